Background: an optimization exercise with open tools, aiming at small area. Do not read the settings as production practice. Where RTL was checked, it was by simulation tests only, not by an equivalence proof against the original. The runs stand in the order in which they began. Some may have run side by side, so a run need not build on the results above it, and the first need not be the original design. Some runs may be left out. An edit can pass the tests and still lose a function that they never use. For runs 1 to 5, only the layout was checked, not whether the RTL still works. The clock port is modelled as an ideal driver, which makes a skipped or thinned clock tree look cheaper than it is; a real chip needs a root buffer or a tree. No activity file was given, so power comes from the tool's default toggle rates.

==> flow/run.sh <==
#!/bin/bash
# Standard ORFS layout with three changes:
#  - one shared tie cell for the constant outputs (no per-port tie duplication)
#  - port buffers use the smallest buffer cell
#  - clock tree without dummy loads
set -euo pipefail
CTS="-sink_clustering_enable -repair_clock_nets -dont_use_dummy_load"
bash standard.sh SKIP_REPAIR_TIE_FANOUT=1 \
  "BUFFER_PORTS_ARGS=-buffer_cell sky130_fd_sc_hd__buf_1" \
  "CTS_ARGS=$CTS" finish > standard.log 2>&1
==> constraint.sdc <==
create_clock -name core_clock -period 20.0 [get_ports {CLK}]
set_input_delay 4.0000 -clock core_clock [delete_from_list [all_inputs] [get_ports {CLK}]]
set_output_delay 4.0000 -clock core_clock [all_outputs]
set_load 0.01 [all_outputs]
==> design.v <==
module Filter(input CLK,
              input RST,
              input IN,
              output [7:0] OUT);
  reg x, y1, y2;
  reg       ph;
  reg [5:0] cnt;
  reg [4:0] acc;
  reg       flag;
  wire [6:0] cnt_inc = {1'b0, cnt} + {6'd0, ~ph};
  wire       last = cnt_inc[6];           
  wire ea = IN & ~y1 & ~last;
  wire eb = y2 & ~y1 & ~last;
  wire [4:0] base = ph ? 5'd0 : acc;
  wire [5:0] sum  = {1'b0, base} + {5'd0, ea} + {5'd0, eb};
  always @(posedge CLK or negedge RST) begin
    if (!RST) begin
      x <= 1'b0;
      y1 <= 1'b0;
      y2 <= 1'b0;
      ph <= 1'b1;
      cnt <= 6'd0;
      flag <= 1'b0;
    end else begin
      x <= IN;
      y1 <= x;
      y2 <= y1;
      ph <= last;
      cnt <= cnt_inc[5:0];
      flag <= (flag & ~ph) | sum[5];
    end
  end
  always @(posedge CLK) begin
    acc <= sum[4:0];
  end
  assign OUT = {7'd0, ph & flag};
endmodule
==> config.mk <==
export PLATFORM = sky130hd
export DESIGN_NAME = Filter
export DESIGN_NICKNAME = Filter
export VERILOG_FILES = /design/flow/design.v
export SDC_FILE = /design/flow/constraint.sdc
export NUM_CORES = 4
export LEC_CHECK = 0
export CAP_MARGIN = 20
export CORE_MARGIN = 2
export CORE_UTILIZATION = 40
export SLEW_MARGIN = 20
==> standard.sh <==
#!/bin/bash
# synth_recipe.tcl (not shown) runs the flow's synth.tcl, then flattens the netlist and writes it again
# the make line also repeats each setting of config.mk as NAME=value (left out here)
make -C /OpenROAD-flow-scripts/flow DESIGN_CONFIG=/design/flow/config.mk WORK_HOME=/design/flow/orfs CLKGATE_MAP_FILE= SYNTH_SCRIPT=/design/flow/synth_recipe.tcl "${@:-finish}"
==> results of run 1 <==
-- logic make-up (layout without fill, tap and decap cells) --
group | Yosys count | in the layout
AND/OR/NAND/NOR | 18 | 18
buffers and inverters | 10 | 9
flip-flops | 16 | 16
XOR/XNOR | 7 | 7
AO/OA/AOI/OAI | 2 | 2
adder cells (fa/ha/maj) | 4 | 4
other | 1 | 1
-- state kept, by name, indices dropped and copies added, names as in the netlist --
register,count
x,1
y1,1
acc,5
ph,1
cnt,6
y2,1
flag,1
-- power breakdown --
group	switching (W)	internal (W)	total [W]
clock network	0.00000902	0.00000697	0.0000160
logic	0.00000623	0.00000628	0.0000125
registers	0.00000372	0.0000391	0.0000429
-- cell usage after synthesis, types with 3 or more instances --
cell / number / area [sq um]
sky130_fd_sc_hd__buf_4: 7 / 52.55
sky130_fd_sc_hd__dfrtp_1: 10 / 250.2
sky130_fd_sc_hd__dfxtp_1: 5 / 100.1
sky130_fd_sc_hd__ha_1: 3 / 37.54
sky130_fd_sc_hd__inv_1: 3 / 11.26
sky130_fd_sc_hd__nand2_1: 6 / 22.52
sky130_fd_sc_hd__nand3_1: 3 / 15.01
sky130_fd_sc_hd__nor2_1: 4 / 15.01
sky130_fd_sc_hd__xnor2_1: 3 / 26.28
sky130_fd_sc_hd__xor2_1: 4 / 35.03
-- worst register-to-register path, delay by kind of cell (launching register included) --
family                     cells  cell delay, ns
AOI/OAI and AO/OA              1            0.15
xor gates and xnor gates       1            0.13
adders and majority gates      4            1.06
buffers and inverters          2            0.17
DFF                            1            0.58
and+or+nand+nor                4            0.34
-- per-stage QoR --
| step | hold slack (ns) | total power (W) |
|---|---|---|
| after global routing | 0.3736 | 0.00007684 |
| after detailed placement | 0.3411 | 0.00005624 |
| after floorplan | 0.3312 | 0.00005429 |
| after global placement | 0.3321 | 0.00005573 |
| after CTS | 0.3600 | 0.00007190 |
| final | 0.3576 | 0.00007135 |
-- layer usage --
| layer | up-vias | global-route usage (%) | routed length (um) |
|---|---|---|---|
| met5 | - | 0 | 0 |
| li1 | 173 | - | - |
| met3 | 0 | 4.800 | 44 |
| met2 | 6 | 13.33 | 308 |
| met1 | 150 | 13.87 | 413 |
| met4 | 0 | 7.059 | 0 |
-- worst max-delay path by stage --
stage / startpoint / endpoint / slack (ns)
after floorplan: IN / acc[4]$_DFF_P_ / 15.01
after global placement: IN / acc[4]$_DFF_P_ / 14.84
after detailed placement: IN / acc[4]$_DFF_P_ / 14.84
after CTS: ph$_DFF_PN1_ / OUT[0] / 14.86
after global routing: ph$_DFF_PN1_ / OUT[0] / 14.83
final: ph$_DFF_PN1_ / OUT[0] / 14.88
-- final cells by class --
class	instances	area, sq um
Fill cell	155	870.8
Tap cell	16	20.02
Timing Repair Buffer	3	11.26
Clock buffer	3	22.52
Multi-Input combinational cell	32	229.0
Inverter	3	11.26
Sequential cell	16	376.6
==> flow_results.xml, run 1 <==
<?xml version="1.0" encoding="UTF-8"?>
<metrics>
  <group name="die">
    <metric name="die_h" unit="um">44.91</metric>
    <metric name="row_count" unit="">14</metric>
    <metric name="design.core.area" unit="sq um">1541</metric>
    <metric name="die-area" unit="sq um">2017</metric>
    <metric name="initial_core_util" unit="%">43.43</metric>
    <metric name="num_io_pins" unit="">11</metric>
    <metric name="die_w" unit="um">44.91</metric>
  </group>
  <group name="synth">
    <metric name="synth_adder_area_share" unit="%">8.598</metric>
    <metric name="proportion_of_synthesized_area_in_mux_cells" unit="%">0</metric>
    <metric name="synth.ff_latch_count" unit="">16</metric>
    <metric name="ys_types" unit="">20</metric>
    <metric name="dominant_combinational_cell_family_by_area_after_synthesis" unit="">simple AND/OR/NAND/NOR gates</metric>
    <metric name="ys_dominant_reg_cell" unit="">sky130_fd_sc_hd__dfrtp_1</metric>
    <metric name="synthXorXnorAreaFrac" unit="%">9.159</metric>
    <metric name="synth_instances" unit="">58</metric>
    <metric name="mappedNetlistArea" unit="sq um">669.4</metric>
    <metric name="synthesis.nets" unit="">65</metric>
    <metric name="synth_warnings" unit="">1</metric>
    <metric name="post_synth_and_or_nand_nor_area_fraction" unit="%">13.27</metric>
    <metric name="synth-async-reset-ratio" unit="%">68.75</metric>
    <metric name="synth_edf_count" unit="">0</metric>
    <metric name="seq_area_frac_synth" unit="%">56.26</metric>
    <metric name="postSynthAreaPerCell" unit="sq um">11.54</metric>
    <metric name="synth-compound-area-share" unit="%">2.617</metric>
  </group>
  <group name="grt">
    <metric name="grt_pass1_vias" unit="">340</metric>
    <metric name="globalRouteOverflowTotal" unit="">0</metric>
    <metric name="globalRouteTotalUtil" unit="%">10.41</metric>
    <metric name="grt_max_degree" unit="">12</metric>
    <metric name="first_pass_grt_wire_length" unit="mm">1.400</metric>
    <metric name="antenna_violations_before_repair" unit="">0</metric>
  </group>
  <group name="timing">
    <metric name="fin_tns_setup" unit="ns">0</metric>
    <metric name="rsz0062_at_grt" unit="">false</metric>
    <metric name="final_critical_path_setup_slack" unit="ns">14.88</metric>
    <metric name="timing.final.setup_violations" unit="">0</metric>
    <metric name="final_min_period_over_clock_period" unit="%">25.62</metric>
    <metric name="report.final.hold_viol_count" unit="">0</metric>
    <metric name="final_max_slew_viol_count" unit="">0</metric>
    <metric name="period_needed" unit="ns">5.124</metric>
    <metric name="clock-skew-final" unit="ns">0.005645</metric>
    <metric name="achievable-frequency" unit="MHz">195.2</metric>
    <metric name="relSlewSlack" unit="%">62.92</metric>
    <metric name="max_slew.worst_pin.slew" unit="ns">0.5563</metric>
  </group>
  <group name="setup_path">
    <metric name="critical_path.reg2reg.endpoint" unit="">acc[4]$_DFF_P_</metric>
    <metric name="path_class" unit="">reg -&gt; out</metric>
    <metric name="worstPathMaxFanout" unit="">5</metric>
    <metric name="critical_path.startpoint_type" unit="">flop</metric>
    <metric name="critPathBufInv" unit="">1</metric>
    <metric name="critPathArrivalTime" unit="ns">1.12</metric>
    <metric name="rr_startpoint" unit="">ph$_DFF_PN1_</metric>
    <metric name="path_cells" unit="">and2_1 -&gt; buf_1</metric>
    <metric name="reg2reg_setup_slack" unit="ns">17.47</metric>
    <metric name="path_delay_family" unit="">flip-flops</metric>
    <metric name="critical_path_required" unit="ns">16.00</metric>
    <metric name="timing.critical_path.slowest_stage_cell" unit="">sky130_fd_sc_hd__dfstp_2</metric>
    <metric name="ff2ff_path_depth" unit="">12</metric>
    <metric name="max_stage_delay" unit="ns">0.58</metric>
    <metric name="critPathCaptureType" unit="">output port</metric>
    <metric name="cp_num_cells" unit="">2</metric>
  </group>
  <group name="place">
    <metric name="portBuffers" unit="">3</metric>
    <metric name="half_perimeter_wire_length_after_detailed_placement" unit="um">568</metric>
    <metric name="post-place-cells" unit="">70</metric>
    <metric name="gpl.final_weighted_congestion" unit="">0.7196</metric>
    <metric name="dpl_cell_area" unit="sq um">648.1</metric>
    <metric name="dp_worst_setup_slack" unit="ns">14.84</metric>
  </group>
  <group name="worst_hold_path">
    <metric name="min_delay_worst_endpoint" unit="">y1$_DFF_PN0_</metric>
    <metric name="hold_class" unit="">reg -&gt; reg</metric>
    <metric name="hp-start" unit="">x$_DFF_PN0_</metric>
    <metric name="whs_path_depth" unit="">0</metric>
  </group>
  <group name="routing">
    <metric name="firstDrtPassIters" unit="">2</metric>
    <metric name="number_of_antenna_violating_nets_in_the_routed_design" unit="">0</metric>
    <metric name="routed-via-count" unit="">329</metric>
    <metric name="avgRoutedWirePerCell" unit="um">10.48</metric>
    <metric name="drt-total-wl" unit="um">765</metric>
    <metric name="via_per_instance_ratio" unit="">4.507</metric>
    <metric name="drt_drc_violations_left" unit="">0</metric>
    <metric name="drt_iter0_drc" unit="">3</metric>
  </group>
  <group name="pwr">
    <metric name="vdd.ir_drop.worst" unit="V">0.00005816</metric>
    <metric name="power.density_cell_area" unit="nW/um^2">106.4</metric>
    <metric name="static-leakage-power" unit="nW">0.2914</metric>
  </group>
  <group name="clocking">
    <metric name="cell_chosen_for_the_clock_root" unit="">sky130_fd_sc_hd__clkbuf_4</metric>
    <metric name="tritoncts.num_buffers" unit="">3</metric>
    <metric name="clock_insertion_delay_worst_skew" unit="ns">0.27</metric>
    <metric name="post_cts_repair_setup_buffers" unit="">0</metric>
    <metric name="cts-root-to-sink-buffers" unit="">2</metric>
    <metric name="cts.repair.resized" unit="">0</metric>
    <metric name="htree_num_levels" unit="">1</metric>
    <metric name="clock_sink_count" unit="">16</metric>
    <metric name="path_clk_slew" unit="ns">0.09</metric>
    <metric name="tritoncts" unit="">yes</metric>
    <metric name="cts_hold_buffers" unit="">0</metric>
  </group>
  <group name="finish">
    <metric name="post_layout_nonfiller_instances" unit="">73</metric>
    <metric name="layout_common_cells" unit="">10 x sky130_fd_sc_hd__dfrtp_1, 6 x sky130_fd_sc_hd__nand2_1, 5 x sky130_fd_sc_hd__dfxtp_1, 4 x sky130_fd_sc_hd__xor2_1, 4 x sky130_fd_sc_hd__nor2_1</metric>
    <metric name="postLayoutCoreUtil" unit="%">43.51</metric>
    <metric name="n_antenna_cell" unit="">0</metric>
    <metric name="final_design_area_no_fill" unit="sq um">670.6</metric>
    <metric name="area.growth.synth_to_final" unit="%">0.1869</metric>
    <metric name="drive_gt1_share" unit="%">10.53</metric>
    <metric name="layout_commonest_cell" unit="">sky130_fd_sc_hd__dfrtp_1</metric>
    <metric name="num-nets-final" unit="">66</metric>
  </group>
  <group name="outcome">
    <metric name="status" unit="">complete, no violations</metric>
  </group>
  <group name="run">
    <metric name="cap_violations" unit="">0</metric>
  </group>
</metrics>
==> run 2, diff against run 1 <==
==> design.v (replaced) <==
module Filter(input CLK,
              input RST,
              input IN,
              output [7:0] OUT);
  reg x, y1;
  reg       ph;
  reg [5:0] cnt;
  wire [6:0] cnt_inc = {1'b0, cnt} + {6'd0, ~ph};
  wire       last_in = cnt_inc[6];    
  reg [5:0] acc;
  reg       dec;
  wire inc = y1 ? (~x & ~last_in) : (IN & ~ph);
  wire [5:0] acc_next = ph ? {5'd0, y1 & ~x} : acc + {5'd0, inc};
  always @(posedge CLK or negedge RST) begin
    if (!RST) begin
      x <= 1'b0;
      y1 <= 1'b0;
      ph <= 1'b0;
      cnt <= 6'd0;
      acc <= 6'd0;
      dec <= 1'b0;
    end else begin
      x <= IN;
      y1 <= x;
      ph <= last_in;
      cnt <= cnt_inc[5:0];
      acc <= acc_next;
      dec <= ph & acc[5];
    end
  end
  assign OUT = {7'd0, dec};
endmodule
==> flow_results.xml, run 2 <==
<?xml version="1.0" encoding="UTF-8"?>
<metrics>
  <group name="grt">
    <metric name="antenna_violations_before_repair" unit="">0</metric>
    <metric name="grt_pass1_vias" unit="">384</metric>
    <metric name="globalRouteOverflowTotal" unit="">0</metric>
    <metric name="first_pass_grt_wire_length" unit="mm">1.649</metric>
    <metric name="globalRouteTotalUtil" unit="%">12.15</metric>
    <metric name="grt_max_degree" unit="">17</metric>
  </group>
  <group name="routing">
    <metric name="routed-via-count" unit="">364</metric>
    <metric name="drt-total-wl" unit="um">913</metric>
    <metric name="firstDrtPassIters" unit="">2</metric>
    <metric name="via_per_instance_ratio" unit="">4.853</metric>
    <metric name="avgRoutedWirePerCell" unit="um">12.17</metric>
    <metric name="drt_iter0_drc" unit="">3</metric>
    <metric name="number_of_antenna_violating_nets_in_the_routed_design" unit="">0</metric>
    <metric name="drt_drc_violations_left" unit="">0</metric>
  </group>
  <group name="clocking">
    <metric name="post_cts_repair_setup_buffers" unit="">0</metric>
    <metric name="tritoncts.num_buffers" unit="">3</metric>
    <metric name="cts_hold_buffers" unit="">0</metric>
    <metric name="clock_insertion_delay_worst_skew" unit="ns">0.28</metric>
    <metric name="cts-root-to-sink-buffers" unit="">2</metric>
    <metric name="cell_chosen_for_the_clock_root" unit="">sky130_fd_sc_hd__clkbuf_4</metric>
    <metric name="path_clk_slew" unit="ns">0.09</metric>
    <metric name="htree_num_levels" unit="">1</metric>
    <metric name="cts.repair.resized" unit="">0</metric>
    <metric name="tritoncts" unit="">yes</metric>
    <metric name="clock_sink_count" unit="">16</metric>
  </group>
  <group name="timing">
    <metric name="timing.final.setup_violations" unit="">0</metric>
    <metric name="rsz0062_at_grt" unit="">false</metric>
    <metric name="clock-skew-final" unit="ns">0.005551</metric>
    <metric name="final_max_slew_viol_count" unit="">0</metric>
    <metric name="fin_tns_setup" unit="ns">0</metric>
    <metric name="period_needed" unit="ns">4.925</metric>
    <metric name="relSlewSlack" unit="%">43.33</metric>
    <metric name="achievable-frequency" unit="MHz">203.0</metric>
    <metric name="final_min_period_over_clock_period" unit="%">24.63</metric>
    <metric name="report.final.hold_viol_count" unit="">0</metric>
    <metric name="max_slew.worst_pin.slew" unit="ns">0.8501</metric>
  </group>
  <group name="synth">
    <metric name="synthesis.nets" unit="">67</metric>
    <metric name="ys_types" unit="">18</metric>
    <metric name="postSynthAreaPerCell" unit="sq um">11.78</metric>
    <metric name="ys_dominant_reg_cell" unit="">sky130_fd_sc_hd__dfrtp_1</metric>
    <metric name="synth_edf_count" unit="">0</metric>
    <metric name="most_frequent_cells_after_synthesis" unit="">16 x sky130_fd_sc_hd__dfrtp_1, 8 x sky130_fd_sc_hd__buf_4, 6 x sky130_fd_sc_hd__nor2_1</metric>
    <metric name="synth_instances" unit="">60</metric>
    <metric name="synth-async-reset-ratio" unit="%">100.0</metric>
    <metric name="yosys.area.top_type" unit="">sky130_fd_sc_hd__dfrtp_1</metric>
    <metric name="seq_area_frac_synth" unit="%">56.64</metric>
    <metric name="synth.ff_latch_count" unit="">16</metric>
    <metric name="synthMostInstantiatedCell" unit="">sky130_fd_sc_hd__dfrtp_1</metric>
    <metric name="synth_warnings" unit="">1</metric>
    <metric name="synth_top_area_share" unit="%">56.64</metric>
    <metric name="mappedNetlistArea" unit="sq um">706.9</metric>
    <metric name="ys_top_cells_by_area" unit="">sky130_fd_sc_hd__dfrtp_1 57%, sky130_fd_sc_hd__buf_4 8.5%, sky130_fd_sc_hd__ha_1 7.1%, sky130_fd_sc_hd__xor2_1 5.0%, sky130_fd_sc_hd__xnor2_1 3.7%</metric>
  </group>
  <group name="pwr">
    <metric name="static-leakage-power" unit="nW">0.3070</metric>
    <metric name="power.density_cell_area" unit="nW/um^2">106.0</metric>
    <metric name="vdd.ir_drop.worst" unit="V">0.00005222</metric>
  </group>
  <group name="finish">
    <metric name="n_antenna_cell" unit="">0</metric>
    <metric name="multiInputGateArea" unit="sq um">239.0</metric>
    <metric name="postLayoutCoreUtil" unit="%">41.56</metric>
    <metric name="top_regs" unit="">acc (6), cnt (6)</metric>
    <metric name="num-nets-final" unit="">67</metric>
    <metric name="post_layout_nonfiller_instances" unit="">75</metric>
    <metric name="layout_common_cells" unit="">16 x sky130_fd_sc_hd__dfrtp_1, 6 x sky130_fd_sc_hd__nor2_1</metric>
    <metric name="final.fill_count" unit="">164</metric>
    <metric name="register_area" unit="sq um">400.4</metric>
    <metric name="layout_commonest_cell" unit="">sky130_fd_sc_hd__dfrtp_1</metric>
    <metric name="area.growth.synth_to_final" unit="%">-0.7080</metric>
    <metric name="drive_gt1_share" unit="%">10.34</metric>
  </group>
  <group name="die">
    <metric name="row_count" unit="">15</metric>
    <metric name="die_h" unit="um">46.04</metric>
    <metric name="initial_core_util" unit="%">41.85</metric>
    <metric name="die_w" unit="um">46.04</metric>
    <metric name="die-area" unit="sq um">2120</metric>
    <metric name="design.core.area" unit="sq um">1689</metric>
    <metric name="num_io_pins" unit="">11</metric>
  </group>
  <group name="place">
    <metric name="post-place-cells" unit="">72</metric>
    <metric name="half_perimeter_wire_length_after_detailed_placement" unit="um">652.4</metric>
    <metric name="portBuffers" unit="">3</metric>
    <metric name="gpl.final_weighted_congestion" unit="">0.6826</metric>
  </group>
  <group name="setup_path">
    <metric name="critical_path_required" unit="ns">20.17</metric>
    <metric name="rr_startpoint" unit="">ph$_DFF_PN0_</metric>
    <metric name="path_class" unit="">in -&gt; reg</metric>
    <metric name="critPathCaptureType" unit="">flop</metric>
    <metric name="critPathArrivalTime" unit="ns">5.09</metric>
    <metric name="critical_path.startpoint_type" unit="">input pin</metric>
    <metric name="worstPathMaxFanout" unit="">2</metric>
    <metric name="ff2ff_path_depth" unit="">11</metric>
    <metric name="worstSetupStartpoint" unit="">IN</metric>
  </group>
  <group name="run">
    <metric name="cap_violations" unit="">0</metric>
  </group>
  <group name="worst_hold_path">
    <metric name="whs_path_depth" unit="">0</metric>
    <metric name="hp-start" unit="">x$_DFF_PN0_</metric>
    <metric name="hold_class" unit="">reg -&gt; reg</metric>
  </group>
  <group name="outcome">
    <metric name="status" unit="">complete, no violations</metric>
  </group>
</metrics>
run 2: cell type report:
| cell class | instances | share of cell area, % |
|---|---|---|
| clock buffer | 3 | 3.209 |
| sequential | 16 | 57.04 |
| timing repair buffer | 3 | 1.604 |
| multi-input combinational | 34 | 34.05 |
| inverter | 2 | 1.070 |
| tap | 17 | 3.030 |
run 2: kinds of logic (layout without fill, tap and decap cells):
kind of cell	after synthesis	after routing	synth area share [%]
simple gates	19	19	13.98
other cells	1	1	0.5305
flops	16	16	56.64
fa+ha+maj	4	4	7.080
buf+inv	10	8	9.558
xor+xnor	7	7	8.673
compound gates	3	3	3.539
run 2: metal layers:
layer / vias up / track usage (%) / part of all wire, %
met5: - / 0 / 0
met4: 0 / 5.143 / 0.99
met3: 2 / 7.540 / 6.1
met2: 8 / 18.61 / 46
met1: 170 / 13.38 / 47
li1: 184 / - / -
run 2: critical path: stages:
cell	delay, ns
sky130_fd_sc_hd__buf_1	0.08
sky130_fd_sc_hd__inv_1	0.05
sky130_fd_sc_hd__o32ai_1	0.26
sky130_fd_sc_hd__ha_1	0.23
sky130_fd_sc_hd__ha_1	0.20
sky130_fd_sc_hd__nand3_1	0.10
sky130_fd_sc_hd__xor2_1	0.13
sky130_fd_sc_hd__nor2_1	0.05
run 2: metrics by stage:
step	total power [W]	hold WS (ns)	area, sq um	worst slack [ns]
3_3_place_gp	0.00005771	0.3634	679.4	14.79
3_5_place_dp	0.00005899	0.3612	679.4	14.77
5_1_grt	0.00008046	0.3881	701.9	14.94
6_report	0.00007441	0.3735	701.9	15.07
2_1_floorplan	0.00005571	0.3456	706.9	14.96
4_1_cts	0.00007603	0.3807	701.9	15.07
run 2: path summary, 6_finish.rpt:
path	to	slack, ns
worst max-delay path	acc[4]$_DFF_PN0_	15.07
worst min-delay path	y1$_DFF_PN0_	0.37
worst max register to register	acc[4]$_DFF_PN0_	17.81
worst min register to register	y1$_DFF_PN0_	0.37
max in group asynchronous	x$_DFF_PN0_	15.68
min in group asynchronous	cnt[5]$_DFF_PN0_	3.79
run 2: power by group:
part,leakage [nW],switching [W],internal [W]
clock network,0.0138,0.00000916,0.00000698
registers,0.190,0.00000517,0.0000388
logic,0.103,0.00000765,0.00000661
==> run 3, diff against run 2 <==
--- a/flow/run.sh
+++ b/flow/run.sh
@@ -5,5 +5,5 @@
 #  - clock tree without dummy loads
 set -euo pipefail
-CTS="-sink_clustering_enable -repair_clock_nets -dont_use_dummy_load"
+CTS="-sink_clustering_enable -repair_clock_nets -dont_use_dummy_load -sink_clustering_size 30 -sink_clustering_max_diameter 200 -buf_list sky130_fd_sc_hd__clkbuf_4 -root_buf sky130_fd_sc_hd__clkbuf_4"
 bash standard.sh SKIP_REPAIR_TIE_FANOUT=1 \
   "BUFFER_PORTS_ARGS=-buffer_cell sky130_fd_sc_hd__buf_1" \
==> flow_results.xml, run 3 <==
<?xml version="1.0" encoding="UTF-8"?>
<metrics>
  <group name="worst_hold_path">
    <metric name="whs_path_depth" unit="">0</metric>
    <metric name="min_delay_worst_endpoint" unit="">y1$_DFF_PN0_</metric>
    <metric name="hp-start" unit="">x$_DFF_PN0_</metric>
    <metric name="hold_class" unit="">reg -&gt; reg</metric>
  </group>
  <group name="finish">
    <metric name="postLayoutCoreUtil" unit="%">41.56</metric>
    <metric name="top_regs" unit="">acc (6), cnt (6)</metric>
    <metric name="num-nets-final" unit="">67</metric>
    <metric name="layout_commonest_cell" unit="">sky130_fd_sc_hd__dfrtp_1</metric>
    <metric name="area.growth.synth_to_final" unit="%">-0.7080</metric>
    <metric name="drive_gt1_share" unit="%">10.34</metric>
    <metric name="n_antenna_cell" unit="">0</metric>
    <metric name="final.fill_count" unit="">164</metric>
    <metric name="layout_common_cells" unit="">16 x sky130_fd_sc_hd__dfrtp_1, 6 x sky130_fd_sc_hd__nor2_1</metric>
  </group>
  <group name="routing">
    <metric name="drt_iter0_drc" unit="">3</metric>
    <metric name="number_of_antenna_violating_nets_in_the_routed_design" unit="">0</metric>
    <metric name="drt-total-wl" unit="um">913</metric>
    <metric name="firstDrtPassIters" unit="">2</metric>
    <metric name="via_per_instance_ratio" unit="">4.853</metric>
    <metric name="avgRoutedWirePerCell" unit="um">12.17</metric>
    <metric name="drt_drc_violations_left" unit="">0</metric>
    <metric name="routed-via-count" unit="">364</metric>
  </group>
  <group name="pwr">
    <metric name="p_total" unit="W">0.00007441</metric>
    <metric name="vdd.ir_drop.worst" unit="V">0.00005222</metric>
    <metric name="static-leakage-power" unit="nW">0.3070</metric>
    <metric name="power.density_cell_area" unit="nW/um^2">106.0</metric>
  </group>
  <group name="place">
    <metric name="portBuffers" unit="">3</metric>
    <metric name="half_perimeter_wire_length_after_detailed_placement" unit="um">652.4</metric>
    <metric name="gpl.final_weighted_congestion" unit="">0.6826</metric>
  </group>
  <group name="setup_path">
    <metric name="critical_path.startpoint_type" unit="">input pin</metric>
    <metric name="timing.critical_path.slowest_stage_cell" unit="">sky130_fd_sc_hd__o32ai_1</metric>
    <metric name="reg2reg_setup_slack" unit="ns">17.81</metric>
    <metric name="path_class" unit="">in -&gt; reg</metric>
    <metric name="path_cells" unit="">buf_1 -&gt; inv_1 -&gt; o32ai_1 -&gt; ha_1 -&gt; ha_1 -&gt; nand3_1 -&gt; xor2_1 -&gt; nor2_1</metric>
    <metric name="critPathCaptureType" unit="">flop</metric>
    <metric name="critical-path-top-cell-by-count" unit="">sky130_fd_sc_hd__ha_1</metric>
    <metric name="critPathBufInv" unit="">2</metric>
    <metric name="critPathArrivalTime" unit="ns">5.09</metric>
    <metric name="worstSetupStartpoint" unit="">IN</metric>
    <metric name="worstPathMaxFanout" unit="">2</metric>
    <metric name="critical_path_required" unit="ns">20.17</metric>
    <metric name="critical_path.reg2reg.endpoint" unit="">acc[4]$_DFF_PN0_</metric>
    <metric name="max_stage_delay" unit="ns">0.26</metric>
    <metric name="rr_startpoint" unit="">ph$_DFF_PN0_</metric>
    <metric name="ff2ff_path_depth" unit="">11</metric>
    <metric name="path_delay_family" unit="">adder cells</metric>
  </group>
  <group name="synth">
    <metric name="ys_top_cells_by_area" unit="">sky130_fd_sc_hd__dfrtp_1 57%, sky130_fd_sc_hd__buf_4 8.5%, sky130_fd_sc_hd__ha_1 7.1%, sky130_fd_sc_hd__xor2_1 5.0%, sky130_fd_sc_hd__xnor2_1 3.7%</metric>
    <metric name="most_frequent_cells_after_synthesis" unit="">16 x sky130_fd_sc_hd__dfrtp_1, 8 x sky130_fd_sc_hd__buf_4, 6 x sky130_fd_sc_hd__nor2_1</metric>
    <metric name="synth_top_area_share" unit="%">56.64</metric>
    <metric name="synthesis.nets" unit="">67</metric>
    <metric name="ys_dominant_reg_cell" unit="">sky130_fd_sc_hd__dfrtp_1</metric>
    <metric name="synthMostInstantiatedCell" unit="">sky130_fd_sc_hd__dfrtp_1</metric>
    <metric name="synth_instances" unit="">60</metric>
    <metric name="synth_edf_count" unit="">0</metric>
    <metric name="synth_warnings" unit="">1</metric>
    <metric name="mappedNetlistArea" unit="sq um">706.9</metric>
    <metric name="postSynthAreaPerCell" unit="sq um">11.78</metric>
    <metric name="synth.ff_latch_count" unit="">16</metric>
    <metric name="synth-async-reset-ratio" unit="%">100.0</metric>
    <metric name="ys_types" unit="">18</metric>
    <metric name="yosys.area.top_type" unit="">sky130_fd_sc_hd__dfrtp_1</metric>
    <metric name="seq_area_frac_synth" unit="%">56.64</metric>
  </group>
  <group name="timing">
    <metric name="achievable-frequency" unit="MHz">203.0</metric>
    <metric name="final_min_period_over_clock_period" unit="%">24.63</metric>
    <metric name="max_slew.worst_pin.slew" unit="ns">0.8501</metric>
    <metric name="timing.final.setup_violations" unit="">0</metric>
    <metric name="relSlewSlack" unit="%">43.33</metric>
    <metric name="fin_tns_setup" unit="ns">0</metric>
    <metric name="rsz0062_at_grt" unit="">false</metric>
    <metric name="period_needed" unit="ns">4.925</metric>
    <metric name="final_max_slew_viol_count" unit="">0</metric>
    <metric name="report.final.hold_viol_count" unit="">0</metric>
    <metric name="clock-skew-final" unit="ns">0.005551</metric>
  </group>
  <group name="run">
    <metric name="cap_violations" unit="">0</metric>
  </group>
  <group name="clocking">
    <metric name="post_cts_repair_setup_buffers" unit="">0</metric>
    <metric name="cts.repair.resized" unit="">0</metric>
    <metric name="tritoncts" unit="">yes</metric>
    <metric name="tritoncts.num_buffers" unit="">3</metric>
    <metric name="path_clk_slew" unit="ns">0.09</metric>
    <metric name="cts-root-to-sink-buffers" unit="">2</metric>
    <metric name="htree_num_levels" unit="">1</metric>
    <metric name="cell_chosen_for_the_clock_root" unit="">sky130_fd_sc_hd__clkbuf_4</metric>
    <metric name="cts_hold_buffers" unit="">0</metric>
    <metric name="clock_insertion_delay_worst_skew" unit="ns">0.28</metric>
    <metric name="clock_sink_count" unit="">16</metric>
  </group>
  <group name="die">
    <metric name="die_h" unit="um">46.04</metric>
    <metric name="row_count" unit="">15</metric>
    <metric name="num_io_pins" unit="">11</metric>
    <metric name="design.core.area" unit="sq um">1689</metric>
    <metric name="initial_core_util" unit="%">41.85</metric>
    <metric name="die_w" unit="um">46.04</metric>
    <metric name="die-area" unit="sq um">2120</metric>
  </group>
  <group name="grt">
    <metric name="globalRouteTotalUtil" unit="%">12.15</metric>
    <metric name="globalRouteOverflowTotal" unit="">0</metric>
    <metric name="antenna_violations_before_repair" unit="">0</metric>
    <metric name="grt_max_degree" unit="">17</metric>
    <metric name="grt_pass1_vias" unit="">384</metric>
    <metric name="first_pass_grt_wire_length" unit="mm">1.649</metric>
  </group>
  <group name="outcome">
    <metric name="status" unit="">complete, no violations</metric>
  </group>
</metrics>
[run 3: cell counts after synthesis]
No cell type changed its count.
[run 3: final cells by class]
cell class / instances / area, sq um / share of cell area (%)
multi-input cells: 34 / 239.0 / 34.05
clock buffers: 3 / 22.52 / 3.209
repair buffers: 3 / 11.26 / 1.604
well taps: 17 / 21.27 / 3.030
flip-flops and latches: 16 / 400.4 / 57.04
inverters: 2 / 7.507 / 1.070
[run 3: how the worst max path moves through the flow]
stage,slack [ns],to,cells after the start
after global routing,14.94,acc[4]$_DFF_PN0_,8
after floorplan,14.96,acc[4]$_DFF_PN0_,7
after global placement,14.79,acc[4]$_DFF_PN0_,8
final,15.07,acc[4]$_DFF_PN0_,8
after CTS,15.07,acc[4]$_DFF_PN0_,8
after detailed placement,14.77,acc[4]$_DFF_PN0_,8
[run 3: logic make-up (layout without fill, tap and decap cells)]
| group | count (synthesis) | after routing | synth area share (%) |
|---|---|---|---|
| and+or+nand+nor | 19 | 19 | 13.98 |
| DFF | 16 | 16 | 56.64 |
| buffers and inverters | 10 | 8 | 9.558 |
| xor gates and xnor gates | 7 | 7 | 8.673 |
| adders and majority gates | 4 | 4 | 7.080 |
| AOI/OAI and AO/OA | 3 | 3 | 3.539 |
| other | 1 | 1 | 0.5305 |
[run 3: power by group]
group | switching (W) | internal [W]
clock network | 0.00000916 | 0.00000698
registers | 0.00000517 | 0.0000388
logic | 0.00000765 | 0.00000661
[run 3: metrics by stage]
stage	hold slack, ns	area, sq um	setup WS [ns]	std cells
after global routing	0.3881	701.9	14.94	75
after detailed placement	0.3612	679.4	14.77	72
after global placement	0.3634	679.4	14.79	72
final	0.3735	701.9	15.07	75
after CTS	0.3807	701.9	15.07	75
after floorplan	0.3456	706.9	14.96	60
[run 3: metal layers]
layer  GRT usage (%)  vias up  wire length [um]
li1                -      184                 -
met4           5.143        0                 9
met3           7.540        2                56
met2           18.61        8               416
met5               0        -                 0
met1           13.38      170               431
==> run 4, diff against run 3 <==
==> design.v (replaced) <==
module Filter(input CLK,
              input RST,
              input IN,
              output [7:0] OUT);
  reg x, y1;
  reg  [6:0] ph;
  wire last_in  = ~(ph[1] | ph[2] | ph[5] | ph[6]);
  wire out_edge = ph[0] & ~(ph[1] | ph[2] | ph[6]);
  wire ph_fb    = ph[3] ^ ph[6] ^ last_in;
  reg [5:0] acc;
  reg       dec;
  wire inc = y1 ? (~x & ~last_in) : (IN & ~out_edge);
  wire [5:0] acc_next = out_edge ? {5'd0, y1 & ~x} : acc + {5'd0, inc};
  always @(posedge CLK or negedge RST) begin
    if (!RST) begin
      x <= 1'b0;
      y1 <= 1'b0;
      ph <= 7'b1000010;
      acc <= 6'd0;
      dec <= 1'b0;
    end else begin
      x <= IN;
      y1 <= x;
      ph <= {ph[5:0], ph_fb};
      acc <= acc_next;
      dec <= out_edge & acc[5];
    end
  end
  assign OUT = {7'd0, dec};
endmodule
==> flow/run.sh (replaced) <==
#!/bin/bash
# Standard ORFS layout with these changes:
#  - one shared tie cell for the constant outputs (no per-port tie duplication)
#  - port buffers use the smallest buffer cell
#  - clock tree without dummy loads
#  - power recovery (downsizing cells with slack) after global routing
set -euo pipefail
CTS="-sink_clustering_enable -repair_clock_nets -dont_use_dummy_load -sink_clustering_size 30 -sink_clustering_max_diameter 200 -buf_list sky130_fd_sc_hd__clkbuf_8 -root_buf sky130_fd_sc_hd__clkbuf_8"
bash standard.sh SKIP_REPAIR_TIE_FANOUT=1 RECOVER_POWER=100 \
  "BUFFER_PORTS_ARGS=-buffer_cell sky130_fd_sc_hd__buf_1" \
  "CTS_ARGS=$CTS" finish > standard.log 2>&1
==> flow_results.xml, run 4 <==
<?xml version="1.0" encoding="UTF-8"?>
<metrics>
  <group name="outcome">
    <metric name="status" unit="">complete, no violations</metric>
  </group>
  <group name="timing">
    <metric name="relSlewSlack" unit="%">42.74</metric>
    <metric name="period_needed" unit="ns">4.874</metric>
    <metric name="clock-skew-final" unit="ns">0.01147</metric>
    <metric name="fin_tns_setup" unit="ns">0</metric>
    <metric name="final_min_period_over_clock_period" unit="%">24.37</metric>
    <metric name="final_critical_path_setup_slack" unit="ns">15.13</metric>
    <metric name="max_slew.worst_pin.slew" unit="ns">0.8589</metric>
    <metric name="timing.final.setup_violations" unit="">0</metric>
    <metric name="final_max_slew_viol_count" unit="">0</metric>
    <metric name="achievable-frequency" unit="MHz">205.2</metric>
    <metric name="report.final.hold_viol_count" unit="">0</metric>
    <metric name="rsz0062_at_grt" unit="">false</metric>
  </group>
  <group name="setup_path">
    <metric name="path_cells" unit="">buf_1 -&gt; nand2_1 -&gt; o22ai_1 -&gt; ha_1 -&gt; ha_1 -&gt; nand3_1 -&gt; xor2_1 -&gt; nor2_1</metric>
    <metric name="max_stage_delay" unit="ns">0.21</metric>
    <metric name="worstPathMaxFanout" unit="">3</metric>
    <metric name="path_class" unit="">in -&gt; reg</metric>
    <metric name="critical-path-top-cell-by-count" unit="">sky130_fd_sc_hd__ha_1</metric>
    <metric name="timing.critical_path.slowest_stage_cell" unit="">sky130_fd_sc_hd__ha_1</metric>
    <metric name="critPathArrivalTime" unit="ns">4.98</metric>
    <metric name="critical_path_required" unit="ns">20.10</metric>
    <metric name="critPathCaptureType" unit="">flop</metric>
    <metric name="critical_path.startpoint_type" unit="">input pin</metric>
    <metric name="path_delay_family" unit="">adder cells</metric>
    <metric name="critPathBufInv" unit="">1</metric>
  </group>
  <group name="synth">
    <metric name="synth.ff_latch_count" unit="">16</metric>
    <metric name="ys_types" unit="">22</metric>
    <metric name="mappedNetlistArea" unit="sq um">656.9</metric>
    <metric name="postSynthAreaPerCell" unit="sq um">12.39</metric>
    <metric name="ys_dominant_reg_cell" unit="">sky130_fd_sc_hd__dfrtp_1</metric>
    <metric name="synth-async-reset-ratio" unit="%">100.0</metric>
    <metric name="ys_top_cells_by_area" unit="">sky130_fd_sc_hd__dfrtp_1 53%, sky130_fd_sc_hd__buf_4 9.1%, sky130_fd_sc_hd__dfstp_2 8.0%, sky130_fd_sc_hd__ha_1 3.8%, sky130_fd_sc_hd__xnor2_1 2.7%</metric>
    <metric name="yosys.area.top_type" unit="">sky130_fd_sc_hd__dfrtp_1</metric>
    <metric name="synthesis.nets" unit="">58</metric>
    <metric name="synth_top_area_share" unit="%">53.33</metric>
    <metric name="synth_edf_count" unit="">0</metric>
    <metric name="most_frequent_cells_after_synthesis" unit="">14 x sky130_fd_sc_hd__dfrtp_1, 8 x sky130_fd_sc_hd__buf_4, 4 x sky130_fd_sc_hd__nor2_1</metric>
    <metric name="seq_area_frac_synth" unit="%">61.33</metric>
    <metric name="synth_instances" unit="">53</metric>
    <metric name="synth_warnings" unit="">1</metric>
    <metric name="synthMostInstantiatedCell" unit="">sky130_fd_sc_hd__dfrtp_1</metric>
  </group>
  <group name="finish">
    <metric name="layout_common_cells" unit="">14 x sky130_fd_sc_hd__dfrtp_1, 4 x sky130_fd_sc_hd__nor2_1, 3 x sky130_fd_sc_hd__nand2_1, 3 x sky130_fd_sc_hd__nand3_1, 3 x sky130_fd_sc_hd__clkbuf_8</metric>
    <metric name="flip_flop_count_of_the_largest_register_all_copies_and_words_added" unit="">7</metric>
    <metric name="n_antenna_cell" unit="">0</metric>
    <metric name="area.growth.synth_to_final" unit="%">0.7619</metric>
    <metric name="layout_commonest_cell" unit="">sky130_fd_sc_hd__dfrtp_1</metric>
    <metric name="drive_gt1_share" unit="%">11.76</metric>
    <metric name="top_regs" unit="">ph (7), acc (6)</metric>
    <metric name="biggest_register" unit="">ph</metric>
    <metric name="num-nets-final" unit="">58</metric>
  </group>
  <group name="clocking">
    <metric name="post_cts_repair_setup_buffers" unit="">0</metric>
    <metric name="clock_sink_count" unit="">16</metric>
    <metric name="cts-root-to-sink-buffers" unit="">2</metric>
    <metric name="cts.repair.resized" unit="">0</metric>
    <metric name="clock_insertion_delay_worst_skew" unit="ns">0.25</metric>
    <metric name="cts_hold_buffers" unit="">0</metric>
    <metric name="path_clk_slew" unit="ns">0.06</metric>
    <metric name="cell_chosen_for_the_clock_root" unit="">sky130_fd_sc_hd__clkbuf_8</metric>
    <metric name="tritoncts" unit="">yes</metric>
    <metric name="htree_num_levels" unit="">1</metric>
    <metric name="tritoncts.num_buffers" unit="">3</metric>
  </group>
  <group name="die">
    <metric name="die-area" unit="sq um">1982</metric>
    <metric name="num_io_pins" unit="">11</metric>
    <metric name="die_h" unit="um">44.53</metric>
    <metric name="initial_core_util" unit="%">43.10</metric>
    <metric name="die_w" unit="um">44.53</metric>
    <metric name="design.core.area" unit="sq um">1524</metric>
    <metric name="row_count" unit="">14</metric>
  </group>
  <group name="pwr">
    <metric name="p_total" unit="W">0.00007712</metric>
    <metric name="power.density_cell_area" unit="nW/um^2">116.5</metric>
    <metric name="static-leakage-power" unit="nW">0.2701</metric>
    <metric name="vdd.ir_drop.worst" unit="V">0.00005073</metric>
  </group>
  <group name="grt">
    <metric name="antenna_violations_before_repair" unit="">0</metric>
    <metric name="globalRouteOverflowTotal" unit="">0</metric>
    <metric name="grt_pass1_vias" unit="">305</metric>
    <metric name="globalRouteTotalUtil" unit="%">10.68</metric>
    <metric name="first_pass_grt_wire_length" unit="mm">1.386</metric>
    <metric name="grt_max_degree" unit="">17</metric>
  </group>
  <group name="routing">
    <metric name="top_layer" unit="">met3</metric>
    <metric name="drt_drc_violations_left" unit="">0</metric>
    <metric name="met2WireLength" unit="um">330</metric>
    <metric name="number_of_antenna_violating_nets_in_the_routed_design" unit="">0</metric>
    <metric name="drt_iter0_drc" unit="">7</metric>
    <metric name="drt-met1-wl" unit="um">421</metric>
    <metric name="firstDrtPassIters" unit="">2</metric>
    <metric name="via_per_instance_ratio" unit="">5.045</metric>
    <metric name="drt-total-wl" unit="um">798</metric>
    <metric name="avgRoutedWirePerCell" unit="um">11.91</metric>
    <metric name="routed-via-count" unit="">338</metric>
    <metric name="met3_wirelength" unit="um">46</metric>
  </group>
  <group name="place">
    <metric name="portBuffers" unit="">3</metric>
    <metric name="gpl.final_weighted_congestion" unit="">0.6621</metric>
    <metric name="dp_worst_setup_slack" unit="ns">14.87</metric>
    <metric name="half_perimeter_wire_length_after_detailed_placement" unit="um">562.1</metric>
  </group>
  <group name="run">
    <metric name="cap_violations" unit="">0</metric>
  </group>
  <group name="worst_hold_path">
    <metric name="hold_class" unit="">reg -&gt; reg</metric>
  </group>
</metrics>
==> run 4: cell count changes in the layout (fill, tap and decap cells not counted), sizes merged, moves of 2 or more <==
cell,change
inv,-2
dfrtp,-2
nor2,-2
nand3,-2
xor2,-2
dfstp,+2
ha,-2
==> run 4: metrics by stage <==
step                cell area, sq um  hold slack (ns)  std cells  utilization (%)
floorplan                      656.9           0.3312         53                -
global placement               628.1           0.3328         64            41.22
detailed placement             628.1           0.3347         64            41.22
CTS                            669.4           0.3368         67            43.92
global route                   661.9           0.3575         67            43.43
finish                         661.9           0.3318         67            43.43
==> run 4: final cells by class <==
class	instances	area, sq um
fillers	140	862.1
flip-flops and latches	16	402.9
multi-input cells	29	186.4
clock buffers	3	41.29
well taps	16	20.02
repair buffers	3	11.26
==> run 4: per-layer routing <==
metal,vias to the layer above,track usage (%)
li1,167,-
met3,0,7.755
met2,8,11.88
met5,-,0
met1,163,14.74
met4,0,5.455
==> run 4: kinds of logic (layout without fill, tap and decap cells) <==
kind of cell / after synthesis / after routing / synth area share, %
and+or+nand+nor: 18 / 18 / 16.57
DFF: 16 / 16 / 61.33
buffers and inverters: 8 / 6 / 9.143
AOI/OAI and AO/OA: 4 / 4 / 3.237
xor gates and xnor gates: 4 / 4 / 5.334
adders and majority gates: 2 / 2 / 3.809
other: 1 / 1 / 0.5709
==> run 4: worst paths after layout <==
| path | startpoint | to | slack, ns | depth (start not counted) |
|---|---|---|---|---|
| setup / recovery | IN | acc[4]$_DFF_PN0_ | 15.13 | 8 |
| hold / removal | ph[4]$_DFF_PN0_ | ph[5]$_DFF_PN0_ | 0.33 | 0 |
| setup reg to reg | ph[2]$_DFF_PN0_ | acc[4]$_DFF_PN0_ | 17.97 | 8 |
| hold reg to reg | ph[4]$_DFF_PN0_ | ph[5]$_DFF_PN0_ | 0.33 | 0 |
| max in group asynchronous | RST | acc[0]$_DFF_PN0_ | 15.62 | 1 |
| min in group asynchronous | RST | ph[0]$_DFF_PN0_ | 3.84 | 1 |
==> run 4: power by group <==
part           switching, W  internal, W
Combinational    0.00000611   0.00000591
Clock            0.00000953    0.0000133
Sequential       0.00000413    0.0000382
==> run 5, diff against run 4 <==
==> flow/run.sh (replaced) <==
#!/bin/bash
# Standard ORFS layout with three changes:
#  - one shared tie cell for the constant outputs (no per-port tie duplication)
#  - port buffers use the smallest buffer cell
#  - clock tree without dummy loads
set -euo pipefail
CTS="-sink_clustering_enable -repair_clock_nets -dont_use_dummy_load"
bash standard.sh SKIP_REPAIR_TIE_FANOUT=1 \
  "BUFFER_PORTS_ARGS=-buffer_cell sky130_fd_sc_hd__buf_1" \
  "CTS_ARGS=$CTS" finish > standard.log 2>&1
==> flow_results.xml, run 5 <==
<?xml version="1.0" encoding="UTF-8"?>
<metrics>
  <group name="synth">
    <metric name="most_frequent_cells_after_synthesis" unit="">14 x sky130_fd_sc_hd__dfrtp_1, 8 x sky130_fd_sc_hd__buf_4, 4 x sky130_fd_sc_hd__nor2_1</metric>
    <metric name="synth_top_area_share" unit="%">53.33</metric>
    <metric name="seq_area_frac_synth" unit="%">61.33</metric>
    <metric name="synthesis.nets" unit="">58</metric>
    <metric name="ys_dominant_reg_cell" unit="">sky130_fd_sc_hd__dfrtp_1</metric>
    <metric name="ys_top_cells_by_area" unit="">sky130_fd_sc_hd__dfrtp_1 53%, sky130_fd_sc_hd__buf_4 9.1%, sky130_fd_sc_hd__dfstp_2 8.0%, sky130_fd_sc_hd__ha_1 3.8%, sky130_fd_sc_hd__xnor2_1 2.7%</metric>
    <metric name="synth_warnings" unit="">1</metric>
    <metric name="synth.ff_latch_count" unit="">16</metric>
    <metric name="postSynthAreaPerCell" unit="sq um">12.39</metric>
    <metric name="ys_types" unit="">22</metric>
    <metric name="synth_edf_count" unit="">0</metric>
    <metric name="yosys.area.top_type" unit="">sky130_fd_sc_hd__dfrtp_1</metric>
    <metric name="mappedNetlistArea" unit="sq um">656.9</metric>
    <metric name="synth-async-reset-ratio" unit="%">100.0</metric>
    <metric name="synth_instances" unit="">53</metric>
    <metric name="synthMostInstantiatedCell" unit="">sky130_fd_sc_hd__dfrtp_1</metric>
  </group>
  <group name="grt">
    <metric name="globalRouteTotalUtil" unit="%">10.68</metric>
    <metric name="antenna_violations_before_repair" unit="">0</metric>
    <metric name="globalRouteOverflowTotal" unit="">0</metric>
    <metric name="grt_max_degree" unit="">17</metric>
    <metric name="first_pass_grt_wire_length" unit="mm">1.386</metric>
    <metric name="grt_pass1_vias" unit="">305</metric>
  </group>
  <group name="timing">
    <metric name="fin_tns_setup" unit="ns">0</metric>
    <metric name="relSlewSlack" unit="%">42.63</metric>
    <metric name="period_needed" unit="ns">4.831</metric>
    <metric name="report.final.hold_viol_count" unit="">0</metric>
    <metric name="timing.final.setup_violations" unit="">0</metric>
    <metric name="rsz0062_at_grt" unit="">false</metric>
    <metric name="final_min_period_over_clock_period" unit="%">24.15</metric>
    <metric name="final_max_slew_viol_count" unit="">0</metric>
    <metric name="max_slew.worst_pin.slew" unit="ns">0.8605</metric>
    <metric name="achievable-frequency" unit="MHz">207.0</metric>
    <metric name="clock-skew-final" unit="ns">0.01860</metric>
  </group>
  <group name="pwr">
    <metric name="power.density_cell_area" unit="nW/um^2">109.0</metric>
    <metric name="vdd.ir_drop.worst" unit="V">0.00004983</metric>
    <metric name="static-leakage-power" unit="nW">0.2671</metric>
  </group>
  <group name="setup_path">
    <metric name="path_class" unit="">in -&gt; reg</metric>
    <metric name="worstPathMaxFanout" unit="">3</metric>
    <metric name="critical_path_required" unit="ns">20.16</metric>
    <metric name="critPathCaptureType" unit="">flop</metric>
    <metric name="critPathArrivalTime" unit="ns">4.99</metric>
    <metric name="critical_path.startpoint_type" unit="">input pin</metric>
  </group>
  <group name="clocking">
    <metric name="cell_chosen_for_the_clock_root" unit="">sky130_fd_sc_hd__clkbuf_4</metric>
    <metric name="clock_sink_count" unit="">16</metric>
    <metric name="clock_insertion_delay_worst_skew" unit="ns">0.28</metric>
    <metric name="cts.repair.resized" unit="">0</metric>
    <metric name="cts_hold_buffers" unit="">0</metric>
    <metric name="htree_num_levels" unit="">1</metric>
    <metric name="cts-root-to-sink-buffers" unit="">2</metric>
    <metric name="path_clk_slew" unit="ns">0.09</metric>
    <metric name="post_cts_repair_setup_buffers" unit="">0</metric>
    <metric name="tritoncts.num_buffers" unit="">3</metric>
    <metric name="tritoncts" unit="">yes</metric>
  </group>
  <group name="finish">
    <metric name="biggest_register" unit="">ph</metric>
    <metric name="n_antenna_cell" unit="">0</metric>
    <metric name="layout_commonest_cell" unit="">sky130_fd_sc_hd__dfrtp_1</metric>
    <metric name="drive_gt1_share" unit="%">15.69</metric>
    <metric name="top_regs" unit="">ph (7), acc (6)</metric>
    <metric name="final.fill_count" unit="">141</metric>
    <metric name="postLayoutCoreUtil" unit="%">42.69</metric>
    <metric name="num-nets-final" unit="">58</metric>
    <metric name="flip_flop_count_of_the_largest_register_all_copies_and_words_added" unit="">7</metric>
    <metric name="layout_common_cells" unit="">14 x sky130_fd_sc_hd__dfrtp_1, 4 x sky130_fd_sc_hd__nor2_1</metric>
    <metric name="area.growth.synth_to_final" unit="%">-0.9524</metric>
  </group>
  <group name="run">
    <metric name="cap_violations" unit="">0</metric>
  </group>
  <group name="place">
    <metric name="half_perimeter_wire_length_after_detailed_placement" unit="um">562.1</metric>
    <metric name="portBuffers" unit="">3</metric>
    <metric name="gpl.final_weighted_congestion" unit="">0.6621</metric>
  </group>
  <group name="die">
    <metric name="die_h" unit="um">44.53</metric>
    <metric name="num_io_pins" unit="">11</metric>
    <metric name="die-area" unit="sq um">1982</metric>
    <metric name="die_w" unit="um">44.53</metric>
    <metric name="design.core.area" unit="sq um">1524</metric>
    <metric name="initial_core_util" unit="%">43.10</metric>
    <metric name="row_count" unit="">14</metric>
  </group>
  <group name="routing">
    <metric name="drt_drc_violations_left" unit="">0</metric>
    <metric name="drt_iter0_drc" unit="">5</metric>
    <metric name="number_of_antenna_violating_nets_in_the_routed_design" unit="">0</metric>
    <metric name="routed-via-count" unit="">340</metric>
    <metric name="via_per_instance_ratio" unit="">5.075</metric>
    <metric name="firstDrtPassIters" unit="">3</metric>
    <metric name="drt-total-wl" unit="um">791</metric>
    <metric name="avgRoutedWirePerCell" unit="um">11.81</metric>
  </group>
  <group name="worst_hold_path">
    <metric name="hold_class" unit="">reg -&gt; reg</metric>
  </group>
  <group name="outcome">
    <metric name="status" unit="">complete, no violations</metric>
  </group>
</metrics>
run 5: metrics by stage:
step                cell area [sq um]    power, W  hold WS (ns)  setup slack (ns)  cells
floorplan                       656.9  0.00005413        0.3312             15.07     53
detailed placement              628.1  0.00005599        0.3347             14.87     64
finish                          650.6  0.00007094        0.3279             15.17     67
global placement                628.1  0.00005574        0.3328             14.89     64
global route                    650.6  0.00007744        0.3575             15.09     67
CTS                             650.6  0.00007220        0.3349             15.17     67
run 5: final cells by class:
cell class                      instances  area (sq um)  area share [%]
Sequential cell                        16         402.9           61.92
Multi-Input combinational cell         29         193.9           29.81
Timing Repair Buffer                    3         11.26           1.731
Tap cell                               16         20.02           3.077
Clock buffer                            3         22.52           3.462
run 5: cells by family (layout without fill, tap and decap cells):
family	count (synthesis)	after routing	share of synthesized area (%)
and+or+nand+nor	18	18	16.57
adders and majority gates	2	2	3.809
other	1	1	0.5709
DFF	16	16	61.33
buffers and inverters	8	6	9.143
AOI/OAI and AO/OA	4	4	3.237
xor gates and xnor gates	4	4	5.334
run 5: critical path, stage by stage:
cell	delay, ns
sky130_fd_sc_hd__buf_1	0.09
sky130_fd_sc_hd__nand2_1	0.06
sky130_fd_sc_hd__o22ai_1	0.13
sky130_fd_sc_hd__ha_1	0.21
sky130_fd_sc_hd__ha_1	0.19
sky130_fd_sc_hd__nand3_1	0.11
sky130_fd_sc_hd__xor2_1	0.15
sky130_fd_sc_hd__nor2_1	0.05
run 5: where the power goes:
group / leakage (nW) / total (W) / switching (W) / internal (W)
combinational: 0.0775 / 0.0000131 / 0.00000621 / 0.00000693
clock: 0.0138 / 0.0000156 / 0.00000861 / 0.00000696
sequential: 0.176 / 0.0000422 / 0.00000414 / 0.0000381
total: 0.267 / 0.0000709 / 0.0000190 / 0.0000520
run 5: final timing paths:
path                                  from  slack, ns          endpoint  cells after the start
max                                     IN      15.17  acc[4]$_DFF_PN0_                      8
min                        ph[4]$_DFF_PN0_       0.33   ph[5]$_DFF_PN0_                      0
max reg2reg                ph[2]$_DFF_PN0_      17.96  acc[4]$_DFF_PN0_                      8
min reg2reg                ph[4]$_DFF_PN0_       0.33   ph[5]$_DFF_PN0_                      0
max in group asynchronous              RST      15.65      y1$_DFF_PN0_                      1
min in group asynchronous              RST       3.80   ph[0]$_DFF_PN0_                      1
run 5: metal layers:
| layer | vias to the layer above | GRT usage [%] | part of all wire [%] |
|---|---|---|---|
| met2 | 6 | 11.88 | 42 |
| met1 | 168 | 14.74 | 54 |
| met3 | 0 | 7.755 | 3.9 |
| met5 | - | 0 | 0 |
| met4 | 0 | 5.455 | 0 |
| li1 | 166 | - | - |
==> run 6, diff against run 5 <==
==> design.v (replaced) <==
module Filter(input CLK,
              input RST,
              input IN,
              output [7:0] OUT);
  reg x, y1;
  reg  [6:0] ph;
  wire first    = ~(ph[0] | ph[2] | ph[3] | ph[4]);
  wire last_in  = ~(ph[1] | ph[2] | ph[5] | ph[6]);
  wire out_edge = ph[0] & ~(ph[1] | ph[2] | ph[6]);
  wire ph_fb    = ph[3] ^ ph[6] ^ last_in;
  reg [4:0] acc;
  reg       flag;
  wire       inc = y1 ? (~x & ~last_in) : IN;
  wire [5:0] sum = {1'b0, acc} + {5'd0, inc};
  always @(posedge CLK or negedge RST) begin
    if (!RST) begin
      x <= 1'b0;
      y1 <= 1'b0;
      ph <= 7'b1000010;
      acc[0] <= 1'b0;
      flag <= 1'b0;
    end else begin
      x <= IN;
      y1 <= x;
      ph <= {ph[5:0], ph_fb};
      acc[0] <= out_edge ? (y1 & ~x) : sum[0];
      flag <= ~first & (flag | (sum[5] & ~out_edge));
    end
  end
  always @(posedge CLK) begin
    acc[4:1] <= first ? {3'd0, acc[0] & inc} : sum[4:1];
  end
  assign OUT = {7'd0, first & flag};
endmodule
==> flow/run.sh (replaced) <==
#!/bin/bash
# Standard ORFS layout with these changes:
#  - one shared tie cell for the constant outputs (no per-port tie duplication)
#  - port buffers use the smallest buffer cell
#  - clock tree without dummy loads; after CTS the clock port drives the leaf
#    clock buffers directly, and logic cells get their smallest drive strength
#    (flow/post_cts.tcl)
set -euo pipefail
here=$(pwd)
CTS="-sink_clustering_enable -repair_clock_nets -dont_use_dummy_load -buf_list sky130_fd_sc_hd__clkbuf_4 -root_buf sky130_fd_sc_hd__clkbuf_4"
bash standard.sh SKIP_REPAIR_TIE_FANOUT=1 \
  "BUFFER_PORTS_ARGS=-buffer_cell sky130_fd_sc_hd__buf_1" \
  "CTS_ARGS=$CTS" "POST_CTS_TCL=$here/flow/post_cts.tcl" finish > standard.log 2>&1
==> flow/post_cts.tcl (new file) <==
# Runs at the end of ORFS's CTS step (POST_CTS_TCL).

set block [ord::get_db_block]
set clk_net [$block findNet CLK]
set loads {}
foreach it [$clk_net getITerms] {
  if {[$it isInputSignal]} { lappend loads $it }
}
if {[llength $loads] == 1} {
  set root [[lindex $loads 0] getInst]
  set out_net ""
  foreach it [$root getITerms] {
    if {[$it isOutputSignal]} { set out_net [$it getNet] }
  }
  set sinks [llength [$out_net getITerms]]
  if {[string match "*clkbuf*" [[$root getMaster] getName]] && $sinks <= 5} {
    puts "post_cts: removing clock root buffer [$root getName]"
    remove_buffers [get_cells [$root getName]]
  }
}

# 2. Give every logic cell the smallest drive strength of its function.
proc cell_area {name} {
  set m [[ord::get_db] findMaster $name]
  if {$m eq "NULL"} { return -1 }
  return [expr {[$m getWidth] * [$m getHeight]}]
}
set dont_use $::env(DONT_USE_CELLS)
foreach inst [$block getInsts] {
  set master [[$inst getMaster] getName]
  if {[$inst isFixed]} { continue }
  if {![regexp {^(sky130_fd_sc_hd__[a-z0-9]+)_([0-9]+)$} $master -> base drive]} { continue }
  if {[string match "*clkbuf*" $base] || [string match "*tap*" $base] || [string match "*conb*" $base]} { continue }
  set best $master
  set best_area [cell_area $master]
  foreach d {0 1 2 4} {
    set cand ${base}_$d
    if {$cand eq $master || [lsearch -exact $dont_use $cand] >= 0} { continue }
    set a [cell_area $cand]
    if {$a > 0 && $a < $best_area} { set best $cand; set best_area $a }
  }
  if {$best ne $master} {
    puts "post_cts: [$inst getName] $master -> $best"
    replace_cell [$inst getName] $best
  }
}

estimate_parasitics -placement
repair_design
repair_timing -setup -hold
detailed_placement
check_placement -verbose
report_worst_slack -max
report_worst_slack -min
==> flow_results.xml, run 6 <==
<?xml version="1.0" encoding="UTF-8"?>
<metrics>
  <group name="outcome">
    <metric name="status" unit="">complete, no violations</metric>
  </group>
  <group name="finish">
    <metric name="biggest_register" unit="">ph</metric>
    <metric name="postLayoutCoreUtil" unit="%">39.20</metric>
    <metric name="layout_common_cells" unit="">9 x sky130_fd_sc_hd__dfrtp_1, 5 x sky130_fd_sc_hd__nor2_1, 4 x sky130_fd_sc_hd__dfxtp_1, 3 x sky130_fd_sc_hd__xnor2_1, 3 x sky130_fd_sc_hd__buf_1</metric>
    <metric name="drive_gt1_share" unit="%">10.87</metric>
    <metric name="num-nets-final" unit="">53</metric>
    <metric name="flip_flop_count_of_the_largest_register_all_copies_and_words_added" unit="">7</metric>
    <metric name="area.growth.synth_to_final" unit="%">-5.339</metric>
    <metric name="n_antenna_cell" unit="">0</metric>
    <metric name="post_layout_nonfiller_instances" unit="">62</metric>
    <metric name="top_regs" unit="">ph (7), acc (5)</metric>
    <metric name="layout_commonest_cell" unit="">sky130_fd_sc_hd__dfrtp_1</metric>
  </group>
  <group name="die">
    <metric name="die_w" unit="um">43.03</metric>
    <metric name="die-area" unit="sq um">1852</metric>
    <metric name="num_io_pins" unit="">11</metric>
    <metric name="row_count" unit="">14</metric>
    <metric name="design.core.area" unit="sq um">1471</metric>
    <metric name="initial_core_util" unit="%">41.41</metric>
    <metric name="die_h" unit="um">43.03</metric>
  </group>
  <group name="clocking">
    <metric name="clock_insertion_delay_worst_skew" unit="ns">0.14</metric>
    <metric name="clock_sink_count" unit="">15</metric>
    <metric name="path_clk_slew" unit="ns">0.07</metric>
  </group>
  <group name="synth">
    <metric name="synthesis.nets" unit="">53</metric>
    <metric name="synth.ff_latch_count" unit="">15</metric>
    <metric name="synth_warnings" unit="">1</metric>
    <metric name="synth_edf_count" unit="">0</metric>
    <metric name="yosys.area.top_type" unit="">sky130_fd_sc_hd__dfrtp_1</metric>
    <metric name="ys_top_cells_by_area" unit="">sky130_fd_sc_hd__dfrtp_1 37%, sky130_fd_sc_hd__dfxtp_1 13%, sky130_fd_sc_hd__buf_4 8.6%, sky130_fd_sc_hd__dfstp_2 8.6%, sky130_fd_sc_hd__xnor2_1 4.3%</metric>
    <metric name="mappedNetlistArea" unit="sq um">609.3</metric>
    <metric name="synthMostInstantiatedCell" unit="">sky130_fd_sc_hd__dfrtp_1</metric>
    <metric name="most_frequent_cells_after_synthesis" unit="">9 x sky130_fd_sc_hd__dfrtp_1, 7 x sky130_fd_sc_hd__buf_4, 5 x sky130_fd_sc_hd__nor2_1</metric>
    <metric name="ys_dominant_reg_cell" unit="">sky130_fd_sc_hd__dfrtp_1</metric>
    <metric name="synth-async-reset-ratio" unit="%">73.33</metric>
    <metric name="seq_area_frac_synth" unit="%">58.73</metric>
    <metric name="ys_types" unit="">23</metric>
    <metric name="synth_top_area_share" unit="%">36.96</metric>
    <metric name="synth_instances" unit="">48</metric>
    <metric name="postSynthAreaPerCell" unit="sq um">12.69</metric>
  </group>
  <group name="pwr">
    <metric name="vdd.ir_drop.worst" unit="V">0.00005100</metric>
    <metric name="power.density_cell_area" unit="nW/um^2">107.5</metric>
    <metric name="static-leakage-power" unit="nW">0.2335</metric>
  </group>
  <group name="grt">
    <metric name="grt_pass1_vias" unit="">303</metric>
    <metric name="globalRouteOverflowTotal" unit="">0</metric>
    <metric name="antenna_violations_before_repair" unit="">0</metric>
    <metric name="first_pass_grt_wire_length" unit="mm">1.200</metric>
    <metric name="globalRouteTotalUtil" unit="%">9.269</metric>
    <metric name="grt_max_degree" unit="">12</metric>
  </group>
  <group name="timing">
    <metric name="max_slew.worst_pin.slew" unit="ns">0.8254</metric>
    <metric name="whs" unit="ns">0.3712</metric>
    <metric name="achievable-frequency" unit="MHz">176.4</metric>
    <metric name="final_max_slew_viol_count" unit="">0</metric>
    <metric name="period_needed" unit="ns">5.670</metric>
    <metric name="fin_tns_setup" unit="ns">0</metric>
    <metric name="final_min_period_over_clock_period" unit="%">28.35</metric>
    <metric name="rsz0062_at_grt" unit="">false</metric>
    <metric name="relSlewSlack" unit="%">44.47</metric>
    <metric name="clock-skew-final" unit="ns">0.007600</metric>
    <metric name="report.final.hold_viol_count" unit="">0</metric>
    <metric name="timing.final.setup_violations" unit="">0</metric>
  </group>
  <group name="routing">
    <metric name="via_per_instance_ratio" unit="">4.919</metric>
    <metric name="firstDrtPassIters" unit="">4</metric>
    <metric name="drt-total-wl" unit="um">673</metric>
    <metric name="routed-via-count" unit="">305</metric>
    <metric name="number_of_antenna_violating_nets_in_the_routed_design" unit="">0</metric>
    <metric name="drt_iter0_drc" unit="">2</metric>
    <metric name="drt_drc_violations_left" unit="">0</metric>
    <metric name="avgRoutedWirePerCell" unit="um">10.85</metric>
  </group>
  <group name="setup_path">
    <metric name="critical_path_required" unit="ns">16.00</metric>
    <metric name="path_class" unit="">reg -&gt; out</metric>
    <metric name="critPathArrivalTime" unit="ns">1.67</metric>
    <metric name="critical_path.startpoint_type" unit="">flop</metric>
    <metric name="critPathCaptureType" unit="">output port</metric>
    <metric name="worstPathMaxFanout" unit="">6</metric>
  </group>
  <group name="worst_hold_path">
    <metric name="hold_class" unit="">reg -&gt; reg</metric>
  </group>
  <group name="place">
    <metric name="gpl.final_weighted_congestion" unit="">0.5932</metric>
    <metric name="post-place-cells" unit="">60</metric>
    <metric name="portBuffers" unit="">3</metric>
  </group>
  <group name="run">
    <metric name="cap_violations" unit="">0</metric>
  </group>
</metrics>
-- run 6: changes by cell type after synthesis, moves of 2 or more --
cell and change:
sky130_fd_sc_hd__dfrtp_1 -5, sky130_fd_sc_hd__dfxtp_1 +4, sky130_fd_sc_hd__nand2_1 -2, sky130_fd_sc_hd__nand3_1 -2
-- run 6: area by class of cell --
type	instances	area, sq um
Clock buffer	2	15.01
Sequential cell	15	357.8
Fill cell	154	894.6
Multi-Input combinational cell	25	168.9
Tap cell	16	20.02
Inverter	1	3.754
Timing Repair Buffer	3	11.26
-- run 6: worst paths after layout --
check | cells past startpoint | slack, ns | start | to
worst max-delay path | 3 | 14.33 | ph[2]$_DFF_PN0_ | OUT[0]
worst min-delay path | 0 | 0.37 | x$_DFF_PN0_ | y1$_DFF_PN0_
worst max register to register | 7 | 18.28 | ph[2]$_DFF_PN0_ | acc[4]$_SDFF_PN0_
worst min register to register | 0 | 0.37 | x$_DFF_PN0_ | y1$_DFF_PN0_
max in group asynchronous | 1 | 15.83 | RST | ph[6]$_DFF_PN1_
min in group asynchronous | 1 | 3.80 | RST | ph[3]$_DFF_PN0_
-- run 6: kinds of logic after synthesis --
family	after synthesis	share of synthesized area, %
multiplexers	1	1.848
flip-flops	15	58.73
other	1	0.6154
buffers and inverters	8	9.240
AO/OA/AOI/OAI	3	4.518
AND/OR/NAND/NOR	14	15.20
XOR/XNOR	4	5.751
adder cells (fa/ha/maj)	2	4.106
-- run 6: power by group --
| part | leakage [nW] | total, W | switching [W] | internal (W) |
|---|---|---|---|---|
| logic | 0.0767 | 0.0000115 | 0.00000537 | 0.00000614 |
| registers | 0.148 | 0.0000395 | 0.00000332 | 0.0000362 |
| clock network | 0.00920 | 0.0000110 | 0.00000625 | 0.00000476 |
-- run 6: stage by stage --
step	setup slack, ns	total power [W]	instance area (sq um)
2_1_floorplan	15.00	0.00005095	609.3
3_3_place_gp	14.84	0.00005221	588.1
3_5_place_dp	14.82	0.00005264	588.1
5_1_grt	14.20	0.00006698	576.8
6_report	14.33	0.00006202	576.8
-- run 6: worst max-delay path, cell delays in order (launching register included) --
cell and delay, ns:
sky130_fd_sc_hd__dfrtp_1 0.42, sky130_fd_sc_hd__nor4_1 0.74, sky130_fd_sc_hd__and2_1 0.23, sky130_fd_sc_hd__buf_1 0.15
-- run 6: layer usage --
| layer | part of all wire (%) | track usage (%) | wire (um) |
|---|---|---|---|
| met1 | 49 | 11.05 | 332 |
| met2 | 41 | 13.64 | 278 |
| met3 | 6.2 | 2.553 | 42 |
| met4 | 3.1 | 7.879 | 21 |
| met5 | 0 | 0 | 0 |
==> run 7, diff against run 6 <==
--- a/config.mk
+++ b/config.mk
@@ -7,5 +7,5 @@
 export LEC_CHECK = 0
 export CAP_MARGIN = 20
-export CORE_MARGIN = 2
-export CORE_UTILIZATION = 40
+export CORE_AREA = 4 4 64 64
+export DIE_AREA = 0 0 68 68
 export SLEW_MARGIN = 20
==> flow_results.xml, run 7 <==
<?xml version="1.0" encoding="UTF-8"?>
<metrics>
  <group name="synth">
    <metric name="synth_instances" unit="">48</metric>
    <metric name="ys_top_cells_by_area" unit="">sky130_fd_sc_hd__dfrtp_1 37%, sky130_fd_sc_hd__dfxtp_1 13%, sky130_fd_sc_hd__buf_4 8.6%, sky130_fd_sc_hd__dfstp_2 8.6%, sky130_fd_sc_hd__xnor2_1 4.3%</metric>
    <metric name="synthMostInstantiatedCell" unit="">sky130_fd_sc_hd__dfrtp_1</metric>
    <metric name="most_frequent_cells_after_synthesis" unit="">9 x sky130_fd_sc_hd__dfrtp_1, 7 x sky130_fd_sc_hd__buf_4, 5 x sky130_fd_sc_hd__nor2_1</metric>
    <metric name="mappedNetlistArea" unit="sq um">609.3</metric>
    <metric name="synth.ff_latch_count" unit="">15</metric>
    <metric name="synth_edf_count" unit="">0</metric>
    <metric name="synth-async-reset-ratio" unit="%">73.33</metric>
    <metric name="seq_area_frac_synth" unit="%">58.73</metric>
    <metric name="ys_dominant_reg_cell" unit="">sky130_fd_sc_hd__dfrtp_1</metric>
    <metric name="synth_warnings" unit="">1</metric>
    <metric name="yosys.area.top_type" unit="">sky130_fd_sc_hd__dfrtp_1</metric>
    <metric name="postSynthAreaPerCell" unit="sq um">12.69</metric>
    <metric name="ys_types" unit="">23</metric>
    <metric name="synth_top_area_share" unit="%">36.96</metric>
    <metric name="synthesis.nets" unit="">53</metric>
  </group>
  <group name="finish">
    <metric name="layout_common_cells" unit="">9 x sky130_fd_sc_hd__dfrtp_1, 5 x sky130_fd_sc_hd__nor2_1, 4 x sky130_fd_sc_hd__dfxtp_1, 3 x sky130_fd_sc_hd__xnor2_1, 3 x sky130_fd_sc_hd__buf_1</metric>
    <metric name="area.growth.synth_to_final" unit="%">0.8214</metric>
    <metric name="biggest_register" unit="">ph</metric>
    <metric name="final.fill_count" unit="">390</metric>
    <metric name="top_regs" unit="">ph (7), acc (5)</metric>
    <metric name="flip_flop_count_of_the_largest_register_all_copies_and_words_added" unit="">7</metric>
    <metric name="drive_gt1_share" unit="%">10.87</metric>
    <metric name="n_antenna_cell" unit="">0</metric>
    <metric name="num-nets-final" unit="">53</metric>
    <metric name="layout_commonest_cell" unit="">sky130_fd_sc_hd__dfrtp_1</metric>
  </group>
  <group name="grt">
    <metric name="grt_pass1_vias" unit="">345</metric>
    <metric name="first_pass_grt_wire_length" unit="mm">1.455</metric>
    <metric name="globalRouteOverflowTotal" unit="">0</metric>
    <metric name="globalRouteTotalUtil" unit="%">4.244</metric>
    <metric name="grt_max_degree" unit="">12</metric>
    <metric name="antenna_violations_before_repair" unit="">0</metric>
  </group>
  <group name="routing">
    <metric name="drt_iter0_drc" unit="">1</metric>
    <metric name="via_per_instance_ratio" unit="">3.380</metric>
    <metric name="avgRoutedWirePerCell" unit="um">8.489</metric>
    <metric name="drt-total-wl" unit="um">781</metric>
    <metric name="routed-via-count" unit="">311</metric>
    <metric name="drt_drc_violations_left" unit="">0</metric>
    <metric name="firstDrtPassIters" unit="">2</metric>
    <metric name="number_of_antenna_violating_nets_in_the_routed_design" unit="">0</metric>
  </group>
  <group name="setup_path">
    <metric name="worstPathMaxFanout" unit="">6</metric>
    <metric name="path_class" unit="">reg -&gt; out</metric>
    <metric name="critical_path.startpoint_type" unit="">flop</metric>
    <metric name="critical_path_required" unit="ns">16.00</metric>
    <metric name="timing.critical_path.slowest_stage_cell" unit="">sky130_fd_sc_hd__nor4_1</metric>
    <metric name="critPathArrivalTime" unit="ns">1.64</metric>
    <metric name="critPathCaptureType" unit="">output port</metric>
    <metric name="path_cells" unit="">nor4_1 -&gt; and2_1 -&gt; buf_1</metric>
    <metric name="max_stage_delay" unit="ns">0.72</metric>
  </group>
  <group name="timing">
    <metric name="clock-skew-final" unit="ns">0.002293</metric>
    <metric name="max_slew.worst_pin.slew" unit="ns">0.7922</metric>
    <metric name="final_critical_path_setup_slack" unit="ns">14.36</metric>
    <metric name="achievable-frequency" unit="MHz">177.3</metric>
    <metric name="timing.final.setup_violations" unit="">0</metric>
    <metric name="relSlewSlack" unit="%">46.70</metric>
    <metric name="period_needed" unit="ns">5.641</metric>
    <metric name="final_max_slew_viol_count" unit="">0</metric>
    <metric name="report.final.hold_viol_count" unit="">0</metric>
    <metric name="rsz0062_at_grt" unit="">false</metric>
    <metric name="final_min_period_over_clock_period" unit="%">28.21</metric>
    <metric name="fin_tns_setup" unit="ns">0</metric>
  </group>
  <group name="clocking">
    <metric name="path_clk_slew" unit="ns">0.08</metric>
    <metric name="clock_sink_count" unit="">15</metric>
    <metric name="clock_insertion_delay_worst_skew" unit="ns">0.14</metric>
  </group>
  <group name="die">
    <metric name="num_io_pins" unit="">11</metric>
    <metric name="die-area" unit="sq um">4624</metric>
    <metric name="die_h" unit="um">68</metric>
    <metric name="design.core.area" unit="sq um">3416</metric>
    <metric name="initial_core_util" unit="%">17.84</metric>
    <metric name="row_count" unit="">21</metric>
    <metric name="die_w" unit="um">68</metric>
  </group>
  <group name="place">
    <metric name="gpl.final_weighted_congestion" unit="">0.7611</metric>
    <metric name="portBuffers" unit="">3</metric>
    <metric name="dp_worst_setup_slack" unit="ns">14.82</metric>
  </group>
  <group name="pwr">
    <metric name="power.density_cell_area" unit="nW/um^2">102.4</metric>
    <metric name="static-leakage-power" unit="nW">0.2335</metric>
    <metric name="vdd.ir_drop.worst" unit="V">0.00005491</metric>
  </group>
  <group name="worst_hold_path">
    <metric name="hold_class" unit="">reg -&gt; reg</metric>
  </group>
  <group name="outcome">
    <metric name="status" unit="">complete, no violations</metric>
  </group>
  <group name="run">
    <metric name="cap_violations" unit="">0</metric>
  </group>
</metrics>
run 7: cell counts after synthesis:
No cell type changed its count.
run 7: logic make-up after synthesis:
kind of cell	share of synthesized area (%)
AO/OA/AOI/OAI	4.518
multiplexers	1.848
other	0.6154
XOR/XNOR	5.751
buffers and inverters	9.240
flip-flops	58.73
AND/OR/NAND/NOR	15.20
adder cells (fa/ha/maj)	4.106
run 7: path summary, 6_finish.rpt:
check | startpoint | to | slack (ns) | depth (start not counted)
setup / recovery | ph[2]$_DFF_PN0_ | OUT[0] | 14.36 | 3
min in group asynchronous | RST | ph[0]$_DFF_PN0_ | 3.82 | 1
setup reg to reg | ph[2]$_DFF_PN0_ | acc[4]$_SDFF_PN0_ | 18.28 | 7
hold reg to reg | x$_DFF_PN0_ | y1$_DFF_PN0_ | 0.37 | 0
hold / removal | x$_DFF_PN0_ | y1$_DFF_PN0_ | 0.37 | 0
max in group asynchronous | RST | acc[0]$_DFF_PN0_ | 15.80 | 1
run 7: where the power goes:
group | switching (W) | internal (W) | leakage, nW
Combinational | 0.00000533 | 0.00000617 | 0.0767
Clock | 0.00000695 | 0.00000477 | 0.00920
Sequential | 0.00000350 | 0.0000362 | 0.148
run 7: cell type report:
class	instances	area, sq um	area share (%)
clock buffers	2	15.01	2.444
inverters	1	3.754	0.6110
multi-input cells	25	168.9	27.49
flip-flops and latches	15	357.8	58.25
well taps	46	57.56	9.369
repair buffers	3	11.26	1.833
run 7: critical path, delay by kind of cell (launching register included):
family,cells,cell delay [ns]
flip-flops,1,0.42
AND/OR/NAND/NOR,2,0.94
buffers and inverters,1,0.15
run 7: through the flow:
step | power [W] | cells | hold slack, ns | cell area (sq um) | util, %
6_report | 0.00006289 | 92 | 0.3746 | 614.3 | 17.99
3_5_place_dp | 0.00005274 | 90 | 0.3592 | 625.6 | 18.32
2_1_floorplan | 0.00005095 | 48 | 0.3456 | 609.3 | -
3_3_place_gp | 0.00005230 | 90 | 0.3576 | 625.6 | 18.32
5_1_grt | 0.00006865 | 92 | 0.3945 | 614.3 | 17.99
run 7: layer usage:
layer  vias to the layer above  wire, um  global-route usage (%)  share of wire, %
li1                        154         -                       -                 -
met1                       152       415                   5.105                53
met2                         5       313                   6.980                40
met3                         0        52                   1.970               6.7
met4                         0         0                  0.7444                 0
met5                         -         0                       0                 0
==> run 8, diff against run 7 <==
--- a/flow/run.sh
+++ b/flow/run.sh
@@ -3,6 +3,6 @@
 #  - one shared tie cell for the constant outputs (no per-port tie duplication)
 #  - port buffers use the smallest buffer cell
-#  - clock tree without dummy loads; after CTS the clock port drives the leaf
-#    clock buffers directly, and logic cells get their smallest drive strength
+#  - clock tree without dummy loads; after CTS one clock buffer drives all
+#    registers, and logic cells get their smallest drive strength
 #    (flow/post_cts.tcl)
 set -euo pipefail
--- a/flow/post_cts.tcl
+++ b/flow/post_cts.tcl
@@ -1,4 +1,8 @@
 # Runs at the end of ORFS's CTS step (POST_CTS_TCL).
 
+# 1. The design has few registers: drive them all from one clock buffer.
+#    CTS built a root buffer feeding leaf buffers; the leaf buffers are
+#    removed so the root drives every register, and the root is upsized when
+#    the registers' clock-pin slew would be too high.
 set block [ord::get_db_block]
 set clk_net [$block findNet CLK]
@@ -9,12 +13,40 @@
 if {[llength $loads] == 1} {
   set root [[lindex $loads 0] getInst]
-  set out_net ""
-  foreach it [$root getITerms] {
-    if {[$it isOutputSignal]} { set out_net [$it getNet] }
+  if {[string match "*clkbuf*" [[$root getMaster] getName]]} {
+    set out_net ""
+    foreach it [$root getITerms] {
+      if {[$it isOutputSignal]} { set out_net [$it getNet] }
+    }
+    set leaves {}
+    foreach it [$out_net getITerms] {
+      if {[$it isInputSignal] && [string match "*clkbuf*" [[[$it getInst] getMaster] getName]]} {
+        lappend leaves [[$it getInst] getName]
+      }
+    }
+    foreach l $leaves {
+      puts "post_cts: removing leaf clock buffer $l"
+      remove_buffers [get_cells $l]
+    }
   }
-  set sinks [llength [$out_net getITerms]]
-  if {[string match "*clkbuf*" [[$root getMaster] getName]] && $sinks <= 5} {
-    puts "post_cts: removing clock root buffer [$root getName]"
-    remove_buffers [get_cells [$root getName]]
+}
+
+proc max_clk_slew {} {
+  set mx 0
+  foreach inst [[ord::get_db_block] getInsts] {
+    if {[string match "*__df*" [[$inst getMaster] getName]]} {
+      set s [get_property [get_pins [$inst getName]/CLK] slew_max]
+      if {$s > $mx} { set mx $s }
+    }
+  }
+  return $mx
+}
+estimate_parasitics -placement
+puts "post_cts: clock-pin slew [max_clk_slew]"
+if {[info exists root] && [max_clk_slew] > 0.110} {
+  foreach b {sky130_fd_sc_hd__clkbuf_8 sky130_fd_sc_hd__clkbuf_16} {
+    replace_cell [$root getName] $b
+    estimate_parasitics -placement
+    puts "post_cts: root as $b, clock-pin slew [max_clk_slew]"
+    if {[max_clk_slew] <= 0.110} { break }
   }
 }
@@ -51,4 +83,5 @@
 detailed_placement
 check_placement -verbose
+puts "post_cts: final clock-pin slew [max_clk_slew]"
 report_worst_slack -max
 report_worst_slack -min
==> flow_results.xml, run 8 <==
<?xml version="1.0" encoding="UTF-8"?>
<metrics>
  <group name="routing">
    <metric name="number_of_antenna_violating_nets_in_the_routed_design" unit="">0</metric>
    <metric name="avgRoutedWirePerCell" unit="um">8.758</metric>
    <metric name="routed-via-count" unit="">310</metric>
    <metric name="drt_iter0_drc" unit="">5</metric>
    <metric name="drt_drc_violations_left" unit="">0</metric>
    <metric name="firstDrtPassIters" unit="">2</metric>
    <metric name="via_per_instance_ratio" unit="">3.407</metric>
    <metric name="drt-total-wl" unit="um">797</metric>
  </group>
  <group name="grt">
    <metric name="first_pass_grt_wire_length" unit="mm">1.407</metric>
    <metric name="antenna_violations_before_repair" unit="">0</metric>
    <metric name="grt_pass1_vias" unit="">343</metric>
    <metric name="globalRouteOverflowTotal" unit="">0</metric>
    <metric name="grt_max_degree" unit="">16</metric>
    <metric name="globalRouteTotalUtil" unit="%">4.825</metric>
  </group>
  <group name="finish">
    <metric name="layout_commonest_cell" unit="">sky130_fd_sc_hd__dfrtp_1</metric>
    <metric name="area.growth.synth_to_final" unit="%">0.6161</metric>
    <metric name="n_antenna_cell" unit="">0</metric>
    <metric name="biggest_register" unit="">ph</metric>
    <metric name="drive_gt1_share" unit="%">8.889</metric>
    <metric name="top_regs" unit="">ph (7), acc (5)</metric>
    <metric name="final.fill_count" unit="">388</metric>
    <metric name="postLayoutCoreUtil" unit="%">17.95</metric>
    <metric name="flip_flop_count_of_the_largest_register_all_copies_and_words_added" unit="">7</metric>
    <metric name="layout_common_cells" unit="">9 x sky130_fd_sc_hd__dfrtp_1, 5 x sky130_fd_sc_hd__nor2_1, 4 x sky130_fd_sc_hd__dfxtp_1, 3 x sky130_fd_sc_hd__xnor2_1, 3 x sky130_fd_sc_hd__buf_1</metric>
    <metric name="num-nets-final" unit="">52</metric>
  </group>
  <group name="synth">
    <metric name="synthesis.nets" unit="">53</metric>
    <metric name="yosys.area.top_type" unit="">sky130_fd_sc_hd__dfrtp_1</metric>
    <metric name="ys_types" unit="">23</metric>
    <metric name="most_frequent_cells_after_synthesis" unit="">9 x sky130_fd_sc_hd__dfrtp_1, 7 x sky130_fd_sc_hd__buf_4, 5 x sky130_fd_sc_hd__nor2_1</metric>
    <metric name="synth_instances" unit="">48</metric>
    <metric name="seq_area_frac_synth" unit="%">58.73</metric>
    <metric name="mappedNetlistArea" unit="sq um">609.3</metric>
    <metric name="postSynthAreaPerCell" unit="sq um">12.69</metric>
    <metric name="ys_dominant_reg_cell" unit="">sky130_fd_sc_hd__dfrtp_1</metric>
    <metric name="synth.ff_latch_count" unit="">15</metric>
    <metric name="synth-async-reset-ratio" unit="%">73.33</metric>
    <metric name="synthMostInstantiatedCell" unit="">sky130_fd_sc_hd__dfrtp_1</metric>
    <metric name="ys_top_cells_by_area" unit="">sky130_fd_sc_hd__dfrtp_1 37%, sky130_fd_sc_hd__dfxtp_1 13%, sky130_fd_sc_hd__buf_4 8.6%, sky130_fd_sc_hd__dfstp_2 8.6%, sky130_fd_sc_hd__xnor2_1 4.3%</metric>
    <metric name="synth_warnings" unit="">1</metric>
    <metric name="synth_top_area_share" unit="%">36.96</metric>
    <metric name="synth_edf_count" unit="">0</metric>
  </group>
  <group name="timing">
    <metric name="clock-skew-final" unit="ns">0.0007541</metric>
    <metric name="fin_tns_setup" unit="ns">0</metric>
    <metric name="final_min_period_over_clock_period" unit="%">28.19</metric>
    <metric name="timing.final.setup_violations" unit="">0</metric>
    <metric name="report.final.hold_viol_count" unit="">0</metric>
    <metric name="final_max_slew_viol_count" unit="">0</metric>
    <metric name="achievable-frequency" unit="MHz">177.4</metric>
    <metric name="max_slew.worst_pin.slew" unit="ns">0.7815</metric>
    <metric name="rsz0062_at_grt" unit="">false</metric>
    <metric name="period_needed" unit="ns">5.638</metric>
    <metric name="relSlewSlack" unit="%">47.42</metric>
  </group>
  <group name="pwr">
    <metric name="static-leakage-power" unit="nW">0.2314</metric>
    <metric name="combinational_power_share" unit="%">18.3</metric>
    <metric name="vdd.ir_drop.worst" unit="V">0.00004983</metric>
    <metric name="power_share_of_the_sequential_group" unit="%">63.2</metric>
    <metric name="p_total" unit="W">0.00006275</metric>
    <metric name="clkPwrFrac" unit="%">18.6</metric>
    <metric name="power.density_cell_area" unit="nW/um^2">102.3</metric>
    <metric name="p_int" unit="W">0.00004694</metric>
    <metric name="power_switching" unit="W">0.00001580</metric>
    <metric name="switching_share" unit="%">25.19</metric>
  </group>
  <group name="clocking">
    <metric name="clock_sink_count" unit="">15</metric>
    <metric name="clock_insertion_delay_worst_skew" unit="ns">0.15</metric>
    <metric name="path_clk_slew" unit="ns">0.09</metric>
  </group>
  <group name="setup_path">
    <metric name="critPathArrivalTime" unit="ns">1.64</metric>
    <metric name="worstPathMaxFanout" unit="">6</metric>
    <metric name="path_class" unit="">reg -&gt; out</metric>
    <metric name="critical_path.startpoint_type" unit="">flop</metric>
    <metric name="critical_path_required" unit="ns">16.00</metric>
    <metric name="critPathCaptureType" unit="">output port</metric>
  </group>
  <group name="place">
    <metric name="portBuffers" unit="">3</metric>
    <metric name="gpl.final_weighted_congestion" unit="">0.7611</metric>
  </group>
  <group name="outcome">
    <metric name="status" unit="">complete, no violations</metric>
  </group>
  <group name="die">
    <metric name="row_count" unit="">21</metric>
    <metric name="initial_core_util" unit="%">17.84</metric>
    <metric name="die-area" unit="sq um">4624</metric>
    <metric name="num_io_pins" unit="">11</metric>
    <metric name="die_w" unit="um">68</metric>
    <metric name="die_h" unit="um">68</metric>
    <metric name="design.core.area" unit="sq um">3416</metric>
  </group>
  <group name="run">
    <metric name="cap_violations" unit="">0</metric>
  </group>
  <group name="worst_hold_path">
    <metric name="hold_class" unit="">reg -&gt; reg</metric>
  </group>
</metrics>
==> run 8: final cells by class <==
cell class / instances / area, sq um / share of cell area [%]
multi-input combinational: 25 / 168.9 / 27.55
tap: 46 / 57.56 / 9.388
clock buffer: 1 / 13.76 / 2.245
sequential: 15 / 357.8 / 58.37
inverter: 1 / 3.754 / 0.6122
timing repair buffer: 3 / 11.26 / 1.837
==> run 8: worst paths after layout <==
kind	start	endpoint	slack, ns	cells past startpoint
setup reg to reg	ph[2]$_DFF_PN0_	acc[4]$_SDFF_PN0_	18.28	7
setup / recovery	ph[2]$_DFF_PN0_	OUT[0]	14.36	3
hold reg to reg	x$_DFF_PN0_	y1$_DFF_PN0_	0.37	0
max in group asynchronous	RST	acc[0]$_DFF_PN0_	15.81	1
hold / removal	x$_DFF_PN0_	y1$_DFF_PN0_	0.37	0
min in group asynchronous	RST	ph[4]$_DFF_PN0_	3.82	1
==> run 8: through the flow <==
| step | instance area, sq um | hold WS (ns) | instances | setup WS [ns] |
|---|---|---|---|---|
| floorplan | 609.3 | 0.3456 | 48 | 15.00 |
| global placement | 625.6 | 0.3576 | 90 | 14.84 |
| detailed placement | 625.6 | 0.3592 | 90 | 14.82 |
| global route | 613.1 | 0.3872 | 91 | 14.11 |
| finish | 613.1 | 0.3745 | 91 | 14.36 |
==> run 8: kinds of logic after synthesis <==
family                     after synthesis  synth area share (%)
xor gates and xnor gates                 4                 5.751
other                                    1                0.6154
buffers and inverters                    8                 9.240
muxes                                    1                 1.848
adders and majority gates                2                 4.106
and+or+nand+nor                         14                 15.20
AOI/OAI and AO/OA                        3                 4.518
DFF                                     15                 58.73
==> run 8: worst max-delay path, cell delays in order (launching register included) <==
cell                      delay (ns)
sky130_fd_sc_hd__dfrtp_1        0.42
sky130_fd_sc_hd__nor4_1         0.71
sky130_fd_sc_hd__and2_1         0.22
sky130_fd_sc_hd__buf_1          0.15
==> run 8: layer usage <==
layer	wire length, um	up-vias	global-route usage [%]	share of wire [%]
met5	0	-	0	0
met4	0	0	0.2481	0
met3	36	0	0.9852	4.5
met2	362	4	8.424	45
met1	398	156	6.406	50
li1	-	150	-	-
==> run 8: power groups by stage <==
stage | clock [W] | combinational, W | sequential [W]
finish | 0.0000116 | 0.0000115 | 0.0000396
global route | 0.0000132 | 0.0000142 | 0.0000406
global placement | 0 | 0.0000120 | 0.0000403
detailed placement | 0 | 0.0000119 | 0.0000408
floorplan | 0 | 0.0000111 | 0.0000399
==> run 9, diff against run 8 <==
--- a/config.mk
+++ b/config.mk
@@ -9,3 +9,4 @@
 export CORE_AREA = 4 4 64 64
 export DIE_AREA = 0 0 68 68
+export PLACE_DENSITY = 0.9
 export SLEW_MARGIN = 20
==> flow_results.xml, run 9 <==
<?xml version="1.0" encoding="UTF-8"?>
<metrics>
  <group name="place">
    <metric name="dpl_cell_area" unit="sq um">625.6</metric>
    <metric name="gpl.final_weighted_congestion" unit="">0.6716</metric>
    <metric name="dp_worst_setup_slack" unit="ns">14.83</metric>
    <metric name="portBuffers" unit="">3</metric>
    <metric name="post-place-cells" unit="">90</metric>
  </group>
  <group name="finish">
    <metric name="n_antenna_cell" unit="">0</metric>
    <metric name="layout_commonest_cell" unit="">sky130_fd_sc_hd__dfrtp_1</metric>
    <metric name="post_layout_nonfiller_instances" unit="">91</metric>
    <metric name="num-nets-final" unit="">52</metric>
    <metric name="drive_gt1_share" unit="%">8.889</metric>
    <metric name="layout_common_cells" unit="">9 x sky130_fd_sc_hd__dfrtp_1, 5 x sky130_fd_sc_hd__nor2_1, 4 x sky130_fd_sc_hd__dfxtp_1, 3 x sky130_fd_sc_hd__xnor2_1, 3 x sky130_fd_sc_hd__buf_1</metric>
    <metric name="biggest_register" unit="">ph</metric>
    <metric name="area.growth.synth_to_final" unit="%">0.6161</metric>
    <metric name="final_design_area_no_fill" unit="sq um">613.1</metric>
    <metric name="flip_flop_count_of_the_largest_register_all_copies_and_words_added" unit="">7</metric>
    <metric name="top_regs" unit="">ph (7), acc (5)</metric>
  </group>
  <group name="timing">
    <metric name="report.final.hold_viol_count" unit="">0</metric>
    <metric name="fin_tns_setup" unit="ns">0</metric>
    <metric name="final_min_period_over_clock_period" unit="%">28.53</metric>
    <metric name="clock-skew-final" unit="ns">0.002761</metric>
    <metric name="period_needed" unit="ns">5.705</metric>
    <metric name="achievable-frequency" unit="MHz">175.3</metric>
    <metric name="final_critical_path_setup_slack" unit="ns">14.30</metric>
    <metric name="rsz0062_at_grt" unit="">false</metric>
    <metric name="relSlewSlack" unit="%">43.31</metric>
    <metric name="max_slew.worst_pin.slew" unit="ns">0.8425</metric>
    <metric name="timing.final.setup_violations" unit="">0</metric>
    <metric name="final_max_slew_viol_count" unit="">0</metric>
  </group>
  <group name="pwr">
    <metric name="power_switching" unit="W">0.00001717</metric>
    <metric name="combinational_power_share" unit="%">19.8</metric>
    <metric name="power.density_cell_area" unit="nW/um^2">105.0</metric>
    <metric name="p_int" unit="W">0.00004722</metric>
    <metric name="static-leakage-power" unit="nW">0.2314</metric>
    <metric name="clkPwrFrac" unit="%">17.5</metric>
    <metric name="vdd.ir_drop.worst" unit="V">0.00002024</metric>
    <metric name="power_share_of_the_sequential_group" unit="%">62.7</metric>
    <metric name="switching_share" unit="%">26.66</metric>
  </group>
  <group name="setup_path">
    <metric name="critPathArrivalTime" unit="ns">1.71</metric>
    <metric name="worstPathMaxFanout" unit="">6</metric>
    <metric name="timing.critical_path.slowest_stage_cell" unit="">sky130_fd_sc_hd__nor4_1</metric>
    <metric name="critical_path.startpoint_type" unit="">flop</metric>
    <metric name="critPathBufInv" unit="">1</metric>
    <metric name="max_stage_delay" unit="ns">0.76</metric>
    <metric name="critical_path_required" unit="ns">16.00</metric>
    <metric name="path_cells" unit="">nor4_1 -&gt; and2_1 -&gt; buf_1</metric>
    <metric name="path_delay_family" unit="">simple AND/OR/NAND/NOR gates</metric>
    <metric name="path_class" unit="">reg -&gt; out</metric>
    <metric name="critPathCaptureType" unit="">output port</metric>
  </group>
  <group name="routing">
    <metric name="routed-via-count" unit="">329</metric>
    <metric name="drt_drc_violations_left" unit="">0</metric>
    <metric name="top_layer" unit="">met3</metric>
    <metric name="number_of_antenna_violating_nets_in_the_routed_design" unit="">0</metric>
    <metric name="firstDrtPassIters" unit="">5</metric>
    <metric name="avgRoutedWirePerCell" unit="um">10.47</metric>
    <metric name="met2WireLength" unit="um">455</metric>
    <metric name="drt_iter0_drc" unit="">22</metric>
    <metric name="drt-total-wl" unit="um">953</metric>
    <metric name="via_per_instance_ratio" unit="">3.615</metric>
    <metric name="met3_wirelength" unit="um">88</metric>
    <metric name="drt-met1-wl" unit="um">409</metric>
  </group>
  <group name="synth">
    <metric name="synthesis.nets" unit="">53</metric>
    <metric name="most_frequent_cells_after_synthesis" unit="">9 x sky130_fd_sc_hd__dfrtp_1, 7 x sky130_fd_sc_hd__buf_4, 5 x sky130_fd_sc_hd__nor2_1</metric>
    <metric name="ys_dominant_reg_cell" unit="">sky130_fd_sc_hd__dfrtp_1</metric>
    <metric name="postSynthAreaPerCell" unit="sq um">12.69</metric>
    <metric name="ys_types" unit="">23</metric>
    <metric name="synth_top_area_share" unit="%">36.96</metric>
    <metric name="synth.ff_latch_count" unit="">15</metric>
    <metric name="seq_area_frac_synth" unit="%">58.73</metric>
    <metric name="synth-async-reset-ratio" unit="%">73.33</metric>
    <metric name="synthMostInstantiatedCell" unit="">sky130_fd_sc_hd__dfrtp_1</metric>
    <metric name="mappedNetlistArea" unit="sq um">609.3</metric>
    <metric name="synth_warnings" unit="">1</metric>
    <metric name="ys_top_cells_by_area" unit="">sky130_fd_sc_hd__dfrtp_1 37%, sky130_fd_sc_hd__dfxtp_1 13%, sky130_fd_sc_hd__buf_4 8.6%, sky130_fd_sc_hd__dfstp_2 8.6%, sky130_fd_sc_hd__xnor2_1 4.3%</metric>
    <metric name="synth_edf_count" unit="">0</metric>
    <metric name="yosys.area.top_type" unit="">sky130_fd_sc_hd__dfrtp_1</metric>
    <metric name="synth_instances" unit="">48</metric>
  </group>
  <group name="worst_hold_path">
    <metric name="hold_class" unit="">reg -&gt; reg</metric>
  </group>
  <group name="die">
    <metric name="die-area" unit="sq um">4624</metric>
    <metric name="design.core.area" unit="sq um">3416</metric>
    <metric name="initial_core_util" unit="%">17.84</metric>
    <metric name="die_w" unit="um">68</metric>
    <metric name="num_io_pins" unit="">11</metric>
    <metric name="die_h" unit="um">68</metric>
    <metric name="row_count" unit="">21</metric>
  </group>
  <group name="grt">
    <metric name="first_pass_grt_wire_length" unit="mm">1.600</metric>
    <metric name="antenna_violations_before_repair" unit="">0</metric>
    <metric name="globalRouteTotalUtil" unit="%">5.613</metric>
    <metric name="globalRouteOverflowTotal" unit="">0</metric>
    <metric name="grt_pass1_vias" unit="">329</metric>
    <metric name="grt_max_degree" unit="">16</metric>
  </group>
  <group name="run">
    <metric name="cap_violations" unit="">0</metric>
  </group>
  <group name="outcome">
    <metric name="status" unit="">complete, no violations</metric>
  </group>
  <group name="clocking">
    <metric name="clock_sink_count" unit="">15</metric>
    <metric name="clock_insertion_delay_worst_skew" unit="ns">0.14</metric>
    <metric name="path_clk_slew" unit="ns">0.08</metric>
  </group>
</metrics>
==> run 9: power by group through the flow <==
| stage | combinational, W | sequential [W] | clock, W |
|---|---|---|---|
| 2_1_floorplan | 0.0000111 | 0.0000399 | 0 |
| 3_3_place_gp | 0.0000116 | 0.0000402 | 0 |
| 3_5_place_dp | 0.0000132 | 0.0000414 | 0 |
| 5_1_grt | 0.0000146 | 0.0000410 | 0.0000130 |
| 6_report | 0.0000127 | 0.0000404 | 0.0000113 |
==> run 9: routing by layer <==
| layer | GRT usage [%] | vias up |
|---|---|---|
| met1 | 7.508 | 171 |
| met4 | 0.7444 | 0 |
| met3 | 2.463 | 0 |
| met2 | 8.544 | 10 |
| met5 | 0 | - |
| li1 | - | 148 |
==> run 9: path summary, 6_finish.rpt <==
check / startpoint / end / slack (ns) / depth (start not counted)
min in group asynchronous: RST / y1$_DFF_PN0_ / 3.81 / 1
worst min register to register: x$_DFF_PN0_ / y1$_DFF_PN0_ / 0.39 / 0
max in group asynchronous: RST / ph[1]$_DFF_PN1_ / 15.82 / 1
worst min-delay path: x$_DFF_PN0_ / y1$_DFF_PN0_ / 0.39 / 0
worst max-delay path: ph[2]$_DFF_PN0_ / OUT[0] / 14.30 / 3
worst max register to register: ph[2]$_DFF_PN0_ / acc[4]$_SDFF_PN0_ / 18.20 / 7
==> run 9: kinds of logic (layout without fill, tap and decap cells) <==
kind of cell	count (synthesis)	count (layout)	share of synthesized area, %
DFF	15	15	58.73
and+or+nand+nor	14	14	15.20
buffers and inverters	8	5	9.240
xor gates and xnor gates	4	4	5.751
AOI/OAI and AO/OA	3	3	4.518
adders and majority gates	2	2	4.106
other	1	1	0.6154
muxes	1	1	1.848
==> run 9: layout make-up <==
type / count / area, sq um
multi-input cells: 25 / 168.9
fillers: 380 / 2803
repair buffers: 3 / 11.26
inverters: 1 / 3.754
well taps: 46 / 57.56
flip-flops and latches: 15 / 357.8
clock buffers: 1 / 13.76
==> run 9: worst register-to-register path, stage by stage, from the launching register on <==
cell and delay [ns]:
sky130_fd_sc_hd__dfrtp_1 0.42, sky130_fd_sc_hd__nor4_1 0.33, sky130_fd_sc_hd__o22ai_1 0.15, sky130_fd_sc_hd__ha_1 0.23, sky130_fd_sc_hd__ha_1 0.22, sky130_fd_sc_hd__nand3_1 0.09, sky130_fd_sc_hd__xor2_1 0.15, sky130_fd_sc_hd__nor2_1 0.06
==> run 9: stage by stage <==
stage / utilization, % / total power [W] / hold slack, ns
global route: 17.95 / 0.00006859 / 0.4089
finish: 17.95 / 0.00006439 / 0.3916
floorplan: - / 0.00005095 / 0.3456
global placement: 18.32 / 0.00005186 / 0.3577
detailed placement: 18.32 / 0.00005464 / 0.3686
==> run 10, diff against run 9 <==
==> flow/run.sh (replaced) <==
#!/bin/bash
# Standard ORFS layout with these changes:
#  - after the standard synthesis, its combinational logic is re-mapped by
#    ABC for area (flow/remap.ys.tcl with the smallest result of the
#    flow/area*.abc scripts); its registers, tie
#    cell and output buffers stay as the standard synthesis made them
#  - one shared tie cell for the constant outputs (no per-port tie duplication)
#  - port buffers use the smallest buffer cell
#  - clock tree without dummy loads; after CTS one clock buffer drives all
#    registers, and logic cells get their smallest drive strength
#    (flow/post_cts.tcl)
set -euo pipefail
here=$(pwd)
res=$here/orfs/results/$FLOW_PLATFORM/Filter/base
CTS="-sink_clustering_enable -repair_clock_nets -dont_use_dummy_load -buf_list sky130_fd_sc_hd__clkbuf_4 -root_buf sky130_fd_sc_hd__clkbuf_4"
ARGS=(SKIP_REPAIR_TIE_FANOUT=1
  "BUFFER_PORTS_ARGS=-buffer_cell sky130_fd_sc_hd__buf_1"
  "CTS_ARGS=$CTS" "POST_CTS_TCL=$here/flow/post_cts.tcl")

# 1. standard synthesis
bash standard.sh "${ARGS[@]}" synth > standard_synth.log 2>&1

# 2. area re-map of the logic
lib=$FLOW_HOME/platforms/$FLOW_PLATFORM/lib/sky130_fd_sc_hd__tt_025C_1v80.lib
dont_use=$(grep -o 'sky130_fd_sc_hd__[a-z0-9_]*' $FLOW_HOME/platforms/$FLOW_PLATFORM/config.mk | grep -E 'lpflow|probe' | sort -u | tr '\n' ' ')
cp $res/1_2_yosys.v $here/1_2_yosys.standard.v
best=""; best_area=""
for n in 1 2 3; do
  REMAP_LIB=$lib REMAP_NETLIST=$here/1_2_yosys.standard.v REMAP_TOP=$FLOW_TOP \
    REMAP_DONT_USE="$dont_use" REMAP_SCRIPT=$here/flow/area$n.abc REMAP_OUT=$here/1_2_yosys.remap$n.v \
    yosys -c $here/flow/remap.ys.tcl > remap$n.log 2>&1 || continue
  a=$(grep "Chip area" remap$n.log | tail -1 | awk '{print $NF}')
  echo "remap script area$n.abc: area $a"
  if [[ -z "$best" ]] || awk -v a="$a" -v b="$best_area" 'BEGIN{exit !(a < b)}'; then
    best=$n; best_area=$a
  fi
done
echo "using area$best.abc"
cp $here/1_2_yosys.remap$best.v $here/1_2_yosys.remap.v
cp $here/1_2_yosys.remap.v $res/1_2_yosys.v
rm -f $res/1_synth.odb $res/1_synth.sdc

# 3. the rest of the standard layout
bash standard.sh "${ARGS[@]}" finish > standard.log 2>&1
==> flow/area1.abc (new file) <==
strash
dch -f
amap
topo
==> flow/area2.abc (new file) <==
strash
dch -f
&get -n
&nf -R 1000
&put
topo
==> flow/area3.abc (new file) <==
strash
dch -f
map -a
topo
==> flow/remap.ys.tcl (new file) <==
# Re-map the combinational logic of the standard synthesis's netlist for
# area. Registers, tie cells and the output buffers are kept as they are
# (same instances, names and cell types).
yosys -import
set lib $::env(REMAP_LIB)
set netlist $::env(REMAP_NETLIST)
read_liberty -ignore_miss_func $lib
blackbox sky130_fd_sc_hd__df* sky130_fd_sc_hd__conb_1 sky130_fd_sc_hd__buf_4
read_verilog $netlist
hierarchy -top $::env(REMAP_TOP)
flatten
opt_clean -purge
set dont_use {}
foreach c [split $::env(REMAP_DONT_USE)] {
  if {$c ne ""} { lappend dont_use -dont_use $c }
}
abc -liberty $lib {*}$dont_use -script $::env(REMAP_SCRIPT)
opt_clean -purge
splitnets
# left out here: clean up, hide names made inside functions
stat -liberty $lib
write_verilog -noattr -noexpr -nohex -nodec $::env(REMAP_OUT)
--- a/config.mk
+++ b/config.mk
@@ -9,4 +9,3 @@
 export CORE_AREA = 4 4 64 64
 export DIE_AREA = 0 0 68 68
-export PLACE_DENSITY = 0.9
 export SLEW_MARGIN = 20
==> flow_results.xml, run 10 <==
<?xml version="1.0" encoding="UTF-8"?>
<metrics>
  <group name="finish">
    <metric name="num-nets-final" unit="">55</metric>
    <metric name="drive_gt1_share" unit="%">6.000</metric>
    <metric name="top_regs" unit="">ph (7), acc (5)</metric>
    <metric name="n_antenna_cell" unit="">0</metric>
    <metric name="area.growth.synth_to_final" unit="%">5.252</metric>
    <metric name="layout_common_cells" unit="">9 x sky130_fd_sc_hd__nor2_1, 9 x sky130_fd_sc_hd__dfrtp_1, 4 x sky130_fd_sc_hd__dfxtp_1, 3 x sky130_fd_sc_hd__nand2_1, 3 x sky130_fd_sc_hd__buf_1</metric>
    <metric name="flip_flop_count_of_the_largest_register_all_copies_and_words_added" unit="">7</metric>
    <metric name="post_layout_nonfiller_instances" unit="">96</metric>
    <metric name="biggest_register" unit="">ph</metric>
    <metric name="final.fill_count" unit="">384</metric>
    <metric name="postLayoutCoreUtil" unit="%">17.62</metric>
  </group>
  <group name="worst_hold_path">
    <metric name="hp-start" unit="">ph[4]$_DFF_PN0_</metric>
    <metric name="min_delay_worst_endpoint" unit="">ph[5]$_DFF_PN0_</metric>
    <metric name="whs_path_depth" unit="">0</metric>
    <metric name="hold_class" unit="">reg -&gt; reg</metric>
  </group>
  <group name="die">
    <metric name="design.core.area" unit="sq um">3416</metric>
    <metric name="row_count" unit="">21</metric>
    <metric name="num_io_pins" unit="">11</metric>
    <metric name="die_h" unit="um">68</metric>
    <metric name="initial_core_util" unit="%">16.74</metric>
    <metric name="die-area" unit="sq um">4624</metric>
    <metric name="die_w" unit="um">68</metric>
  </group>
  <group name="routing">
    <metric name="drt_drc_violations_left" unit="">0</metric>
    <metric name="drt_iter0_drc" unit="">18</metric>
    <metric name="firstDrtPassIters" unit="">4</metric>
    <metric name="number_of_antenna_violating_nets_in_the_routed_design" unit="">0</metric>
    <metric name="avgRoutedWirePerCell" unit="um">7.573</metric>
    <metric name="routed-via-count" unit="">315</metric>
    <metric name="via_per_instance_ratio" unit="">3.281</metric>
    <metric name="drt-total-wl" unit="um">727</metric>
  </group>
  <group name="setup_path">
    <metric name="critical_path_required" unit="ns">16.00</metric>
    <metric name="worstPathMaxFanout" unit="">6</metric>
    <metric name="critPathArrivalTime" unit="ns">1.61</metric>
    <metric name="rr_startpoint" unit="">ph[2]$_DFF_PN0_</metric>
    <metric name="critical_path.reg2reg.endpoint" unit="">flag$_DFF_PN0_</metric>
    <metric name="reg2reg_setup_slack" unit="ns">18.19</metric>
    <metric name="path_class" unit="">reg -&gt; out</metric>
    <metric name="critPathCaptureType" unit="">output port</metric>
    <metric name="critical_path.startpoint_type" unit="">flop</metric>
    <metric name="ff2ff_path_depth" unit="">8</metric>
  </group>
  <group name="synth">
    <metric name="postSynthAreaPerCell" unit="sq um">10.79</metric>
    <metric name="synth_instances" unit="">53</metric>
    <metric name="synth_warnings" unit="">1</metric>
    <metric name="synthesis.nets" unit="">56</metric>
    <metric name="mappedNetlistArea" unit="sq um">571.8</metric>
  </group>
  <group name="grt">
    <metric name="grt_max_degree" unit="">16</metric>
    <metric name="antenna_violations_before_repair" unit="">0</metric>
    <metric name="globalRouteTotalUtil" unit="%">4.654</metric>
    <metric name="grt_pass1_vias" unit="">317</metric>
    <metric name="globalRouteOverflowTotal" unit="">0</metric>
    <metric name="first_pass_grt_wire_length" unit="mm">1.311</metric>
  </group>
  <group name="timing">
    <metric name="report.final.hold_viol_count" unit="">0</metric>
    <metric name="timing.final.setup_violations" unit="">0</metric>
    <metric name="relSlewSlack" unit="%">48.49</metric>
    <metric name="period_needed" unit="ns">5.608</metric>
    <metric name="final_max_slew_viol_count" unit="">0</metric>
    <metric name="fin_tns_setup" unit="ns">0</metric>
    <metric name="final_min_period_over_clock_period" unit="%">28.04</metric>
    <metric name="rsz0062_at_grt" unit="">false</metric>
    <metric name="achievable-frequency" unit="MHz">178.3</metric>
    <metric name="max_slew.worst_pin.slew" unit="ns">0.7655</metric>
    <metric name="clock-skew-final" unit="ns">0.002380</metric>
  </group>
  <group name="place">
    <metric name="gpl.final_weighted_congestion" unit="">0.7278</metric>
    <metric name="post-place-cells" unit="">95</metric>
    <metric name="portBuffers" unit="">3</metric>
    <metric name="half_perimeter_wire_length_after_detailed_placement" unit="um">576.3</metric>
  </group>
  <group name="pwr">
    <metric name="p_total" unit="W">0.00006042</metric>
    <metric name="static-leakage-power" unit="nW">0.2104</metric>
    <metric name="power.density_cell_area" unit="nW/um^2">100.4</metric>
    <metric name="vdd.ir_drop.worst" unit="V">0.00001409</metric>
  </group>
  <group name="clocking">
    <metric name="clock_insertion_delay_worst_skew" unit="ns">0.14</metric>
    <metric name="clock_sink_count" unit="">15</metric>
    <metric name="path_clk_slew" unit="ns">0.08</metric>
  </group>
  <group name="run">
    <metric name="cap_violations" unit="">0</metric>
  </group>
  <group name="outcome">
    <metric name="status" unit="">complete, no violations</metric>
  </group>
</metrics>
run 10: layer usage:
layer / vias to the layer above / share of wire (%) / GRT usage (%)
li1: 161 / - / -
met1: 142 / 45 / 5.205
met2: 10 / 45 / 7.822
met3: 2 / 8.9 / 1.970
met4: 0 / 1.1 / 1.737
met5: - / 0 / 0
run 10: worst max-delay path, cell delays in order, from the launching register on:
cell,delay (ns)
sky130_fd_sc_hd__dfrtp_1,0.42
sky130_fd_sc_hd__nor4_1,0.68
sky130_fd_sc_hd__and2_0,0.21
sky130_fd_sc_hd__buf_1,0.15
run 10: final cells by class:
type / count / area (sq um) / area share [%]
inverter: 2 / 7.507 / 1.247
multi-input combinational: 29 / 153.9 / 25.57
sequential: 15 / 357.8 / 59.46
clock buffer: 1 / 13.76 / 2.287
timing repair buffer: 3 / 11.26 / 1.871
tap: 46 / 57.56 / 9.563
run 10: through the flow:
step	hold WS [ns]	setup slack (ns)	instance area (sq um)
after global routing	0.4099	14.19	601.8
after detailed placement	0.3676	14.53	588.1
final	0.3884	14.39	601.8
after floorplan	0.3543	14.78	571.8
after global placement	0.3657	14.56	588.1
run 10: how the worst max path moves through the flow:
stage | from | to | slack [ns] | cells after the start
after global placement | ph[0]$_DFF_PN0_ | OUT[0] | 14.56 | 3
final | ph[0]$_DFF_PN0_ | OUT[0] | 14.39 | 3
after floorplan | ph[0]$_DFF_PN0_ | OUT[0] | 14.78 | 2
after detailed placement | ph[0]$_DFF_PN0_ | OUT[0] | 14.53 | 3
after global routing | ph[0]$_DFF_PN0_ | OUT[0] | 14.19 | 3
run 10: power by group:
| group | switching [W] | internal [W] |
|---|---|---|
| Sequential | 0.00000267 | 0.0000361 |
| Clock | 0.00000668 | 0.00000460 |
| Combinational | 0.00000533 | 0.00000508 |
| Total | 0.0000147 | 0.0000457 |
==> run 11, diff against run 10 <==
--- a/design.v
+++ b/design.v
@@ -5,8 +5,8 @@
   reg x, y1;
   reg  [6:0] ph;
-  wire first    = ~(ph[0] | ph[2] | ph[3] | ph[4]);
-  wire last_in  = ~(ph[1] | ph[2] | ph[5] | ph[6]);
-  wire out_edge = ph[0] & ~(ph[1] | ph[2] | ph[6]);
-  wire ph_fb    = ph[3] ^ ph[6] ^ last_in;
+  wire first    = ph[0] & ~ph[2] & ~ph[3] & ~ph[6];
+  wire last_in  = ~ph[0] & ~ph[1] & ~ph[4] & ~ph[5];
+  wire out_edge = ~ph[0] & ~ph[1] & ~ph[5] & ~ph[6];
+  wire ph_fb    = ph[2] ^ ph[6] ^ 1'b1 ^ (ph[2] & ~ph[3] & ~ph[5]);
   reg [4:0] acc;
   reg       flag;
@@ -17,5 +17,5 @@
       x <= 1'b0;
       y1 <= 1'b0;
-      ph <= 7'b1000010;
+      ph <= 7'b0100001;
       acc[0] <= 1'b0;
       flag <= 1'b0;
--- a/flow/run.sh
+++ b/flow/run.sh
@@ -26,5 +26,5 @@
 cp $res/1_2_yosys.v $here/1_2_yosys.standard.v
 best=""; best_area=""
-for n in 1 2 3; do
+for n in 1 2 3 4 5; do
   REMAP_LIB=$lib REMAP_NETLIST=$here/1_2_yosys.standard.v REMAP_TOP=$FLOW_TOP \
     REMAP_DONT_USE="$dont_use" REMAP_SCRIPT=$here/flow/area$n.abc REMAP_OUT=$here/1_2_yosys.remap$n.v \
==> flow/area4.abc (new file) <==
strash
&get -n
&deepsyn -J 200 -T 120
&put
strash
dch -f
amap
topo
==> flow/area5.abc (new file) <==
strash
&get -n
&deepsyn -J 200 -T 120
&put
strash
dch -f
&get -n
&nf -R 1000
&put
topo
==> flow_results.xml, run 11 <==
<?xml version="1.0" encoding="UTF-8"?>
<metrics>
  <group name="grt">
    <metric name="first_pass_grt_wire_length" unit="mm">1.497</metric>
    <metric name="globalRouteTotalUtil" unit="%">5.270</metric>
    <metric name="globalRouteOverflowTotal" unit="">0</metric>
    <metric name="antenna_violations_before_repair" unit="">0</metric>
    <metric name="grt_max_degree" unit="">16</metric>
    <metric name="grt_pass1_vias" unit="">351</metric>
  </group>
  <group name="routing">
    <metric name="avgRoutedWirePerCell" unit="um">9.073</metric>
    <metric name="firstDrtPassIters" unit="">4</metric>
    <metric name="routed-via-count" unit="">335</metric>
    <metric name="drt-total-wl" unit="um">871</metric>
    <metric name="number_of_antenna_violating_nets_in_the_routed_design" unit="">0</metric>
    <metric name="drt_drc_violations_left" unit="">0</metric>
    <metric name="drt_iter0_drc" unit="">18</metric>
    <metric name="via_per_instance_ratio" unit="">3.490</metric>
  </group>
  <group name="place">
    <metric name="half_perimeter_wire_length_after_detailed_placement" unit="um">645.8</metric>
    <metric name="portBuffers" unit="">3</metric>
    <metric name="gpl.final_weighted_congestion" unit="">0.7948</metric>
    <metric name="post-place-cells" unit="">95</metric>
  </group>
  <group name="synth">
    <metric name="synth_warnings" unit="">1</metric>
    <metric name="mappedNetlistArea" unit="sq um">564.3</metric>
    <metric name="postSynthAreaPerCell" unit="sq um">10.65</metric>
    <metric name="synth_instances" unit="">53</metric>
    <metric name="synthesis.nets" unit="">56</metric>
  </group>
  <group name="worst_hold_path">
    <metric name="hold_class" unit="">reg -&gt; reg</metric>
  </group>
  <group name="timing">
    <metric name="report.final.hold_viol_count" unit="">0</metric>
    <metric name="max_slew.worst_pin.slew" unit="ns">0.9296</metric>
    <metric name="final_max_slew_viol_count" unit="">0</metric>
    <metric name="clock-skew-final" unit="ns">0.0005067</metric>
    <metric name="achievable-frequency" unit="MHz">171.9</metric>
    <metric name="rsz0062_at_grt" unit="">false</metric>
    <metric name="fin_tns_setup" unit="ns">0</metric>
    <metric name="period_needed" unit="ns">5.818</metric>
    <metric name="final_min_period_over_clock_period" unit="%">29.09</metric>
    <metric name="relSlewSlack" unit="%">37.15</metric>
    <metric name="timing.final.setup_violations" unit="">0</metric>
  </group>
  <group name="die">
    <metric name="row_count" unit="">21</metric>
    <metric name="die_h" unit="um">68</metric>
    <metric name="die-area" unit="sq um">4624</metric>
    <metric name="num_io_pins" unit="">11</metric>
    <metric name="design.core.area" unit="sq um">3416</metric>
    <metric name="initial_core_util" unit="%">16.52</metric>
    <metric name="die_w" unit="um">68</metric>
  </group>
  <group name="finish">
    <metric name="n_antenna_cell" unit="">0</metric>
    <metric name="drive_gt1_share" unit="%">6.000</metric>
    <metric name="multiInputGateArea" unit="sq um">150.1</metric>
    <metric name="post_layout_nonfiller_instances" unit="">96</metric>
    <metric name="register_area" unit="sq um">357.8</metric>
    <metric name="num-nets-final" unit="">55</metric>
    <metric name="layout_common_cells" unit="">9 x sky130_fd_sc_hd__nor2_1, 9 x sky130_fd_sc_hd__dfrtp_1, 4 x sky130_fd_sc_hd__o21ai_0, 4 x sky130_fd_sc_hd__dfxtp_1</metric>
    <metric name="biggest_register" unit="">ph</metric>
    <metric name="area.growth.synth_to_final" unit="%">5.322</metric>
    <metric name="final.fill_count" unit="">395</metric>
    <metric name="top_regs" unit="">ph (7), acc (5)</metric>
    <metric name="flip_flop_count_of_the_largest_register_all_copies_and_words_added" unit="">7</metric>
  </group>
  <group name="outcome">
    <metric name="status" unit="">complete, no violations</metric>
  </group>
  <group name="clocking">
    <metric name="path_clk_slew" unit="ns">0.09</metric>
    <metric name="clock_insertion_delay_worst_skew" unit="ns">0.14</metric>
    <metric name="clock_sink_count" unit="">15</metric>
  </group>
  <group name="setup_path">
    <metric name="critical_path.startpoint_type" unit="">flop</metric>
    <metric name="critPathArrivalTime" unit="ns">1.82</metric>
    <metric name="worstPathMaxFanout" unit="">6</metric>
    <metric name="critical_path_required" unit="ns">16.00</metric>
    <metric name="path_class" unit="">reg -&gt; out</metric>
    <metric name="critPathCaptureType" unit="">output port</metric>
  </group>
  <group name="pwr">
    <metric name="vdd.ir_drop.worst" unit="V">0.00001985</metric>
    <metric name="static-leakage-power" unit="nW">0.2218</metric>
    <metric name="power.density_cell_area" unit="nW/um^2">79.53</metric>
  </group>
  <group name="run">
    <metric name="cap_violations" unit="">0</metric>
  </group>
</metrics>
## run 11: path summary, 6_finish.rpt
path | end | slack [ns] | depth (start not counted) | start
max in group asynchronous | ph[4]$_DFF_PN0_ | 15.81 | 1 | RST
max | OUT[0] | 14.18 | 3 | ph[0]$_DFF_PN1_
min reg2reg | ph[5]$_DFF_PN1_ | 0.38 | 0 | ph[4]$_DFF_PN0_
max reg2reg | acc[4]$_SDFF_PP0_ | 17.88 | 8 | ph[0]$_DFF_PN1_
min | ph[5]$_DFF_PN1_ | 0.38 | 0 | ph[4]$_DFF_PN0_
min in group asynchronous | ph[6]$_DFF_PN0_ | 3.82 | 1 | RST
## run 11: layout make-up
type	instances	area share, %
well taps	46	9.684
multi-input cells	30	25.26
repair buffers	3	1.895
flip-flops and latches	15	60.21
clock buffers	1	2.316
inverters	1	0.6316
## run 11: routing by layer
layer / GRT usage [%] / vias up / part of all wire [%] / wire length, um
met1: 7.207 / 159 / 43 / 372
met5: 0 / - / 0 / 0
met2: 7.822 / 18 / 47 / 411
met3: 2.135 / 0 / 10 / 88
met4: 0.9926 / 0 / 0 / 0
li1: - / 158 / - / -
## run 11: through the flow
stage	hold WS [ns]	instance area, sq um	util (%)	power (W)	worst slack (ns)
2_1_floorplan	0.3461	564.3	-	0.00003632	14.66
3_3_place_gp	0.3568	580.6	17.00	0.00003626	14.49
3_5_place_dp	0.3631	580.6	17.00	0.00003644	14.33
5_1_grt	0.3835	594.3	17.40	0.00004987	13.95
6_report	0.3752	594.3	17.40	0.00004727	14.18
## run 11: worst max-delay path, cell delays in order, from the launching register on
cell and delay [ns]:
sky130_fd_sc_hd__dfstp_2 0.54, sky130_fd_sc_hd__nor4b_1 0.75, sky130_fd_sc_hd__and2_0 0.22, sky130_fd_sc_hd__buf_1 0.15
## run 11: report_power, final
group          internal (W)  switching [W]  leakage (nW)   total [W]
clock network    0.00000461     0.00000684       0.00719   0.0000114
registers         0.0000315    0.000000671         0.152   0.0000322
logic            0.00000127     0.00000235        0.0622  0.00000363
total             0.0000374     0.00000987         0.222   0.0000473

-- static timing again, ports no longer ideal --
The results above use ideal ports. As a check the final layouts listed here were re-extracted and re-timed, cells and wires unchanged.
Step 1, drivers: a clkbuf_16 drives CLK and a buf_2 each remaining input, both assumed.
Step 2 times the ports against the registers' clock, not the clock port: input delays grow and output delays shrink by t, the midpoint of the rising clock arrivals with the driver on.
Three values: ideal, step 1, step 2; two values: the first two.
run | t, ns | setup slack, ns | worst hold slack (ns) | pins driven straight from the clock port
run 1 | 0.289 | 14.876 / 14.859 / 14.844 | 0.358 / 0.358 / 0.358 | 1
run 2 | 0.295 | 15.075 / 15.071 / 14.776 | 0.374 / 0.374 / 0.374 | 1
run 3 | 0.295 | 15.075 / 15.071 / 14.776 | 0.374 / 0.374 / 0.374 | 1
run 4 | 0.260 | 15.126 / 15.125 / 14.865 | 0.332 / 0.332 / 0.332 | 1
run 5 | 0.287 | 15.169 / 15.166 / 14.878 | 0.328 / 0.328 / 0.328 | 1
run 6 | 0.163 | 14.330 / 14.305 / 14.468 | 0.371 / 0.371 / 0.371 | 2
run 7 | 0.164 | 14.359 / 14.337 / 14.501 | 0.375 / 0.375 / 0.375 | 2
run 8 | 0.165 | 14.362 / 14.343 / 14.507 | 0.375 / 0.375 / 0.375 | 1
run 9 | 0.166 | 14.295 / 14.273 / 14.438 | 0.392 / 0.392 / 0.392 | 1
run 10 | 0.165 | 14.393 / 14.371 / 14.536 | 0.388 / 0.388 / 0.388 | 1
run 11 | 0.167 | 14.182 / 14.160 / 14.327 | 0.375 / 0.375 / 0.375 | 1
After both steps every run listed still meets setup and hold.
